From an optimization exercise on the open Yosys and OpenROAD flow, aimed at small area, a short achievable clock period and few clock cycles; shortcuts taken in it are not production practice.
Function was checked by simulation only, so behaviour that the tests miss may differ from the original.
Order is by start time. A run may have started before the one above it ended, and the first run may already hold edits.
Not every run is shown, and edits may drop behaviour that the tests do not exercise.
Power is estimated from default activity; no workload was simulated.

`design/flow/design.v`:
```
module ntt_intt_top_reg (
    input  wire        clk,
    input  wire        rst,
    input  wire        start,
    input  wire        mode,       
    output wire        done,
    output wire [7:0]  bram_addr_a,
    output wire        bram_we_a,
    output wire [15:0] bram_din_a,
    input  wire [15:0] bram_dout_a,
    output wire [7:0]  bram_addr_b,
    output wire        bram_we_b,
    output wire [15:0] bram_din_b,
    input  wire [15:0] bram_dout_b
);
    localparam [12:0] Q = 13'd3329;
    function [11:0] zrom(input [6:0] k);
    begin
      case (k)
      7'd0: zrom = 12'd2285;
      7'd1: zrom = 12'd2571;
      7'd2: zrom = 12'd2970;
      7'd3: zrom = 12'd1812;
      7'd4: zrom = 12'd1493;
      7'd5: zrom = 12'd1422;
      7'd6: zrom = 12'd287;
      7'd7: zrom = 12'd202;
      7'd8: zrom = 12'd3158;
      7'd9: zrom = 12'd622;
      7'd10: zrom = 12'd1577;
      7'd11: zrom = 12'd182;
      7'd12: zrom = 12'd962;
      7'd13: zrom = 12'd2127;
      7'd14: zrom = 12'd1855;
      7'd15: zrom = 12'd1468;
      7'd16: zrom = 12'd573;
      7'd17: zrom = 12'd2004;
      7'd18: zrom = 12'd264;
      7'd19: zrom = 12'd383;
      7'd20: zrom = 12'd2500;
      7'd21: zrom = 12'd1458;
      7'd22: zrom = 12'd1727;
      7'd23: zrom = 12'd3199;
      7'd24: zrom = 12'd2648;
      7'd25: zrom = 12'd1017;
      7'd26: zrom = 12'd732;
      7'd27: zrom = 12'd608;
      7'd28: zrom = 12'd1787;
      7'd29: zrom = 12'd411;
      7'd30: zrom = 12'd3124;
      7'd31: zrom = 12'd1758;
      7'd32: zrom = 12'd1223;
      7'd33: zrom = 12'd652;
      7'd34: zrom = 12'd2777;
      7'd35: zrom = 12'd1015;
      7'd36: zrom = 12'd2036;
      7'd37: zrom = 12'd1491;
      7'd38: zrom = 12'd3047;
      7'd39: zrom = 12'd1785;
      7'd40: zrom = 12'd516;
      7'd41: zrom = 12'd3321;
      7'd42: zrom = 12'd3009;
      7'd43: zrom = 12'd2663;
      7'd44: zrom = 12'd1711;
      7'd45: zrom = 12'd2167;
      7'd46: zrom = 12'd126;
      7'd47: zrom = 12'd1469;
      7'd48: zrom = 12'd2476;
      7'd49: zrom = 12'd3239;
      7'd50: zrom = 12'd3058;
      7'd51: zrom = 12'd830;
      7'd52: zrom = 12'd107;
      7'd53: zrom = 12'd1908;
      7'd54: zrom = 12'd3082;
      7'd55: zrom = 12'd2378;
      7'd56: zrom = 12'd2931;
      7'd57: zrom = 12'd961;
      7'd58: zrom = 12'd1821;
      7'd59: zrom = 12'd2604;
      7'd60: zrom = 12'd448;
      7'd61: zrom = 12'd2264;
      7'd62: zrom = 12'd677;
      7'd63: zrom = 12'd2054;
      7'd64: zrom = 12'd2226;
      7'd65: zrom = 12'd430;
      7'd66: zrom = 12'd555;
      7'd67: zrom = 12'd843;
      7'd68: zrom = 12'd2078;
      7'd69: zrom = 12'd871;
      7'd70: zrom = 12'd1550;
      7'd71: zrom = 12'd105;
      7'd72: zrom = 12'd422;
      7'd73: zrom = 12'd587;
      7'd74: zrom = 12'd177;
      7'd75: zrom = 12'd3094;
      7'd76: zrom = 12'd3038;
      7'd77: zrom = 12'd2869;
      7'd78: zrom = 12'd1574;
      7'd79: zrom = 12'd1653;
      7'd80: zrom = 12'd3083;
      7'd81: zrom = 12'd778;
      7'd82: zrom = 12'd1159;
      7'd83: zrom = 12'd3182;
      7'd84: zrom = 12'd2552;
      7'd85: zrom = 12'd1483;
      7'd86: zrom = 12'd2727;
      7'd87: zrom = 12'd1119;
      7'd88: zrom = 12'd1739;
      7'd89: zrom = 12'd644;
      7'd90: zrom = 12'd2457;
      7'd91: zrom = 12'd349;
      7'd92: zrom = 12'd418;
      7'd93: zrom = 12'd329;
      7'd94: zrom = 12'd3173;
      7'd95: zrom = 12'd3254;
      7'd96: zrom = 12'd817;
      7'd97: zrom = 12'd1097;
      7'd98: zrom = 12'd603;
      7'd99: zrom = 12'd610;
      7'd100: zrom = 12'd1322;
      7'd101: zrom = 12'd2044;
      7'd102: zrom = 12'd1864;
      7'd103: zrom = 12'd384;
      7'd104: zrom = 12'd2114;
      7'd105: zrom = 12'd3193;
      7'd106: zrom = 12'd1218;
      7'd107: zrom = 12'd1994;
      7'd108: zrom = 12'd2455;
      7'd109: zrom = 12'd220;
      7'd110: zrom = 12'd2142;
      7'd111: zrom = 12'd1670;
      7'd112: zrom = 12'd2144;
      7'd113: zrom = 12'd1799;
      7'd114: zrom = 12'd2051;
      7'd115: zrom = 12'd794;
      7'd116: zrom = 12'd1819;
      7'd117: zrom = 12'd2475;
      7'd118: zrom = 12'd2459;
      7'd119: zrom = 12'd478;
      7'd120: zrom = 12'd3221;
      7'd121: zrom = 12'd3021;
      7'd122: zrom = 12'd996;
      7'd123: zrom = 12'd991;
      7'd124: zrom = 12'd958;
      7'd125: zrom = 12'd1869;
      7'd126: zrom = 12'd1522;
      7'd127: zrom = 12'd1628;
      default: zrom = 12'd0;
      endcase
    end
    endfunction
    function [22:0] agen(input [2:0] pp, input [7:0] cc, input md);
      reg [6:0] t, n;
      reg [7:0] x, ph, lm, pu, pd, X;
      reg [3:0] v;
      reg [4:0] v5;
      reg [6:0] kn, ki;
    begin
      if (cc[7]) t = {4'd0, cc[2:0] ^ {2'b00, (pp == 3'd0 || pp == 3'd1)}};
      else       t = cc[6:0];
      n = (pp == 3'd2 || pp == 3'd4 || pp == 3'd6) ? ~t : t;
      case (pp)
        3'd0: begin x = {1'b0, n[2:0], n[6:3]};               lm = 8'h80; end
        3'd1: begin x = {n[2], 1'b0, n[1:0], n[6:3]};         lm = 8'h40; end
        3'd2: begin x = {n[2], n[1], 1'b0, n[6:3], n[0]};     lm = 8'h20; end
        3'd3: begin x = {n[2], n[1], n[6], 1'b0, n[0], n[5:3]}; lm = 8'h10; end
        3'd4: begin x = {n[2], n[1], n[6], n[0], 1'b0, n[5:3]}; lm = 8'h08; end
        3'd5: begin x = {n[2], n[1], n[6:4], 1'b0, n[0], n[3]}; lm = 8'h04; end
        default: begin x = {n[2], n[1], n[6:4], n[0], 1'b0, n[3]}; lm = 8'h02; end
      endcase
      case (pp)
        3'd1: begin v5 = x[4:0] + 5'd1; ph = {x[7:5], v5}; end
        3'd2: begin v = x[4:1] + 4'd1; ph = {x[7:5], v, x[0]}; end
        3'd4: begin v = {x[5], x[2:0]} + 4'd1; ph = {x[7:6], v[3], x[4:3], v[2:0]}; end
        3'd6: begin v = {x[5:3], x[0]} + 4'd1; ph = {x[7:6], v[3:1], x[2:1], v[0]}; end
        default: ph = x;
      endcase
      pu = ph;
      pd = ph | lm;
      X = {x[1], x[2], x[3], x[4], x[5], x[6], x[7], x[0]};
      case (pp)
        3'd0: begin kn = 7'd1;             ki = {1'b1, ~X[7:2]}; end
        3'd1: begin kn = {6'd1, x[7]};     ki = {2'b01, ~X[7:3]}; end
        3'd2: begin kn = {5'd1, x[7:6]};   ki = {3'b001, ~X[7:4]}; end
        3'd3: begin kn = {4'd1, x[7:5]};   ki = {4'b0001, ~X[7:5]}; end
        3'd4: begin kn = {3'd1, x[7:4]};   ki = {5'b00001, ~X[7:6]}; end
        3'd5: begin kn = {2'd1, x[7:3]};   ki = {6'b000001, ~X[7]}; end
        default: begin kn = {1'b1, x[7:2]}; ki = 7'd1; end
      endcase
      if (md)
        agen = {pu[1], pu[2], pu[3], pu[4], pu[5], pu[6], pu[7], pu[0],
                pd[1], pd[2], pd[3], pd[4], pd[5], pd[6], pd[7], pd[0], ki};
      else
        agen = {pu, pd, kn};
    end
    endfunction
    reg        busy;
    reg [2:0]  p;         
    reg [7:0]  c;         
    reg        mode_r;
    reg        we_r;
    reg        done_r;
    reg [7:0]  addr_a_r, addr_b_r;
    reg [6:0]  k0, k1, k2;
    wire       last_c = (c == 8'd135);
    wire [2:0] p_n    = last_c ? p + 3'd1 : p;
    wire [7:0] c_n    = last_c ? 8'd0 : c + 8'd1;
    wire       fin    = last_c && (p == 3'd6);
    wire [22:0] ag    = agen(p_n, c_n, mode_r);
    always @(posedge clk or posedge rst) begin
      if (rst) begin
        busy   <= 1'b0;
        p      <= 3'd0;
        c      <= 8'd0;
        mode_r <= 1'b0;
        we_r   <= 1'b0;
        done_r <= 1'b0;
      end else begin
        done_r <= 1'b0;
        we_r   <= 1'b0;
        if (!busy) begin
          if (start) begin
            busy   <= 1'b1;
            p      <= 3'd0;
            c      <= 8'd0;
            mode_r <= mode;
          end
        end else if (fin) begin
          busy <= 1'b0;
        end else begin
          p      <= p_n;
          c      <= c_n;
          we_r   <= (c_n >= 8'd8);
          done_r <= (p_n == 3'd6) && (c_n == 8'd135);
        end
      end
    end
    always @(posedge clk) begin
      if (!busy) begin
        addr_a_r <= 8'd0;
        addr_b_r <= mode ? 8'd2 : 8'd128;
        k0       <= mode ? 7'd127 : 7'd1;
      end else begin
        {addr_a_r, addr_b_r, k0} <= ag;
      end
      k1 <= k0;
      k2 <= k1;
    end
    reg  [11:0] a0, b0;           
    reg  [12:0] m1;               
    reg  [11:0] a1, zr;
    reg  [24:0] p2;               
    reg  [11:0] a2;
    reg  [17:0] r1;        
    reg  [11:0] a3;
    reg  [12:0] r2;        
    reg  [11:0] a4;
    reg  [11:0] t5, a5;           
    reg  [11:0] o_up, o_dn;       
    wire [12:0] s2_s  = {1'b0, a0} + {1'b0, b0};
    wire [12:0] s2_sm = (s2_s >= Q) ? s2_s - Q : s2_s;
    wire [12:0] s2_h  = s2_sm[0] ? s2_sm + Q : s2_sm;
    wire [12:0] s2_d  = {1'b0, b0} + (Q - {1'b0, a0});
    wire [11:0] s4_l13 = {p2[7:0], 3'b000} + {1'b0, p2[7:0], 2'b00} + {4'b0000, p2[7:0]};
    wire [17:0] s4_r = {6'd0, s4_l13} - {1'b0, p2[24:8]};    
    wire [11:0] s5_l13 = {r1[7:0], 3'b000} + {1'b0, r1[7:0], 2'b00} + {4'b0000, r1[7:0]};
    wire [12:0] s5_r = {1'b0, s5_l13} - {{3{r1[17]}}, r1[17:8]};
    wire [12:0] s6_t = r2[12] ? r2 + Q : (r2 >= Q) ? r2 - Q : r2;
    wire [12:0] s7_sum  = {1'b0, a5} + {1'b0, t5};
    wire [12:0] s7_sumr = (s7_sum >= Q) ? s7_sum - Q : s7_sum;
    wire [12:0] s7_dif  = {1'b0, a5} - {1'b0, t5};
    wire [12:0] s7_difr = s7_dif[12] ? s7_dif + Q : s7_dif;
    wire [12:0] s7_h    = t5[0] ? {1'b0, t5} + Q : {1'b0, t5};
    always @(posedge clk) begin
      a0 <= bram_dout_a[11:0];
      b0 <= bram_dout_b[11:0];
      zr <= zrom(k2);
      m1 <= mode_r ? s2_d : {1'b0, b0};
      a1 <= mode_r ? s2_h[12:1] : a0;
      p2 <= m1 * zr;
      a2 <= a1;
      r1 <= s4_r;
      a3 <= a2;
      r2 <= s5_r;
      a4 <= a3;
      t5 <= s6_t[11:0];
      a5 <= a4;
      o_up <= mode_r ? a5 : s7_sumr[11:0];
      o_dn <= mode_r ? s7_h[12:1] : s7_difr[11:0];
    end
    assign bram_addr_a = addr_a_r;
    assign bram_addr_b = addr_b_r;
    assign bram_we_a   = we_r;
    assign bram_we_b   = we_r;
    assign bram_din_a  = {4'd0, o_up};
    assign bram_din_b  = {4'd0, o_dn};
    assign done        = done_r;
endmodule
```
`design/flow/run.sh`:
```
#!/bin/bash
# synth_recipe.tcl (not shown) runs the flow's synth.tcl, then flattens the netlist and writes it again
# the make line also repeats each setting of config.mk as NAME=value (left out here)
make -C /OpenROAD-flow-scripts/flow DESIGN_CONFIG=/design/flow/config.mk WORK_HOME=/design/flow/orfs CLKGATE_MAP_FILE= SYNTH_SCRIPT=/design/flow/synth_recipe.tcl finish
```
`design/flow/config.mk`:
```
export PLATFORM = sky130hd
export DESIGN_NAME = ntt_intt_top_reg
export DESIGN_NICKNAME = ntt_intt_top_reg
export VERILOG_FILES = /design/flow/design.v
export SDC_FILE = /design/flow/constraint.sdc
export NUM_CORES = 4
export LEC_CHECK = 0
export CAP_MARGIN = 20
export CORE_MARGIN = 2
export CORE_UTILIZATION = 40
export PLACE_DENSITY = 0.6
export SLEW_MARGIN = 20
export SYNTH_MEMORY_MAX_BITS = 4096
```
`design/flow/constraint.sdc`:
```
create_clock -name core_clock -period 18.0 [get_ports {clk}]
set_input_delay 3.6000 -clock core_clock [delete_from_list [all_inputs] [get_ports {clk}]]
set_output_delay 3.6000 -clock core_clock [all_outputs]
set_load 0.01 [all_outputs]
```
==> metrics.yaml, run 1 <==
status: "no timing/DRC/antenna violations"
layout.nets: 2920
die_w_um: 234.1
grt_pass1_wl_mm: 88.11
synth_warnings: 1
fin_skew_ns: 0.01478
clock-sinks: 252
ios: 87
syn-instance-count: 2580
fin_crit_ns: 6.144
area_growth_pct: 9.797
cp_max_fo: 12
route.vias.total: 17790
critical_path_class: "reg -> reg"
fillers: 5161
report.final.setup_viol: 0
cts_buffer_depth: 3
hold_buffers: 0
drc: 0
htreeDepth: 1
first_global_vias: 17344
yosysMostFrequentCell: "inv_1"
drv_cap: 0
yosys-top-cells-count: "310 x inv_1, 275 x nand2_1, 237 x dfxtp_1"
design_area_um2: 23250
startpoint_type: "register"
wl_per_cell_um: 16.43
holdCritPathClass: "reg -> reg"
yosysTopAreaCellShare_pct: 22.41
crit_path_end_kind: "register"
fmax_mhz: 162.8
synth_top_area_cell: "dfxtp_1"
final_antenna_net_count: 0
diodes: 0
yosys-top-cells-area: "dfxtp_1 22%, fa_1 14%, ha_1 11%"
dp_hpwl_mm: 40.84
cts_tree: "done"
gp_congestion: 0.9233
slew_viol_final: 0
clk_pin_slew_ns: 0.06
reg2reg_depth: 19
grt_max_degree: 106
wl_mm: 53.61
syn-cell-area_um2: 21170
avgSynthCellArea_um2: 8.207
num_rows: 84
clock-root-buffer: "clkbuf_16"
drtIter0Drc: 1353
drive_gt1_share_pct: 4.117
synth_edf_count: 0
hold_ws_ns: 0.3168
dp.cells: 3210
ys_seq_area_share_pct: 24.18
via_per_inst: 5.452
die_y_um: 234.1
dpl_cell_area_um2: 22280
cts_resized: 0
clock_latency_ns: 0.56
fin_crit_sh_pct: 34.13
worstPathArrival_ns: 6.64
first_pass_iters: 8
ys_ff_latch: 252
ys_types: 87
initial_core_util_pct: 40.37
overflow: 0
cp.required_ns: 18.50
rrSetupSlack_ns: 11.86
io_buffers: 70
grt_use_total_pct: 19.57
whs_path_depth: 0
tightest_slew_ns: 1.044
grt_setup_unrepaired: "no"
synthArstFlopShare_pct: 5.952
die_area_um2: 54790
tns_ns: 0
synth_flop_cell: "dfxtp_1"
fin_cells: 3263
fp.coreArea_um2: 52450
slew_headroom_pct: 30.33
cts_made_buffers: 29
post_cts_buffers: 0
antenna_found_initial: 2
hold_viol: 0
==> layout make-up <==
| cell class | instances | area (um2) | share of cell area (%) |
|---|---|---|---|
| Inverter | 313 | 1175 | 5.054 |
| Clock inverter | 14 | 140.1 | 0.6028 |
| Multi-Input combinational cell | 1872 | 14300 | 61.51 |
| Timing Repair Buffer | 85 | 813.3 | 3.498 |
| Sequential cell | 252 | 5126 | 22.05 |
| Tap cell | 688 | 860.8 | 3.703 |
| Clock buffer | 39 | 833.3 | 3.584 |
==> worst paths after layout <==
| check | endpoint | from |
|---|---|---|
| worst max-delay path | p2[21] | m1[2] |
| worst min-delay path | a5[9] | a4[9] |
| worst max register to register | p2[21] | m1[2] |
| worst min register to register | a5[9] | a4[9] |
| max in group asynchronous | mode_r | rst |
| min in group asynchronous | c[1] | rst |
==> routing by layer <==
layer	share of wire [%]	track usage (%)	vias to the layer above
li1	-	-	8633
met1	45	26.17	8530
met2	47	33.29	517
met3	4.6	2.152	106
met4	2.7	5.657	4
met5	0.056	0	-
==> critical path, stage by stage (launching register included) <==
cell,delay [ns]
dfxtp_1,0.74
nand2_1,0.18
fa_1,0.52
fa_1,0.55
inv_1,0.05
fa_1,0.50
fa_1,0.54
inv_1,0.05
fa_1,0.52
inv_1,0.04
ha_1,0.34
and2_1,0.15
o21ai_0,0.16
o31ai_1,0.13
o41ai_1,0.61
o2111ai_1,0.23
a21oi_1,0.32
o21bai_1,0.10
a21oi_1,0.18
xnor2_1,0.13
==> flip-flops by register name, summed over array words and instances, names as in the netlist, 8 cells and up <==
| name | cells |
|---|---|
| addr_a_r | 8 |
| b0 | 12 |
| p2 | 25 |
| a1 | 12 |
| m1 | 13 |
| a4 | 12 |
| a2 | 12 |
| o_dn | 12 |
| t5 | 12 |
| r1 | 18 |
| a5 | 12 |
| a0 | 12 |
| r2 | 13 |
| a3 | 12 |
| c | 8 |
| zr | 12 |
| o_up | 12 |
==> through the flow <==
stage / util [%] / worst slack [ns]
3_3_place_gp: 42.47 / 11.97
4_1_cts: 44.33 / 11.84
2_1_floorplan: - / 12.59
5_1_grt: 44.33 / 11.44
3_5_place_dp: 42.47 / 11.87
6_report: 44.33 / 11.86
==> cell families after synthesis <==
| kind of cell | Yosys count | share of synthesized area (%) |
|---|---|---|
| DFF | 252 | 24.18 |
| AOI/OAI and AO/OA | 617 | 18.85 |
| other | 1 | 0.01771 |
| muxes | 23 | 1.312 |
| buffers and inverters | 463 | 8.444 |
| and+or+nand+nor | 758 | 16.98 |
| xor gates and xnor gates | 135 | 5.584 |
| adders and majority gates | 331 | 24.63 |
==> cells in the final DEF, fill, tap and decap left out, types with 14 or more instances in the layout <==
cell	synthesis	layout
inv_1	310	310
nand2_1	275	275
dfxtp_1	237	235
ha_1	188	188
nor2_1	163	163
a21oi_1	159	159
o21ai_0	143	143
fa_1	143	143
xnor2_1	97	97
and2_1	72	72
clkdlybuf4s50_1	0	70
nand3_1	48	48
nor3_1	46	46
a31oi_1	41	41
xor2_1	38	37
o211ai_1	33	33
clkbuf_16	0	29
nor2b_1	27	27
nand2b_1	26	26
o21bai_1	24	24
a211oi_1	23	23
and3_1	22	22
a21o_1	22	22
nand4_1	19	19
o21a_1	16	16
o31ai_1	15	15
or3_1	15	15
buf_4	10	15
dfrtp_1	15	14
Testbench counts, summed over its fixed seeds: cycles 30,496.
Power of run 1 is left out: the tool's default activity adds up to more than one toggle a clock period on the data nets, which glitch-free logic cannot reach.
==> run 2, diff against run 1 <==
==> design/flow/design.v (replaced) <==
module ntt_intt_top_reg (
    input  wire        clk,
    input  wire        rst,
    input  wire        start,
    input  wire        mode,       
    output wire        done,
    output wire [7:0]  bram_addr_a,
    output wire        bram_we_a,
    output wire [15:0] bram_din_a,
    input  wire [15:0] bram_dout_a,
    output wire [7:0]  bram_addr_b,
    output wire        bram_we_b,
    output wire [15:0] bram_din_b,
    input  wire [15:0] bram_dout_b
);
    localparam [12:0] Q = 13'd3329;
    function [24:0] zrom(input [6:0] k);
    begin
      case (k)
      7'd0: zrom = {1'b1, 6'b100110, 6'b000000, 6'b000000, 6'b000000};   
      7'd1: zrom = {1'b1, 6'b100000, 6'b000010, 6'b010100, 6'b000001};   
      7'd2: zrom = {1'b1, 6'b010000, 6'b001010, 6'b000001, 6'b000100};   
      7'd3: zrom = {1'b1, 6'b100001, 6'b010000, 6'b000110, 6'b000000};   
      7'd4: zrom = {1'b0, 6'b100111, 6'b010000, 6'b001000, 6'b000000};   
      7'd5: zrom = {1'b0, 6'b100100, 6'b010000, 6'b000000, 6'b001001};   
      7'd6: zrom = {1'b0, 6'b010000, 6'b000100, 6'b000001, 6'b000000};   
      7'd7: zrom = {1'b0, 6'b010100, 6'b000000, 6'b001010, 6'b000001};   
      7'd8: zrom = {1'b1, 6'b010000, 6'b000000, 6'b001111, 6'b000000};   
      7'd9: zrom = {1'b0, 6'b100000, 6'b001000, 6'b000100, 6'b010001};   
      7'd10: zrom = {1'b0, 6'b001001, 6'b100000, 6'b000100, 6'b010010};   
      7'd11: zrom = {1'b0, 6'b010000, 6'b000010, 6'b001100, 6'b000001};   
      7'd12: zrom = {1'b0, 6'b100010, 6'b000000, 6'b001000, 6'b000001};   
      7'd13: zrom = {1'b1, 6'b110010, 6'b000000, 6'b001100, 6'b000001};   
      7'd14: zrom = {1'b1, 6'b100010, 6'b010000, 6'b001000, 6'b000001};   
      7'd15: zrom = {1'b0, 6'b100000, 6'b010000, 6'b001010, 6'b000000};   
      7'd16: zrom = {1'b0, 6'b101001, 6'b000000, 6'b000010, 6'b010000};   
      7'd17: zrom = {1'b1, 6'b111001, 6'b000000, 6'b000110, 6'b000000};   
      7'd18: zrom = {1'b0, 6'b010100, 6'b000000, 6'b000000, 6'b000010};   
      7'd19: zrom = {1'b0, 6'b010000, 6'b001000, 6'b000001, 6'b000000};   
      7'd20: zrom = {1'b1, 6'b101001, 6'b000000, 6'b010010, 6'b000000};   
      7'd21: zrom = {1'b0, 6'b100010, 6'b010000, 6'b001100, 6'b000001};   
      7'd22: zrom = {1'b1, 6'b001010, 6'b100000, 6'b000000, 6'b010001};   
      7'd23: zrom = {1'b1, 6'b010010, 6'b000000, 6'b000000, 6'b001001};   
      7'd24: zrom = {1'b1, 6'b100001, 6'b000000, 6'b011100, 6'b000010};   
      7'd25: zrom = {1'b0, 6'b100001, 6'b000000, 6'b000000, 6'b000010};   
      7'd26: zrom = {1'b0, 6'b100000, 6'b000100, 6'b011010, 6'b000000};   
      7'd27: zrom = {1'b0, 6'b100000, 6'b001000, 6'b000000, 6'b010100};   
      7'd28: zrom = {1'b1, 6'b000000, 6'b100010, 6'b000000, 6'b010001};   
      7'd29: zrom = {1'b0, 6'b000000, 6'b010100, 6'b000011, 6'b001000};   
      7'd30: zrom = {1'b1, 6'b010101, 6'b000000, 6'b001010, 6'b000000};   
      7'd31: zrom = {1'b1, 6'b001010, 6'b100000, 6'b000001, 6'b010100};   
      7'd32: zrom = {1'b0, 6'b110000, 6'b000010, 6'b001001, 6'b000000};   
      7'd33: zrom = {1'b0, 6'b100100, 6'b000000, 6'b010010, 6'b001000};   
      7'd34: zrom = {1'b1, 6'b101000, 6'b000000, 6'b000100, 6'b010010};   
      7'd35: zrom = {1'b0, 6'b100000, 6'b000010, 6'b000101, 6'b000000};   
      7'd36: zrom = {1'b1, 6'b110101, 6'b000000, 6'b000010, 6'b000000};   
      7'd37: zrom = {1'b0, 6'b100110, 6'b010000, 6'b001001, 6'b000000};   
      7'd38: zrom = {1'b1, 6'b010000, 6'b000100, 6'b000010, 6'b000001};   
      7'd39: zrom = {1'b1, 6'b000100, 6'b100000, 6'b000000, 6'b010010};   
      7'd40: zrom = {1'b0, 6'b100010, 6'b000000, 6'b000000, 6'b010000};   
      7'd41: zrom = {1'b1, 6'b000100, 6'b000000, 6'b000000, 6'b000010};   
      7'd42: zrom = {1'b1, 6'b011000, 6'b000000, 6'b000000, 6'b000000};   
      7'd43: zrom = {1'b1, 6'b100000, 6'b000100, 6'b010010, 6'b001001};   
      7'd44: zrom = {1'b1, 6'b001110, 6'b100000, 6'b000000, 6'b010001};   
      7'd45: zrom = {1'b1, 6'b110100, 6'b000000, 6'b000010, 6'b001001};   
      7'd46: zrom = {1'b0, 6'b000000, 6'b001000, 6'b000000, 6'b000001};   
      7'd47: zrom = {1'b0, 6'b100001, 6'b010000, 6'b001010, 6'b000000};   
      7'd48: zrom = {1'b1, 6'b101111, 6'b000000, 6'b010000, 6'b000000};   
      7'd49: zrom = {1'b1, 6'b001000, 6'b000100, 6'b000010, 6'b000001};   
      7'd50: zrom = {1'b1, 6'b010100, 6'b000000, 6'b000001, 6'b000000};   
      7'd51: zrom = {1'b0, 6'b101000, 6'b000000, 6'b010000, 6'b000001};   
      7'd52: zrom = {1'b0, 6'b000000, 6'b001000, 6'b000111, 6'b000000};   
      7'd53: zrom = {1'b1, 6'b100101, 6'b010000, 6'b000010, 6'b001000};   
      7'd54: zrom = {1'b1, 6'b010000, 6'b000010, 6'b000101, 6'b000000};   
      7'd55: zrom = {1'b1, 6'b100000, 6'b000010, 6'b001101, 6'b000000};   
      7'd56: zrom = {1'b1, 6'b000100, 6'b010000, 6'b000000, 6'b001001};   
      7'd57: zrom = {1'b0, 6'b100001, 6'b000000, 6'b001000, 6'b000000};   
      7'd58: zrom = {1'b1, 6'b100010, 6'b010000, 6'b000000, 6'b000100};   
      7'd59: zrom = {1'b1, 6'b100111, 6'b000000, 6'b011000, 6'b000000};   
      7'd60: zrom = {1'b0, 6'b000000, 6'b010000, 6'b001000, 6'b000000};   
      7'd61: zrom = {1'b1, 6'b101001, 6'b000000, 6'b000100, 6'b000010};   
      7'd62: zrom = {1'b0, 6'b100011, 6'b000000, 6'b011000, 6'b000100};   
      7'd63: zrom = {1'b1, 6'b110000, 6'b000000, 6'b000011, 6'b000000};   
      7'd64: zrom = {1'b1, 6'b101100, 6'b000000, 6'b000001, 6'b000000};   
      7'd65: zrom = {1'b0, 6'b000000, 6'b010000, 6'b001100, 6'b000001};   
      7'd66: zrom = {1'b0, 6'b101000, 6'b000000, 6'b000111, 6'b010000};   
      7'd67: zrom = {1'b0, 6'b101100, 6'b000000, 6'b010011, 6'b000000};   
      7'd68: zrom = {1'b1, 6'b110010, 6'b000000, 6'b000001, 6'b000100};   
      7'd69: zrom = {1'b0, 6'b100000, 6'b001010, 6'b010001, 6'b000100};   
      7'd70: zrom = {1'b0, 6'b000100, 6'b100000, 6'b000000, 6'b010001};   
      7'd71: zrom = {1'b0, 6'b000001, 6'b001000, 6'b000100, 6'b000010};   
      7'd72: zrom = {1'b0, 6'b000000, 6'b010010, 6'b001000, 6'b000101};   
      7'd73: zrom = {1'b0, 6'b101100, 6'b000000, 6'b000011, 6'b010000};   
      7'd74: zrom = {1'b0, 6'b010001, 6'b000000, 6'b001100, 6'b000000};   
      7'd75: zrom = {1'b1, 6'b010000, 6'b000000, 6'b000111, 6'b000000};   
      7'd76: zrom = {1'b1, 6'b011010, 6'b000000, 6'b000001, 6'b000100};   
      7'd77: zrom = {1'b1, 6'b000100, 6'b010000, 6'b001010, 6'b000000};   
      7'd78: zrom = {1'b0, 6'b001000, 6'b100010, 6'b000000, 6'b010101};   
      7'd79: zrom = {1'b0, 6'b000011, 6'b101000, 6'b000100, 6'b010000};   
      7'd80: zrom = {1'b1, 6'b010000, 6'b000010, 6'b000100, 6'b000001};   
      7'd81: zrom = {1'b0, 6'b100100, 6'b000000, 6'b010010, 6'b000001};   
      7'd82: zrom = {1'b0, 6'b110000, 6'b000010, 6'b000001, 6'b001000};   
      7'd83: zrom = {1'b1, 6'b010110, 6'b000000, 6'b000001, 6'b001000};   
      7'd84: zrom = {1'b1, 6'b100101, 6'b000000, 6'b010000, 6'b000010};   
      7'd85: zrom = {1'b0, 6'b100100, 6'b010000, 6'b001011, 6'b000000};   
      7'd86: zrom = {1'b1, 6'b101000, 6'b000100, 6'b000010, 6'b010001};   
      7'd87: zrom = {1'b0, 6'b101000, 6'b000100, 6'b000001, 6'b000000};   
      7'd88: zrom = {1'b1, 6'b001000, 6'b100010, 6'b000100, 6'b010001};   
      7'd89: zrom = {1'b0, 6'b100010, 6'b000000, 6'b010000, 6'b001000};   
      7'd90: zrom = {1'b1, 6'b100000, 6'b001000, 6'b010100, 6'b000010};   
      7'd91: zrom = {1'b0, 6'b011001, 6'b000100, 6'b000010, 6'b000000};   
      7'd92: zrom = {1'b0, 6'b000010, 6'b010000, 6'b001000, 6'b000101};   
      7'd93: zrom = {1'b0, 6'b011101, 6'b000000, 6'b000000, 6'b000010};   
      7'd94: zrom = {1'b1, 6'b010000, 6'b000100, 6'b000010, 6'b001000};   
      7'd95: zrom = {1'b1, 6'b001100, 6'b000000, 6'b000011, 6'b000000};   
      7'd96: zrom = {1'b0, 6'b101001, 6'b000000, 6'b010100, 6'b000000};   
      7'd97: zrom = {1'b0, 6'b101101, 6'b000000, 6'b000000, 6'b000010};   
      7'd98: zrom = {1'b0, 6'b101000, 6'b000100, 6'b000011, 6'b010000};   
      7'd99: zrom = {1'b0, 6'b100010, 6'b001000, 6'b000000, 6'b010101};   
      7'd100: zrom = {1'b0, 6'b111000, 6'b000000, 6'b000110, 6'b000001};   
      7'd101: zrom = {1'b1, 6'b110011, 6'b000000, 6'b000000, 6'b000000};   
      7'd102: zrom = {1'b1, 6'b100001, 6'b010000, 6'b001000, 6'b000010};   
      7'd103: zrom = {1'b0, 6'b000000, 6'b010000, 6'b000000, 6'b001000};   
      7'd104: zrom = {1'b1, 6'b110000, 6'b000000, 6'b001001, 6'b000000};   
      7'd105: zrom = {1'b1, 6'b010100, 6'b000000, 6'b000000, 6'b001010};   
      7'd106: zrom = {1'b0, 6'b110010, 6'b000000, 6'b001000, 6'b000001};   
      7'd107: zrom = {1'b1, 6'b111000, 6'b000010, 6'b000101, 6'b000000};   
      7'd108: zrom = {1'b1, 6'b100000, 6'b001000, 6'b010110, 6'b000001};   
      7'd109: zrom = {1'b0, 6'b010000, 6'b000100, 6'b001010, 6'b000000};   
      7'd110: zrom = {1'b1, 6'b110010, 6'b000000, 6'b001001, 6'b000100};   
      7'd111: zrom = {1'b1, 6'b000000, 6'b101000, 6'b000011, 6'b010000};   
      7'd112: zrom = {1'b1, 6'b110001, 6'b000000, 6'b001000, 6'b000100};   
      7'd113: zrom = {1'b1, 6'b100000, 6'b010000, 6'b000010, 6'b000001};   
      7'd114: zrom = {1'b1, 6'b110000, 6'b000000, 6'b000000, 6'b000001};   
      7'd115: zrom = {1'b0, 6'b100000, 6'b000100, 6'b010010, 6'b000001};   
      7'd116: zrom = {1'b1, 6'b100000, 6'b010010, 6'b000000, 6'b000101};   
      7'd117: zrom = {1'b1, 6'b101100, 6'b000010, 6'b010000, 6'b000001};   
      7'd118: zrom = {1'b1, 6'b100000, 6'b001010, 6'b010000, 6'b000101};   
      7'd119: zrom = {1'b0, 6'b000000, 6'b010100, 6'b001000, 6'b000001};   
      7'd120: zrom = {1'b1, 6'b000000, 6'b001000, 6'b000110, 6'b000000};   
      7'd121: zrom = {1'b1, 6'b011010, 6'b000000, 6'b000100, 6'b000000};   
      7'd122: zrom = {1'b0, 6'b100010, 6'b000000, 6'b000000, 6'b000100};   
      7'd123: zrom = {1'b0, 6'b100000, 6'b000100, 6'b001001, 6'b000000};   
      7'd124: zrom = {1'b0, 6'b100000, 6'b000000, 6'b001000, 6'b000001};   
      7'd125: zrom = {1'b1, 6'b100010, 6'b010000, 6'b001100, 6'b000000};   
      7'd126: zrom = {1'b0, 6'b100010, 6'b010000, 6'b000100, 6'b000001};   
      7'd127: zrom = {1'b0, 6'b001000, 6'b100100, 6'b000010, 6'b010000};   
      default: zrom = 25'd0;
      endcase
    end
    endfunction
    function [7:0] place(input [2:0] pp, input [7:0] cc);
      reg [6:0] t, n;
    begin
      if (cc[7]) t = {4'd0, cc[2:0] ^ {2'b00, (pp == 3'd0 || pp == 3'd1)}};
      else       t = cc[6:0];
      n = (pp == 3'd2 || pp == 3'd4 || pp == 3'd6) ? ~t : t;
      case (pp)
        3'd0: place = {1'b0, n[2:0], n[6:3]};
        3'd1: place = {n[2], 1'b0, n[1:0], n[6:3]};
        3'd2: place = {n[2], n[1], 1'b0, n[6:3], n[0]};
        3'd3: place = {n[2], n[1], n[6], 1'b0, n[0], n[5:3]};
        3'd4: place = {n[2], n[1], n[6], n[0], 1'b0, n[5:3]};
        3'd5: place = {n[2], n[1], n[6:4], 1'b0, n[0], n[3]};
        default: place = {n[2], n[1], n[6:4], n[0], 1'b0, n[3]};
      endcase
    end
    endfunction
    function [22:0] phys(input [2:0] pp, input [7:0] x, input md);
      reg [7:0] ph, lm, pu, pd, X;
      reg [3:0] v;
      reg [4:0] v5;
      reg [6:0] kn, ki;
    begin
      case (pp)
        3'd0: lm = 8'h80;
        3'd1: lm = 8'h40;
        3'd2: lm = 8'h20;
        3'd3: lm = 8'h10;
        3'd4: lm = 8'h08;
        3'd5: lm = 8'h04;
        default: lm = 8'h02;
      endcase
      case (pp)
        3'd1: begin v5 = x[4:0] + 5'd1; ph = {x[7:5], v5}; end
        3'd2: begin v = x[4:1] + 4'd1; ph = {x[7:5], v, x[0]}; end
        3'd4: begin v = {x[5], x[2:0]} + 4'd1; ph = {x[7:6], v[3], x[4:3], v[2:0]}; end
        3'd6: begin v = {x[5:3], x[0]} + 4'd1; ph = {x[7:6], v[3:1], x[2:1], v[0]}; end
        default: ph = x;
      endcase
      pu = ph;
      pd = ph | lm;
      X = {x[1], x[2], x[3], x[4], x[5], x[6], x[7], x[0]};
      case (pp)
        3'd0: begin kn = 7'd1;             ki = {1'b1, ~X[7:2]}; end
        3'd1: begin kn = {6'd1, x[7]};     ki = {2'b01, ~X[7:3]}; end
        3'd2: begin kn = {5'd1, x[7:6]};   ki = {3'b001, ~X[7:4]}; end
        3'd3: begin kn = {4'd1, x[7:5]};   ki = {4'b0001, ~X[7:5]}; end
        3'd4: begin kn = {3'd1, x[7:4]};   ki = {5'b00001, ~X[7:6]}; end
        3'd5: begin kn = {2'd1, x[7:3]};   ki = {6'b000001, ~X[7]}; end
        default: begin kn = {1'b1, x[7:2]}; ki = 7'd1; end
      endcase
      if (md)
        phys = {pu[1], pu[2], pu[3], pu[4], pu[5], pu[6], pu[7], pu[0],
                pd[1], pd[2], pd[3], pd[4], pd[5], pd[6], pd[7], pd[0], ki};
      else
        phys = {pu, pd, kn};
    end
    endfunction
    reg        busy;
    reg        run;       
    reg [2:0]  pc;
    reg [7:0]  cc;
    reg        va;        
    reg [2:0]  pa;
    reg [7:0]  xa;
    reg        wa, la;    
    reg        mode_r;
    reg        we_r;
    reg        done_r;
    reg [7:0]  addr_a_r, addr_b_r;
    reg [6:0]  k0, k1, k2;
    wire       last_c = (cc == 8'd135);
    wire       last_s = last_c && (pc == 3'd6);
    wire       go     = run | (start & ~busy);
    wire [22:0] ag    = phys(pa, xa, mode_r);
    always @(posedge clk or posedge rst) begin
      if (rst) begin
        busy   <= 1'b0;
        run    <= 1'b0;
        pc     <= 3'd0;
        cc     <= 8'd1;
        va     <= 1'b0;
        wa     <= 1'b0;
        la     <= 1'b0;
        mode_r <= 1'b0;
        we_r   <= 1'b0;
        done_r <= 1'b0;
      end else begin
        if (!busy) begin
          if (start) begin
            busy   <= 1'b1;
            run    <= 1'b1;
            mode_r <= mode;
          end
        end else if (done_r) begin
          busy <= 1'b0;
        end
        va     <= go;
        wa     <= go && (cc >= 8'd8);
        la     <= go && last_s;
        we_r   <= va && wa;
        done_r <= va && la;
        if (go) begin
          if (last_s) begin
            run <= 1'b0;
            pc  <= 3'd0;
            cc  <= 8'd1;
          end else if (last_c) begin
            pc <= pc + 3'd1;
            cc <= 8'd0;
          end else begin
            cc <= cc + 8'd1;
          end
        end
      end
    end
    always @(posedge clk) begin
      xa <= place(pc, cc);
      pa <= pc;
      if (!busy) begin
        addr_a_r <= 8'd0;
        addr_b_r <= mode ? 8'd2 : 8'd128;
        k0       <= mode ? 7'd127 : 7'd1;
      end else begin
        {addr_a_r, addr_b_r, k0} <= ag;
      end
      k1 <= k0;
      k2 <= k1;
    end
    reg  [11:0] a0, b0;           
    reg  [11:0] m1;               
    reg  [12:0] a1;
    reg  [5:0]  zb_p1, zb_p2, zb_n1, zb_n2;    
    reg         f3;
    reg  [8:0]  p4l;              
    reg  [15:0] p4s, p4c;
    reg  [11:0] a2;
    reg         f4;
    reg  [15:0] r1;               
    reg  [11:0] a3;
    reg         f5;
    reg  [12:0] r2;               
    reg  [11:0] a4;
    reg         f6;
    reg  [11:0] t5, a5;           
    reg         f7;
    reg  [11:0] o_up, o_dn;       
    integer bi;
    wire [12:0] s2_s  = {1'b0, a0} + {1'b0, b0};
    wire [12:0] s2_d  = {1'b0, b0} - {1'b0, a0};
    wire [12:0] s2_dm = s2_d[12] ? s2_d + Q : s2_d;
    reg  [23:0] rw [0:5];
    reg  [12:0] mg;
    reg  [5:0]  ng;
    always @* begin
      for (bi = 0; bi < 6; bi = bi + 1) begin
        ng[bi] = zb_n1[bi] | zb_n2[bi];
        mg = ({13{zb_p1[bi]}} & {1'b0, m1}) | ({13{zb_p2[bi]}} & {m1, 1'b0}) |
             ({13{zb_n1[bi]}} & ~{1'b0, m1}) | ({13{zb_n2[bi]}} & ~{m1, 1'b0});
        if (bi == 0)
          rw[bi] = {8'd0, ~ng[0], ng[0], ng[0], mg};
        else if (bi == 5)
          rw[bi] = ({9'd0, 2'b11, mg} << 10) | ({23'd0, ng[4]} << 8);
        else
          rw[bi] = ({9'd0, 1'b1, ~ng[bi], mg} << (2*bi)) |
                   ({23'd0, ng[bi-1]} << (2*(bi-1)));
      end
    end
    wire [23:0] c1s = rw[0] ^ rw[1] ^ rw[2];
    wire [23:0] c1c = {(rw[0][22:0] & rw[1][22:0]) | (rw[0][22:0] & rw[2][22:0]) | (rw[1][22:0] & rw[2][22:0]), 1'b0};
    wire [23:0] c2s = rw[3] ^ rw[4] ^ rw[5];
    wire [23:0] c2c = {(rw[3][22:0] & rw[4][22:0]) | (rw[3][22:0] & rw[5][22:0]) | (rw[4][22:0] & rw[5][22:0]), 1'b0};
    wire [23:0] c3s = c1s ^ c1c ^ c2s;
    wire [23:0] c3c = {(c1s[22:0] & c1c[22:0]) | (c1s[22:0] & c2s[22:0]) | (c1c[22:0] & c2s[22:0]), 1'b0};
    wire [23:0] c4s = c3s ^ c3c ^ c2c;
    wire [23:0] c4c = {(c3s[22:0] & c3c[22:0]) | (c3s[22:0] & c2c[22:0]) | (c3c[22:0] & c2c[22:0]), 1'b0};
    wire [8:0]  s3_pl = {1'b0, c4s[7:0]} + {1'b0, c4c[7:0]};
    wire [12:0] s3_sm = (a1 >= Q) ? a1 - Q : a1;
    wire [15:0] s4_r   = {5'd0, p4l[7:0], 3'b000} + {6'd0, p4l[7:0], 2'b00} + {8'd0, p4l[7:0]}
                       - p4s - p4c - {15'd0, p4l[8]};    
    wire [12:0] s4_h   = a2[0] ? {1'b0, a2} + Q : {1'b0, a2};
    wire [11:0] s5_l13 = {r1[7:0], 3'b000} + {1'b0, r1[7:0], 2'b00} + {4'b0000, r1[7:0]};
    wire [12:0] s5_r   = {1'b0, s5_l13} - {{5{r1[15]}}, r1[15:8]};
    wire [12:0] s6_t = r2[12] ? r2 + Q : (r2 >= Q) ? r2 - Q : r2;
    wire [12:0] s7_sum  = {1'b0, a5} + {1'b0, t5};
    wire [12:0] s7_sumr = (s7_sum >= Q) ? s7_sum - Q : s7_sum;
    wire [12:0] s7_dif  = {1'b0, a5} - {1'b0, t5};
    wire [12:0] s7_difr = s7_dif[12] ? s7_dif + Q : s7_dif;
    wire [12:0] s7_h    = t5[0] ? {1'b0, t5} + Q : {1'b0, t5};
    wire [11:0] s7_hn   = (s7_h[12:1] == 12'd0) ? 12'd0 : Q[11:0] - s7_h[12:1];
    always @(posedge clk) begin
      a0 <= bram_dout_a[11:0];
      b0 <= bram_dout_b[11:0];
      {f3, zb_p1, zb_p2, zb_n1, zb_n2} <= zrom(k2);
      m1 <= mode_r ? s2_dm[11:0] : b0;
      a1 <= mode_r ? s2_s : {1'b0, a0};
      p4l <= s3_pl;
      p4s <= c4s[23:8];
      p4c <= c4c[23:8];
      a2 <= mode_r ? s3_sm[11:0] : a1[11:0];
      f4 <= f3;
      r1 <= s4_r;
      a3 <= mode_r ? s4_h[12:1] : a2;
      f5 <= f4;
      r2 <= s5_r;
      a4 <= a3;
      f6 <= f5;
      t5 <= s6_t[11:0];
      a5 <= a4;
      f7 <= f6;
      o_up <= mode_r ? a5 : (f7 ? s7_difr[11:0] : s7_sumr[11:0]);
      o_dn <= mode_r ? (f7 ? s7_hn : s7_h[12:1]) : (f7 ? s7_sumr[11:0] : s7_difr[11:0]);
    end
    assign bram_addr_a = addr_a_r;
    assign bram_addr_b = addr_b_r;
    assign bram_we_a   = we_r;
    assign bram_we_b   = we_r;
    assign bram_din_a  = {4'd0, o_up};
    assign bram_din_b  = {4'd0, o_dn};
    assign done        = done_r;
endmodule
--- a/design/flow/config.mk
+++ b/design/flow/config.mk
@@ -5,6 +5,7 @@
 export SDC_FILE = /design/flow/constraint.sdc
 export NUM_CORES = 4
 export LEC_CHECK = 0
+export ABC_AREA = 1
 export CAP_MARGIN = 20
 export CORE_MARGIN = 2
 export CORE_UTILIZATION = 40
==> run 2 against run 1 <==
  * Synthesized cell count grew 12%
  * Die area grew 0.27%
  * Synthesized area grew 0.27%
==> metrics.yaml, run 2 <==
synthArstFlopShare_pct: 6.441  # +0.49 points
antenna_found_initial: 1  # -1
pre_cts_ws_ns: 12.77  # +0.8994 ns
fin_crit_sh_pct: 27.99  # -6.1 points
final_cell_mix: "517 x nand2_1, 456 x inv_1, 275 x dfxtp_1, 194 x nand3_1, 189 x nor2_1"
cp_slowest_cell: "clkdlybuf4s50_1"
startpoint_type: "register"
htreeDepth: 2  # +1
crit_family: "buffers and inverters"
yosys-top-cells-count: "517 x nand2_1, 457 x inv_1, 276 x dfxtp_1"
grt_pass1_wl_mm: 102.8  # +17%
synth_flop_cell: "dfxtp_1"
design_area_um2: 23440  # +0.84%
die_w_um: 234.4  # +0.13%
cp_max_fo: 2  # -10
cts_tree: "done"
cts_made_buffers: 35  # +21%
io_buffers: 70  # unchanged
route.vias.total: 19680  # +11%
worstPathArrival_ns: 1.44  # -5.20 ns
ys_types: 64  # -26%
area_growth_pct: 10.42
holdCritPathClass: "reg -> reg"
ir_drop_uv: 138.5
synth_top_area_cell: "dfxtp_1"
cp.buffers_inverters: 1  # -2
yosys-top-cells-area: "dfxtp_1 26%, ha_1 9.4%, nand2_1 9.1%"
layout.nets: 3187  # +9.1%
crit_path_end_kind: "primary output"
clock-root-buffer: "clkbuf_16"
reg_top3: "p4c: 16 flops, p4s: 16 flops, r1: 16 flops"
grt_setup_unrepaired: "no"
fin_crit_ns: 5.038  # -1.106 ns
tightest_slew_ns: 1.021  # -0.02318 ns
clk_pin_slew_ns: 0.06  # about the same
clock_latency_ns: 0.55  # about the same
fin_skew_ns: 0.02026  # +0.005485 ns
first_global_vias: 18924  # +9.1%
final_common_cell: "nand2_1"
dp_hpwl_mm: 50.79  # +24%
drtIter0Drc: 1775  # +31%
overflow: 0  # unchanged
clock-sinks: 295  # +17%
first_pass_iters: 6  # -2
fillers: 5366  # +4.0%
leakage_nw: 11.22
wl_mm: 65.41  # +22%
final_antenna_net_count: 0  # unchanged
hold_buffers: 0  # unchanged
post_cts_buffers: 0  # unchanged
ys_seq_area_share_pct: 28.27  # +4.1 points
diodes: 0  # unchanged
syn-instance-count: 2893  # +12%
slew_headroom_pct: 31.87  # +1.5 points
fin_cells: 3608  # +11%
die_y_um: 234.4  # +0.13%
avgSynthCellArea_um2: 7.339  # -11%
drive_gt1_share_pct: 3.870  # -0.25 points
via_per_inst: 5.455  # about the same
crit_chain: "clkdlybuf4s50_1"
utilization_pct: 44.61  # +0.28 points
num_rows: 84  # unchanged
ys_ff_latch: 295  # +17%
yosysMostFrequentCell: "nand2_1"
status: "no timing/DRC/antenna violations"
gp_congestion: 0.9418  # +2.0%
cp.required_ns: 14.40  # -4.10 ns
setup_ws_ns: 12.96  # +1.106 ns
powerDensity_nw_per_um2: 171.1
tns_ns: 0  # unchanged
yosysTopAreaCellShare_pct: 26.02  # +3.6 points
fp.coreArea_um2: 52550  # +0.20%
synth_warnings: 2  # +1
dp.cells: 3549  # +11%
cts_resized: 0  # unchanged
fmax_mhz: 198.5  # +22%
max_stage_delay_ns: 0.54  # -0.20 ns
cts_buffer_depth: 3  # unchanged
drc: 0  # unchanged
slew_viol_final: 0  # unchanged
drv_cap: 0  # unchanged
hold_viol: 0  # unchanged
synth_edf_count: 0  # unchanged
die_area_um2: 54940  # +0.27%
critical_path_class: "reg -> out"
wl_per_cell_um: 18.13  # +10%
syn-cell-area_um2: 21230  # +0.27%
initial_core_util_pct: 40.40  # about the same
grt_use_total_pct: 23.76  # +4.2 points
report.final.setup_viol: 0  # unchanged
dpl_cell_area_um2: 22380  # +0.48%
grt_max_degree: 93  # -12%
ios: 87  # unchanged
## run 2: worst paths after layout
path / start / end / slack (ns) / cells past startpoint
min in group asynchronous: rst / we_r / 3.50 / 2
max: done_r / done / 12.96 / 1
max reg2reg: p4l[2] / r1[14] / 14.31 / 18
max in group asynchronous: rst / mode_r / 13.99 / 2
min reg2reg: a3[9] / a4[9] / 0.32 / 0
min: a3[9] / a4[9] / 0.32 / 0
## run 2: power breakdown
group / switching (mW) / total [mW] / internal [mW]
clock: 0.276 / 0.653 / 0.377
sequential: 0.0975 / 0.914 / 0.816
combinational: 1.50 / 2.44 / 0.943
total: 1.88 / 4.01 / 2.14
## run 2: worst reg2reg max path, stage by stage, from the launching register on
cell and delay, ns:
dfxtp_1 0.42, ha_1 0.29, fa_1 0.54, inv_1 0.05, fa_1 0.47, inv_1 0.04
ha_1 0.21, fa_1 0.47, nand3_1 0.09, nand2_1 0.10, nand4_1 0.10, nand2_1 0.09
a21oi_1 0.14, o21bai_1 0.09, nand2_1 0.06, inv_1 0.05, o21ai_0 0.14, nand2_1 0.08
xor2_1 0.15
## run 2: kinds of logic (layout without fill, tap and decap cells)
family,count (synthesis),in the layout,share of synthesized area (%)
xor gates and xnor gates,112,112,4.620
buffers and inverters,610,630,11.19
muxes,1,1,0.04715
AOI/OAI and AO/OA,586,586,16.67
adders and majority gates,253,253,18.23
other,1,8,0.01766
DFF,295,295,28.27
and+or+nand+nor,1035,1035,20.96
## run 2: area by class of cell
cell class	instances	area, um2	share of cell area (%)
multi-input cells	1995	12880	54.94
inverters	487	1831	7.808
well taps	688	860.8	3.672
flip-flops and latches	295	6005	25.61
repair buffers	84	805.8	3.437
clock buffers	49	958.4	4.088
clock inverters	10	102.6	0.4376
## run 2: per-stage QoR
stage          total power, mW  hold WS [ns]
5_1_grt                  4.451        0.3247
2_1_floorplan            2.770        0.3096
3_5_place_dp             3.375        0.3121
4_1_cts                  4.051        0.3244
3_3_place_gp             3.324        0.3107
6_report                 4.012        0.3235
## run 2: metal layers
metal / wire length, um / GRT usage, %
met4: 2753 / 9.984
met2: 29890 / 39.72
met5: 0 / 0
met1: 28570 / 30.89
met3: 4196 / 3.016
Testbench counts for the RTL of run 2, summed over its fixed seeds: cycles 30,496.
==> run 3, diff against run 2 <==
==> design/flow/flow/run.sh (new file) <==
#!/bin/bash
# The standard layout (standard.sh, all ORFS steps unchanged), except
# that buffer_ports puts a sky130_fd_sc_hd__buf_2 on every input and output
# port instead of the delay cell it picks by default.
set -euo pipefail
export BUFFER_PORTS_ARGS="-buffer_cell sky130_fd_sc_hd__buf_2"
bash standard.sh > standard_flow.log 2>&1
==> design/flow/standard.sh (new file) <==
#!/bin/bash
# synth_recipe.tcl (not shown) runs the flow's synth.tcl, then flattens the netlist and writes it again
# the make line also repeats each setting of config.mk as NAME=value (left out here)
make -C /OpenROAD-flow-scripts/flow DESIGN_CONFIG=/design/flow/config.mk WORK_HOME=/design/flow/orfs CLKGATE_MAP_FILE= SYNTH_SCRIPT=/design/flow/synth_recipe.tcl "${@:-finish}"
removed: design/flow/run.sh
==> run 3 against run 2 <==
  * Final area shrank 0.66%
  * Wire length shrank 1.6%
  * Combinational power shrank 2%
  * Synthesized area is the same
  * Highest routed layer unchanged
  * Register-to-register slack lost 0.03 ns
  * Still clean
  * Critical path depth is the same
  * Die area is the same
==> metrics.yaml, run 3 <==
die_y_um: 234.4  # unchanged
yosys-top-cells-area: "dfxtp_1 26%, ha_1 9.4%, nand2_1 9.1%"
synth_warnings: 2  # unchanged
num_rows: 84  # unchanged
critical_path_class: "reg -> out"
synthSimpleGateAreaFrac_pct: 20.96  # unchanged
synth_top_area_cell: "dfxtp_1"
synth_edf_count: 0  # unchanged
die_area_um2: 54940  # unchanged
ys_seq_area_share_pct: 28.27  # unchanged
slew_viol_final: 0  # unchanged
cts_tree: "done"
pre_cts_ws_ns: 12.99  # +0.2275 ns
reg_top3: "p4c: 16 flops, p4s: 16 flops, r1: 16 flops"
tns_ns: 0  # unchanged
grt_use_total_pct: 23.25  # -0.51 points
endpoint: "done"
fin_crit_ns: 4.683  # -0.3549 ns
cts_resized: 0  # unchanged
wl_per_cell_um: 17.82  # -1.7%
diodes: 0  # unchanged
fmax_mhz: 213.5  # +7.6%
cp_max_fo: 2  # unchanged
avgSynthCellArea_um2: 7.339  # unchanged
clock_latency_ns: 0.57  # +0.02 ns
synth-compound-area-share_pct: 16.67  # unchanged
seq_power_share_pct: 22.5  # -0.3 points
internal_power_mw: 2.171  # +1.6%
powerDensity_nw_per_um2: 173.9  # +1.6%
final_cell_mix: "517 x nand2_1, 456 x inv_1, 275 x dfxtp_1, 194 x nand3_1, 188 x nor2_1"
p_comb_share_pct: 59.0  # -1.9 points
drc: 0  # unchanged
crit_chain: "buf_2"
crit_path_end_kind: "primary output"
dp_hpwl_mm: 49.58  # -2.4%
ir_drop_uv: 156.4  # +13%
crit_path_start: "done_r"
htreeDepth: 2  # unchanged
fp.coreArea_um2: 52550  # unchanged
syn-instance-count: 2893  # unchanged
fin_crit_sh_pct: 26.02  # -2.0 points
drv_cap: 0  # unchanged
clock-root-buffer: "clkbuf_16"
layout.nets: 3187  # unchanged
synthAdderAreaFrac_pct: 18.23  # unchanged
wl_mm: 64.38  # -1.6%
via_per_inst: 5.450  # about the same
post_cts_buffers: 0  # unchanged
rrSetupSlack_ns: 14.28  # -0.03 ns
fin_skew_ns: 0.02613  # +0.005871 ns
first_global_vias: 18760  # -0.87%
dp.cells: 3548  # -0.028%
status: "no timing/DRC/antenna violations"
final_antenna_net_count: 0  # unchanged
worstPathArrival_ns: 1.08  # -0.36 ns
drive_gt1_share_pct: 6.803  # +2.9 points
report.final.setup_viol: 0  # unchanged
crit_cells: 1  # unchanged
reg2reg_depth: 18  # unchanged
ys_ff_latch: 295  # unchanged
ys_types: 64  # unchanged
area_growth_pct: 9.694
antenna_found_initial: 1  # unchanged
crit_family: "flip-flops"
yosysTopAreaCellShare_pct: 26.02  # unchanged
grt_setup_unrepaired: "no"
utilization_pct: 44.32  # -0.29 points
final_common_cell: "nand2_1"
die_w_um: 234.4  # unchanged
clk_pin_slew_ns: 0.06  # about the same
clock-sinks: 295  # unchanged
syn-cell-area_um2: 21230  # unchanged
synthMuxAreaShare_pct: 0.04714  # unchanged
drtIter0Drc: 1657  # -6.6%
startpoint_type: "register"
clockPowerShare_pct: 18.5  # +2.2 points
synth_xor_area_share_pct: 4.620  # unchanged
reg2reg_from: "p4l[2]"
switching_share_pct: 46.40  # -0.35 points
holdCritPathClass: "reg -> reg"
tightest_slew_ns: 0.9387  # -0.08204 ns
hold_viol: 0  # unchanged
ios: 87  # unchanged
slew_headroom_pct: 37.35  # +5.5 points
cts_made_buffers: 36  # +2.9%
p_sw_mw: 1.879  # +0.21%
route.vias.total: 19690  # +0.051%
setup_ws_ns: 13.32  # +0.3549 ns
io_buffers: 70  # unchanged
initial_core_util_pct: 40.40  # unchanged
cp_slowest_cell: "dfrtp_1"
cts_buffer_depth: 3  # unchanged
max_stage_delay_ns: 0.37  # -0.17 ns
rr_endpoint: "r1[14]"
synth_top_family_by_area: "simple AND/OR/NAND/NOR gates"
grt_pass1_wl_mm: 100.9  # -1.9%
leakage_nw: 11.38  # +1.4%
fin_cells: 3613  # +0.14%
gp_congestion: 0.9689  # +2.9%
yosys-top-cells-count: "517 x nand2_1, 457 x inv_1, 276 x dfxtp_1"
cp.required_ns: 14.40  # about the same
cp.buffers_inverters: 1  # unchanged
synthArstFlopShare_pct: 6.441  # unchanged
overflow: 0  # unchanged
synth_flop_cell: "dfxtp_1"
first_pass_iters: 7  # +1
grt_max_degree: 93  # unchanged
yosysMostFrequentCell: "nand2_1"
hold_buffers: 0  # unchanged
==> run 3: cell counts after synthesis <==
No cell type changed its count.
==> run 3: power groups by stage <==
stage          combinational, mW  clock [mW]  sequential [mW]
3_3_place_gp                2.35           0            0.923
2_1_floorplan               1.87           0            0.903
6_report                    2.39       0.747            0.912
5_1_grt                     2.77       0.797            0.925
4_1_cts                     2.40       0.771            0.914
3_5_place_dp                2.38           0            0.927
==> run 3: area by class of cell <==
| type | count | area, um2 |
|---|---|---|
| timing repair buffer | 83 | 447.9 |
| multi-input combinational | 1995 | 12880 |
| clock buffer | 42 | 973.4 |
| fill | 5354 | 29260 |
| sequential | 295 | 6005 |
| inverter | 487 | 1831 |
| clock inverter | 23 | 289.0 |
| tap | 688 | 860.8 |
==> run 3: cell families after synthesis <==
logic type | count (synthesis)
AOI/OAI and AO/OA | 586
xor gates and xnor gates | 112
adders and majority gates | 253
buffers and inverters | 610
DFF | 295
muxes | 1
other | 1
and+or+nand+nor | 1035
==> run 3: worst min path at each step <==
stage | to | start | slack, ns | depth (start not counted)
2_1_floorplan | a4[0] | a3[0] | 0.31 | 0
3_3_place_gp | a4[8] | a3[8] | 0.31 | 0
3_5_place_dp | a4[8] | a3[8] | 0.31 | 0
4_1_cts | k2[3] | k1[3] | 0.33 | 0
5_1_grt | k2[3] | k1[3] | 0.33 | 0
6_report | k1[0] | k0[0] | 0.32 | 0
==> run 3: worst reg2reg max path, stage by stage (launching register included) <==
cell and delay [ns]:
dfxtp_1 0.44, ha_1 0.29, fa_1 0.53, inv_1 0.05
fa_1 0.47, inv_1 0.04, ha_1 0.20, fa_1 0.47
nand3_1 0.09, nand2_1 0.11, nand4_1 0.09, nand2_1 0.09
a21oi_1 0.15, o21bai_1 0.10, nand2_1 0.07, inv_1 0.05
o21ai_0 0.15, nand2_1 0.08, xor2_1 0.14
==> run 3: metrics by stage <==
step	hold WS [ns]	instance area (um2)	power, mW
2_1_floorplan	0.3096	21260	2.770
3_3_place_gp	0.3104	22020	3.272
3_5_place_dp	0.3121	22020	3.311
4_1_cts	0.3259	23290	4.089
5_1_grt	0.3274	23290	4.488
6_report	0.3248	23290	4.051
==> run 3: metal layers <==
metal,up-vias,track usage (%),share of wire [%]
met5,-,0,0
met4,0,11.30,4.8
met3,196,3.307,6.5
met2,851,38.08,46
met1,9067,30.06,43
li1,9576,-,-
==> run 4, diff against run 3 <==
==> design/flow/design.v (replaced) <==
module ntt_intt_top_reg (
    input  wire        clk,
    input  wire        rst,
    input  wire        start,
    input  wire        mode,       
    output wire        done,
    output wire [7:0]  bram_addr_a,
    output wire        bram_we_a,
    output wire [15:0] bram_din_a,
    input  wire [15:0] bram_dout_a,
    output wire [7:0]  bram_addr_b,
    output wire        bram_we_b,
    output wire [15:0] bram_din_b,
    input  wire [15:0] bram_dout_b
);
    localparam [12:0] Q = 13'd3329;
    function [17:0] zrom(input [6:0] k);
    begin
      case (k)
      7'd0: zrom = {1'b1, 6'b100110, 6'b000000, 5'b00000};   
      7'd1: zrom = {1'b1, 6'b110100, 6'b000011, 5'b10101};   
      7'd2: zrom = {1'b1, 6'b010001, 6'b001110, 5'b00101};   
      7'd3: zrom = {1'b1, 6'b100111, 6'b010000, 5'b00110};   
      7'd4: zrom = {1'b0, 6'b101111, 6'b010000, 5'b01000};   
      7'd5: zrom = {1'b0, 6'b100100, 6'b011001, 5'b01001};   
      7'd6: zrom = {1'b0, 6'b010001, 6'b000100, 5'b00001};   
      7'd7: zrom = {1'b0, 6'b011110, 6'b000001, 5'b01011};   
      7'd8: zrom = {1'b1, 6'b011111, 6'b000000, 5'b01111};   
      7'd9: zrom = {1'b0, 6'b100100, 6'b011001, 5'b10101};   
      7'd10: zrom = {1'b0, 6'b001101, 6'b110010, 5'b10110};   
      7'd11: zrom = {1'b0, 6'b011100, 6'b000011, 5'b01101};   
      7'd12: zrom = {1'b0, 6'b101010, 6'b000001, 5'b01001};   
      7'd13: zrom = {1'b1, 6'b111110, 6'b000001, 5'b01101};   
      7'd14: zrom = {1'b1, 6'b101010, 6'b010001, 5'b01001};   
      7'd15: zrom = {1'b0, 6'b101010, 6'b010000, 5'b01010};   
      7'd16: zrom = {1'b0, 6'b101011, 6'b010000, 5'b10010};   
      7'd17: zrom = {1'b1, 6'b111111, 6'b000000, 5'b00110};   
      7'd18: zrom = {1'b0, 6'b010100, 6'b000010, 5'b00010};   
      7'd19: zrom = {1'b0, 6'b010001, 6'b001000, 5'b00001};   
      7'd20: zrom = {1'b1, 6'b111011, 6'b000000, 5'b10010};   
      7'd21: zrom = {1'b0, 6'b101110, 6'b010001, 5'b01101};   
      7'd22: zrom = {1'b1, 6'b001010, 6'b110001, 5'b10001};   
      7'd23: zrom = {1'b1, 6'b010010, 6'b001001, 5'b01001};   
      7'd24: zrom = {1'b1, 6'b111101, 6'b000010, 5'b11110};   
      7'd25: zrom = {1'b0, 6'b100001, 6'b000010, 5'b00010};   
      7'd26: zrom = {1'b0, 6'b111010, 6'b000100, 5'b11010};   
      7'd27: zrom = {1'b0, 6'b100000, 6'b011100, 5'b10100};   
      7'd28: zrom = {1'b1, 6'b000000, 6'b110011, 5'b10001};   
      7'd29: zrom = {1'b0, 6'b000011, 6'b011100, 5'b01011};   
      7'd30: zrom = {1'b1, 6'b011111, 6'b000000, 5'b01010};   
      7'd31: zrom = {1'b1, 6'b001011, 6'b110100, 5'b10101};   
      7'd32: zrom = {1'b0, 6'b111001, 6'b000010, 5'b01001};   
      7'd33: zrom = {1'b0, 6'b110110, 6'b001000, 5'b11010};   
      7'd34: zrom = {1'b1, 6'b101100, 6'b010010, 5'b10110};   
      7'd35: zrom = {1'b0, 6'b100101, 6'b000010, 5'b00101};   
      7'd36: zrom = {1'b1, 6'b110111, 6'b000000, 5'b00010};   
      7'd37: zrom = {1'b0, 6'b101111, 6'b010000, 5'b01001};   
      7'd38: zrom = {1'b1, 6'b010010, 6'b000101, 5'b00011};   
      7'd39: zrom = {1'b1, 6'b000100, 6'b110010, 5'b10010};   
      7'd40: zrom = {1'b0, 6'b100010, 6'b010000, 5'b10000};   
      7'd41: zrom = {1'b1, 6'b000100, 6'b000010, 5'b00010};   
      7'd42: zrom = {1'b1, 6'b011000, 6'b000000, 5'b00000};   
      7'd43: zrom = {1'b1, 6'b110010, 6'b001101, 5'b11011};   
      7'd44: zrom = {1'b1, 6'b001110, 6'b110001, 5'b10001};   
      7'd45: zrom = {1'b1, 6'b110110, 6'b001001, 5'b01011};   
      7'd46: zrom = {1'b0, 6'b000000, 6'b001001, 5'b00001};   
      7'd47: zrom = {1'b0, 6'b101011, 6'b010000, 5'b01010};   
      7'd48: zrom = {1'b1, 6'b111111, 6'b000000, 5'b10000};   
      7'd49: zrom = {1'b1, 6'b001010, 6'b000101, 5'b00011};   
      7'd50: zrom = {1'b1, 6'b010101, 6'b000000, 5'b00001};   
      7'd51: zrom = {1'b0, 6'b111000, 6'b000001, 5'b10001};   
      7'd52: zrom = {1'b0, 6'b000111, 6'b001000, 5'b00111};   
      7'd53: zrom = {1'b1, 6'b100111, 6'b011000, 5'b01010};   
      7'd54: zrom = {1'b1, 6'b010101, 6'b000010, 5'b00101};   
      7'd55: zrom = {1'b1, 6'b101101, 6'b000010, 5'b01101};   
      7'd56: zrom = {1'b1, 6'b000100, 6'b011001, 5'b01001};   
      7'd57: zrom = {1'b0, 6'b101001, 6'b000000, 5'b01000};   
      7'd58: zrom = {1'b1, 6'b100010, 6'b010100, 5'b00100};   
      7'd59: zrom = {1'b1, 6'b111111, 6'b000000, 5'b11000};   
      7'd60: zrom = {1'b0, 6'b001000, 6'b010000, 5'b01000};   
      7'd61: zrom = {1'b1, 6'b101101, 6'b000010, 5'b00110};   
      7'd62: zrom = {1'b0, 6'b111011, 6'b000100, 5'b11100};   
      7'd63: zrom = {1'b1, 6'b110011, 6'b000000, 5'b00011};   
      7'd64: zrom = {1'b1, 6'b101101, 6'b000000, 5'b00001};   
      7'd65: zrom = {1'b0, 6'b001100, 6'b010001, 5'b01101};   
      7'd66: zrom = {1'b0, 6'b101111, 6'b010000, 5'b10111};   
      7'd67: zrom = {1'b0, 6'b111111, 6'b000000, 5'b10011};   
      7'd68: zrom = {1'b1, 6'b110011, 6'b000100, 5'b00101};   
      7'd69: zrom = {1'b0, 6'b110001, 6'b001110, 5'b10101};   
      7'd70: zrom = {1'b0, 6'b000100, 6'b110001, 5'b10001};   
      7'd71: zrom = {1'b0, 6'b000101, 6'b001010, 5'b00110};   
      7'd72: zrom = {1'b0, 6'b001000, 6'b010111, 5'b01101};   
      7'd73: zrom = {1'b0, 6'b101111, 6'b010000, 5'b10011};   
      7'd74: zrom = {1'b0, 6'b011101, 6'b000000, 5'b01100};   
      7'd75: zrom = {1'b1, 6'b010111, 6'b000000, 5'b00111};   
      7'd76: zrom = {1'b1, 6'b011011, 6'b000100, 5'b00101};   
      7'd77: zrom = {1'b1, 6'b001110, 6'b010000, 5'b01010};   
      7'd78: zrom = {1'b0, 6'b001000, 6'b110111, 5'b10101};   
      7'd79: zrom = {1'b0, 6'b000111, 6'b111000, 5'b10100};   
      7'd80: zrom = {1'b1, 6'b010100, 6'b000011, 5'b00101};   
      7'd81: zrom = {1'b0, 6'b110110, 6'b000001, 5'b10011};   
      7'd82: zrom = {1'b0, 6'b110001, 6'b001010, 5'b01001};   
      7'd83: zrom = {1'b1, 6'b010111, 6'b001000, 5'b01001};   
      7'd84: zrom = {1'b1, 6'b110101, 6'b000010, 5'b10010};   
      7'd85: zrom = {1'b0, 6'b101111, 6'b010000, 5'b01011};   
      7'd86: zrom = {1'b1, 6'b101010, 6'b010101, 5'b10011};   
      7'd87: zrom = {1'b0, 6'b101001, 6'b000100, 5'b00001};   
      7'd88: zrom = {1'b1, 6'b001100, 6'b110011, 5'b10101};   
      7'd89: zrom = {1'b0, 6'b110010, 6'b001000, 5'b11000};   
      7'd90: zrom = {1'b1, 6'b110100, 6'b001010, 5'b10110};   
      7'd91: zrom = {1'b0, 6'b011011, 6'b000100, 5'b00010};   
      7'd92: zrom = {1'b0, 6'b001010, 6'b010101, 5'b01101};   
      7'd93: zrom = {1'b0, 6'b011101, 6'b000010, 5'b00010};   
      7'd94: zrom = {1'b1, 6'b010010, 6'b001100, 5'b01010};   
      7'd95: zrom = {1'b1, 6'b001111, 6'b000000, 5'b00011};   
      7'd96: zrom = {1'b0, 6'b111101, 6'b000000, 5'b10100};   
      7'd97: zrom = {1'b0, 6'b101101, 6'b000010, 5'b00010};   
      7'd98: zrom = {1'b0, 6'b101011, 6'b010100, 5'b10011};   
      7'd99: zrom = {1'b0, 6'b100010, 6'b011101, 5'b10101};   
      7'd100: zrom = {1'b0, 6'b111110, 6'b000001, 5'b00111};   
      7'd101: zrom = {1'b1, 6'b110011, 6'b000000, 5'b00000};   
      7'd102: zrom = {1'b1, 6'b101001, 6'b010010, 5'b01010};   
      7'd103: zrom = {1'b0, 6'b000000, 6'b011000, 5'b01000};   
      7'd104: zrom = {1'b1, 6'b111001, 6'b000000, 5'b01001};   
      7'd105: zrom = {1'b1, 6'b010100, 6'b001010, 5'b01010};   
      7'd106: zrom = {1'b0, 6'b111010, 6'b000001, 5'b01001};   
      7'd107: zrom = {1'b1, 6'b111101, 6'b000010, 5'b00101};   
      7'd108: zrom = {1'b1, 6'b110110, 6'b001001, 5'b10111};   
      7'd109: zrom = {1'b0, 6'b011010, 6'b000100, 5'b01010};   
      7'd110: zrom = {1'b1, 6'b111011, 6'b000100, 5'b01101};   
      7'd111: zrom = {1'b1, 6'b000011, 6'b111000, 5'b10011};   
      7'd112: zrom = {1'b1, 6'b111001, 6'b000100, 5'b01100};   
      7'd113: zrom = {1'b1, 6'b100010, 6'b010001, 5'b00011};   
      7'd114: zrom = {1'b1, 6'b110000, 6'b000001, 5'b00001};   
      7'd115: zrom = {1'b0, 6'b110010, 6'b000101, 5'b10011};   
      7'd116: zrom = {1'b1, 6'b100000, 6'b010111, 5'b00101};   
      7'd117: zrom = {1'b1, 6'b111100, 6'b000011, 5'b10001};   
      7'd118: zrom = {1'b1, 6'b110000, 6'b001111, 5'b10101};   
      7'd119: zrom = {1'b0, 6'b001000, 6'b010101, 5'b01001};   
      7'd120: zrom = {1'b1, 6'b000110, 6'b001000, 5'b00110};   
      7'd121: zrom = {1'b1, 6'b011110, 6'b000000, 5'b00100};   
      7'd122: zrom = {1'b0, 6'b100010, 6'b000100, 5'b00100};   
      7'd123: zrom = {1'b0, 6'b101001, 6'b000100, 5'b01001};   
      7'd124: zrom = {1'b0, 6'b101000, 6'b000001, 5'b01001};   
      7'd125: zrom = {1'b1, 6'b101110, 6'b010000, 5'b01100};   
      7'd126: zrom = {1'b0, 6'b100110, 6'b010001, 5'b00101};   
      7'd127: zrom = {1'b0, 6'b001010, 6'b110100, 5'b10010};   
      default: zrom = 18'd0;
      endcase
    end
    endfunction
    function [7:0] place(input [2:0] pp, input [7:0] cc);
      reg [6:0] t, n;
    begin
      if (cc[7]) t = {4'd0, cc[2:0] ^ {2'b00, (pp == 3'd0 || pp == 3'd1)}};
      else       t = cc[6:0];
      n = (pp == 3'd2 || pp == 3'd4 || pp == 3'd6) ? ~t : t;
      case (pp)
        3'd0: place = {1'b0, n[2:0], n[6:3]};
        3'd1: place = {n[2], 1'b0, n[1:0], n[6:3]};
        3'd2: place = {n[2], n[1], 1'b0, n[6:3], n[0]};
        3'd3: place = {n[2], n[1], n[6], 1'b0, n[0], n[5:3]};
        3'd4: place = {n[2], n[1], n[6], n[0], 1'b0, n[5:3]};
        3'd5: place = {n[2], n[1], n[6:4], 1'b0, n[0], n[3]};
        default: place = {n[2], n[1], n[6:4], n[0], 1'b0, n[3]};
      endcase
    end
    endfunction
    function [22:0] phys(input [2:0] pp, input [7:0] x, input md);
      reg [7:0] ph, lm, pu, pd, X;
      reg [3:0] v;
      reg [4:0] v5;
      reg [6:0] kn, ki;
    begin
      case (pp)
        3'd0: lm = 8'h80;
        3'd1: lm = 8'h40;
        3'd2: lm = 8'h20;
        3'd3: lm = 8'h10;
        3'd4: lm = 8'h08;
        3'd5: lm = 8'h04;
        default: lm = 8'h02;
      endcase
      case (pp)
        3'd1: begin v5 = x[4:0] + 5'd1; ph = {x[7:5], v5}; end
        3'd2: begin v = x[4:1] + 4'd1; ph = {x[7:5], v, x[0]}; end
        3'd4: begin v = {x[5], x[2:0]} + 4'd1; ph = {x[7:6], v[3], x[4:3], v[2:0]}; end
        3'd6: begin v = {x[5:3], x[0]} + 4'd1; ph = {x[7:6], v[3:1], x[2:1], v[0]}; end
        default: ph = x;
      endcase
      pu = ph;
      pd = ph | lm;
      X = {x[1], x[2], x[3], x[4], x[5], x[6], x[7], x[0]};
      case (pp)
        3'd0: begin kn = 7'd1;             ki = {1'b1, ~X[7:2]}; end
        3'd1: begin kn = {6'd1, x[7]};     ki = {2'b01, ~X[7:3]}; end
        3'd2: begin kn = {5'd1, x[7:6]};   ki = {3'b001, ~X[7:4]}; end
        3'd3: begin kn = {4'd1, x[7:5]};   ki = {4'b0001, ~X[7:5]}; end
        3'd4: begin kn = {3'd1, x[7:4]};   ki = {5'b00001, ~X[7:6]}; end
        3'd5: begin kn = {2'd1, x[7:3]};   ki = {6'b000001, ~X[7]}; end
        default: begin kn = {1'b1, x[7:2]}; ki = 7'd1; end
      endcase
      if (md)
        phys = {pu[1], pu[2], pu[3], pu[4], pu[5], pu[6], pu[7], pu[0],
                pd[1], pd[2], pd[3], pd[4], pd[5], pd[6], pd[7], pd[0], ki};
      else
        phys = {pu, pd, kn};
    end
    endfunction
    reg        busy;
    reg        run;       
    reg [2:0]  pc;
    reg [7:0]  cc;
    reg [2:0]  pa;
    reg [7:0]  xa;
    reg        wa, la;    
    reg        mode_r;
    reg        we_r;
    reg        done_r;
    reg [7:0]  addr_a_r, addr_b_r;
    reg [6:0]  k0, k1, k2;
    wire       last_c = (cc == 8'd135);
    wire       last_s = last_c && (pc == 3'd6);
    wire [22:0] ag    = phys(pa, xa, mode_r);
    always @(posedge clk or posedge rst) begin
      if (rst) begin
        busy   <= 1'b0;
        run    <= 1'b0;
        pc     <= 3'd0;
        cc     <= 8'd2;
        wa     <= 1'b0;
        la     <= 1'b0;
        mode_r <= 1'b0;
        we_r   <= 1'b0;
        done_r <= 1'b0;
      end else begin
        if (!busy) begin
          if (start) begin
            busy   <= 1'b1;
            run    <= 1'b1;
            mode_r <= mode;
          end
        end else if (done_r) begin
          busy <= 1'b0;
        end
        wa     <= run && (cc >= 8'd8);
        la     <= run && last_s;
        we_r   <= wa;
        done_r <= la;
        if (run) begin
          if (last_s) begin
            run <= 1'b0;
            pc  <= 3'd0;
            cc  <= 8'd2;
          end else if (last_c) begin
            pc <= pc + 3'd1;
            cc <= 8'd0;
          end else begin
            cc <= cc + 8'd1;
          end
        end
      end
    end
    always @(posedge clk) begin
      if (run) begin
        xa <= place(pc, cc);
        pa <= pc;
      end else begin
        xa <= 8'h10;      
        pa <= 3'd0;
      end
      if (!busy) begin
        addr_a_r <= 8'd0;
        addr_b_r <= mode ? 8'd2 : 8'd128;
        k0       <= mode ? 7'd127 : 7'd1;
      end else begin
        {addr_a_r, addr_b_r, k0} <= ag;
      end
      k1 <= k0;
      k2 <= k1;
    end
    reg  [11:0] a0, b0;           
    reg  [11:0] m1;               
    reg  [12:0] a1;
    reg  [5:0]  zb_one, zb_two;   
    reg  [4:0]  zb_neg;           
    reg         f3;
    reg  [8:0]  p4l;              
    reg  [15:0] p4s, p4c;
    reg  [11:0] a2;
    reg         f4;
    reg  [15:0] r1;               
    reg  [11:0] a3;
    reg         f5;
    reg  [12:0] r2;               
    reg  [11:0] a4;
    reg         f6;
    reg  [11:0] t5, a5;           
    reg         f7;
    reg  [11:0] o_up, o_dn;       
    integer bi;
    wire [12:0] s2_s  = {1'b0, a0} + {1'b0, b0};
    wire [12:0] s2_d  = {1'b0, b0} - {1'b0, a0};
    wire [12:0] s2_dm = s2_d[12] ? s2_d + Q : s2_d;
    reg  [23:0] rw [0:5];
    reg  [12:0] mg;
    reg  [5:0]  ng;
    always @* begin
      ng = {1'b0, zb_neg};
      for (bi = 0; bi < 6; bi = bi + 1) begin
        mg = (({13{zb_one[bi]}} & {1'b0, m1}) | ({13{zb_two[bi]}} & {m1, 1'b0})) ^ {13{ng[bi]}};
        if (bi == 0)
          rw[bi] = {8'd0, ~ng[0], ng[0], ng[0], mg};
        else if (bi == 5)
          rw[bi] = ({9'd0, 2'b11, mg} << 10) | ({23'd0, ng[4]} << 8);
        else
          rw[bi] = ({9'd0, 1'b1, ~ng[bi], mg} << (2*bi)) |
                   ({23'd0, ng[bi-1]} << (2*(bi-1)));
      end
    end
    wire [23:0] c1s = rw[0] ^ rw[1] ^ rw[2];
    wire [23:0] c1c = {(rw[0][22:0] & rw[1][22:0]) | (rw[0][22:0] & rw[2][22:0]) | (rw[1][22:0] & rw[2][22:0]), 1'b0};
    wire [23:0] c2s = rw[3] ^ rw[4] ^ rw[5];
    wire [23:0] c2c = {(rw[3][22:0] & rw[4][22:0]) | (rw[3][22:0] & rw[5][22:0]) | (rw[4][22:0] & rw[5][22:0]), 1'b0};
    wire [23:0] c3s = c1s ^ c1c ^ c2s;
    wire [23:0] c3c = {(c1s[22:0] & c1c[22:0]) | (c1s[22:0] & c2s[22:0]) | (c1c[22:0] & c2s[22:0]), 1'b0};
    wire [23:0] c4s = c3s ^ c3c ^ c2c;
    wire [23:0] c4c = {(c3s[22:0] & c3c[22:0]) | (c3s[22:0] & c2c[22:0]) | (c3c[22:0] & c2c[22:0]), 1'b0};
    wire [8:0]  s3_pl = {1'b0, c4s[7:0]} + {1'b0, c4c[7:0]};
    wire [12:0] s3_sm = (a1 >= Q) ? a1 - Q : a1;
    wire [15:0] s4_r   = {5'd0, p4l[7:0], 3'b000} + {6'd0, p4l[7:0], 2'b00} + {8'd0, p4l[7:0]}
                       - p4s - p4c - {15'd0, p4l[8]};    
    wire [12:0] s4_h   = a2[0] ? {1'b0, a2} + Q : {1'b0, a2};
    wire [11:0] s5_l13 = {r1[7:0], 3'b000} + {1'b0, r1[7:0], 2'b00} + {4'b0000, r1[7:0]};
    wire [12:0] s5_r   = {1'b0, s5_l13} - {{5{r1[15]}}, r1[15:8]};
    wire [12:0] s6_t = r2[12] ? r2 + Q : (r2 >= Q) ? r2 - Q : r2;
    wire [12:0] s7_sum  = {1'b0, a5} + {1'b0, t5};
    wire [12:0] s7_sumr = (s7_sum >= Q) ? s7_sum - Q : s7_sum;
    wire [12:0] s7_dif  = {1'b0, a5} - {1'b0, t5};
    wire [12:0] s7_difr = s7_dif[12] ? s7_dif + Q : s7_dif;
    wire [12:0] s7_h    = t5[0] ? {1'b0, t5} + Q : {1'b0, t5};
    wire [11:0] s7_hn   = (s7_h[12:1] == 12'd0) ? 12'd0 : Q[11:0] - s7_h[12:1];
    always @(posedge clk) begin
      a0 <= bram_dout_a[11:0];
      b0 <= bram_dout_b[11:0];
      {f3, zb_one, zb_two, zb_neg} <= zrom(k2);
      m1 <= mode_r ? s2_dm[11:0] : b0;
      a1 <= mode_r ? s2_s : {1'b0, a0};
      p4l <= s3_pl;
      p4s <= c4s[23:8];
      p4c <= c4c[23:8];
      a2 <= mode_r ? s3_sm[11:0] : a1[11:0];
      f4 <= f3;
      r1 <= s4_r;
      a3 <= mode_r ? s4_h[12:1] : a2;
      f5 <= f4;
      r2 <= s5_r;
      a4 <= a3;
      f6 <= f5;
      t5 <= s6_t[11:0];
      a5 <= a4;
      f7 <= f6;
      o_up <= mode_r ? a5 : (f7 ? s7_difr[11:0] : s7_sumr[11:0]);
      o_dn <= mode_r ? (f7 ? s7_hn : s7_h[12:1]) : (f7 ? s7_sumr[11:0] : s7_difr[11:0]);
    end
    assign bram_addr_a = addr_a_r;
    assign bram_addr_b = addr_b_r;
    assign bram_we_a   = we_r;
    assign bram_we_b   = we_r;
    assign bram_din_a  = {4'd0, o_up};
    assign bram_din_b  = {4'd0, o_dn};
    assign done        = done_r;
endmodule
--- a/design/flow/config.mk
+++ b/design/flow/config.mk
@@ -9,6 +9,8 @@
 export CAP_MARGIN = 20
 export CORE_MARGIN = 2
 export CORE_UTILIZATION = 40
+export CTS_CLUSTER_DIAMETER = 200
+export CTS_CLUSTER_SIZE = 30
 export PLACE_DENSITY = 0.6
 export SLEW_MARGIN = 20
 export SYNTH_MEMORY_MAX_BITS = 4096
==> run 4 against run 3 <==
  * Critical endpoint unchanged
  * Core utilization fell by 1.5 points
  * Largest power group unchanged
  * Global-route usage decreased by 0.65 points
  * Power decreased by 14%
  * Sequential power shrank 2%
  * Final area fell by 3.0%
  * Maximum frequency rose by 0.87%
  * Still clean
==> metrics.yaml, run 4 <==
crit_cells: 1  # unchanged
grt_use_met2_pct: 37.82  # -0.26 points
p_comb_share_pct: 64.5  # +5.5 points
fin_skew_ns: 0.03207  # +0.005941 ns
wl_per_cell_um: 17.88  # +0.34%
die_w_um: 235.4  # +0.44%
initial_core_util_pct: 40.60  # +0.20 points
synth_flop_cell: "dfxtp_1"
antenna_found_initial: 0  # -1
synthArstFlopShare_pct: 6.207  # -0.23 points
tightest_slew_ns: 1.089  # +0.1506 ns
report.final.setup_viol: 0  # unchanged
crit_chain: "buf_2"
ir_drop_uv: 162.0  # +3.5%
fp.coreArea_um2: 52760  # +0.40%
cp_slowest_cell: "dfrtp_1"
status: "no timing/DRC/antenna violations"
cts_made_buffers: 13  # -64%
startpoint_type: "register"
met3_usage_pct: 2.873  # -0.43 points
route.vias.total: 19099  # -3.0%
dp_hpwl_mm: 49.75  # +0.36%
htreeDepth: 1  # -1
internal_power_mw: 1.806  # -17%
critical_path_class: "reg -> out"
synth_top_area_cell: "dfxtp_1"
drc: 0  # unchanged
use_met1_pct: 29.68  # -0.38 points
yosysTopAreaCellShare_pct: 25.42  # -0.61 points
layout.nets: 3190  # +0.094%
tns_ns: 0  # unchanged
setup_ws_ns: 13.36  # +0.04030 ns
clk_pin_slew_ns: 0.12  # +0.06 ns
avgSynthCellArea_um2: 7.380  # +0.55%
slew_headroom_pct: 27.11  # -10 points
first_pass_iters: 6  # -1
worstPathArrival_ns: 1.04  # -0.04 ns
clock-root-buffer: "clkbuf_16"
hold_viol: 0  # unchanged
synth_edf_count: 0  # unchanged
ys_seq_area_share_pct: 27.53  # -0.74 points
holdCritPathClass: "reg -> reg"
fillers: 5457  # +1.9%
top_usage_layer: "met2"
crit_path_end_kind: "primary output"
first_global_vias: 18376  # -2.0%
synth_warnings: 2  # unchanged
hold_buffers: 0  # unchanged
fin_cells: 3583  # -0.83%
final_cell_mix: "508 x nand2_1, 483 x inv_1, 271 x dfxtp_1, 203 x nor2_1, 179 x o21ai_0"
reg2reg_depth: 8  # -10
diodes: 0  # unchanged
gp_congestion: 0.9950  # +2.7%
cts_buffer_depth: 3  # unchanged
grt_use_total_pct: 22.60  # -0.65 points
cp_max_fo: 2  # unchanged
wl_mm: 64.06  # -0.50%
crit_family: "flip-flops"
reg_top3: "p4c: 16 flops, p4s: 16 flops, r1: 16 flops"
drtIter0Drc: 1548  # -6.6%
num_rows: 84  # unchanged
rrSetupSlack_ns: 14.13  # -0.15 ns
drive_gt1_share_pct: 5.354  # -1.4 points
die_y_um: 235.4  # +0.44%
clock-sinks: 290  # -1.7%
leakage_nw: 11.16  # -2.0%
cts_resized: 0  # unchanged
grt_max_degree: 90  # -3.2%
pre_cts_ws_ns: 13.70  # +0.7087 ns
fin_crit_ns: 4.643  # -0.04030 ns
post_cts_buffers: 0  # unchanged
yosys-top-cells-area: "dfxtp_1 25%, ha_1 9.9%, nand2_1 8.9%"
syn-cell-area_um2: 21420  # +0.90%
crit_path_start: "done_r"
endpoint: "done"
io_buffers: 70  # unchanged
rr_endpoint: "p4l[7]"
yosysMostFrequentCell: "nand2_1"
cts_tree: "done"
final_common_cell: "nand2_1"
seq_power_share_pct: 25.7  # +3.2 points
area_growth_pct: 5.467
ys_ff_latch: 290  # -1.7%
powerDensity_nw_per_um2: 154.0  # -11%
fmax_mhz: 215.4  # +0.87%
dp.cells: 3566  # +0.51%
via_per_inst: 5.330  # -2.2%
switching_share_pct: 48.08  # +1.7 points
max_stage_delay_ns: 0.39  # +0.02 ns
fin_crit_sh_pct: 25.79  # -0.22 points
overflow: 0  # unchanged
drv_cap: 0  # unchanged
yosys-top-cells-count: "508 x nand2_1, 484 x inv_1, 272 x dfxtp_1"
cp.required_ns: 14.40  # about the same
reg2reg_from: "zb_neg[0]"
p_sw_mw: 1.673  # -11%
clock_latency_ns: 0.52  # -0.05 ns
grt_setup_unrepaired: "no"
cp.buffers_inverters: 1  # unchanged
syn-instance-count: 2903  # +0.35%
die_area_um2: 55420  # +0.88%
slew_viol_final: 0  # unchanged
grt_pass1_wl_mm: 100.9  # about the same
ys_types: 64  # unchanged
clockPowerShare_pct: 9.7  # -8.8 points
final_antenna_net_count: 0  # unchanged
utilization_pct: 42.82  # -1.5 points
ios: 87  # unchanged
==> run 4: cell count changes in the layout (fill, tap and decap cells not counted), sizes merged, moves of 13 or more <==
cell | previous run | this run
a21oi | 144 | 131
a221oi | 37 | 10
clkbuf | 42 | 15
clkinv | 30 | 5
inv | 476 | 496
nand3 | 197 | 169
nand4 | 50 | 30
nor2 | 192 | 207
xor2 | 92 | 164
==> run 4: power by group through the flow <==
stage               logic [mW]  registers, mW  clock network, mW
CTS                       2.27          0.896              0.356
global route              2.61          0.907              0.375
floorplan                 1.79          0.885                  0
detailed placement        2.25          0.911                  0
global placement          2.21          0.908                  0
finish                    2.24          0.896              0.338
==> run 4: layout make-up <==
cell class / instances / area, um2 / area share, %
Multi-Input combinational cell: 2001 / 13120 / 58.08
Sequential cell: 290 / 5899 / 26.11
Inverter: 499 / 1873 / 8.290
Tap cell: 688 / 860.8 / 3.810
Timing Repair Buffer: 88 / 485.5 / 2.149
Clock buffer: 15 / 332.8 / 1.473
Clock inverter: 2 / 20.02 / 0.08860
==> run 4: through the flow <==
stage / hold slack (ns) / power, mW / instance area [um2]
4_1_cts: 0.3184 / 3.519 / 22590
3_3_place_gp: 0.3105 / 3.123 / 22240
5_1_grt: 0.3235 / 3.897 / 22590
6_report: 0.3198 / 3.479 / 22590
2_1_floorplan: 0.3096 / 2.671 / 21450
3_5_place_dp: 0.3121 / 3.162 / 22240
==> run 4: cell families (layout without fill, tap and decap cells) <==
group                      after synthesis  count (layout)  synth area share [%]
and+or+nand+nor                       1004            1004                 19.95
buffers and inverters                  619             604                 11.34
AOI/OAI and AO/OA                      537             537                 14.92
DFF                                    290             290                 27.53
adders and majority gates              261             261                 18.43
xor gates and xnor gates               190             190                 7.768
other                                    1               8               0.01750
muxes                                    1               1               0.04673
==> run 4: how the worst min path moves through the flow <==
stage | start | to | slack [ns] | cells after the start
finish | k1[1] | k2[1] | 0.32 | 0
global route | k0[4] | k1[4] | 0.32 | 0
CTS | k1[1] | k2[1] | 0.32 | 0
detailed placement | k1[1] | k2[1] | 0.31 | 0
global placement | f5 | f6 | 0.31 | 0
floorplan | a3[0] | a4[0] | 0.31 | 0
==> run 4: per-layer routing <==
metal	vias up	share of wire, %
li1	9364	-
met1	8800	43
met2	759	46
met3	176	6.5
met4	0	4.4
met5	-	0
Testbench counts for the RTL of run 4, summed over its fixed seeds: cycles 30,496.
==> run 5, diff against run 4 <==
==> design/flow/design.v (replaced) <==
module ntt_intt_top_reg (
    input  wire        clk,
    input  wire        rst,
    input  wire        start,
    input  wire        mode,       
    output wire        done,
    output wire [7:0]  bram_addr_a,
    output wire        bram_we_a,
    output wire [15:0] bram_din_a,
    input  wire [15:0] bram_dout_a,
    output wire [7:0]  bram_addr_b,
    output wire        bram_we_b,
    output wire [15:0] bram_din_b,
    input  wire [15:0] bram_dout_b
);
    localparam [12:0] Q = 13'd3329;
    function [10:0] zrom(input [6:0] k);
    begin
      case (k)
      7'd0: zrom = 11'd1044;
      7'd1: zrom = 11'd758;
      7'd2: zrom = 11'd359;
      7'd3: zrom = 11'd1517;
      7'd4: zrom = 11'd1493;
      7'd5: zrom = 11'd1422;
      7'd6: zrom = 11'd287;
      7'd7: zrom = 11'd202;
      7'd8: zrom = 11'd171;
      7'd9: zrom = 11'd622;
      7'd10: zrom = 11'd1577;
      7'd11: zrom = 11'd182;
      7'd12: zrom = 11'd962;
      7'd13: zrom = 11'd1202;
      7'd14: zrom = 11'd1474;
      7'd15: zrom = 11'd1468;
      7'd16: zrom = 11'd573;
      7'd17: zrom = 11'd1325;
      7'd18: zrom = 11'd264;
      7'd19: zrom = 11'd383;
      7'd20: zrom = 11'd829;
      7'd21: zrom = 11'd1458;
      7'd22: zrom = 11'd1602;
      7'd23: zrom = 11'd130;
      7'd24: zrom = 11'd681;
      7'd25: zrom = 11'd1017;
      7'd26: zrom = 11'd732;
      7'd27: zrom = 11'd608;
      7'd28: zrom = 11'd1542;
      7'd29: zrom = 11'd411;
      7'd30: zrom = 11'd205;
      7'd31: zrom = 11'd1571;
      7'd32: zrom = 11'd1223;
      7'd33: zrom = 11'd652;
      7'd34: zrom = 11'd552;
      7'd35: zrom = 11'd1015;
      7'd36: zrom = 11'd1293;
      7'd37: zrom = 11'd1491;
      7'd38: zrom = 11'd282;
      7'd39: zrom = 11'd1544;
      7'd40: zrom = 11'd516;
      7'd41: zrom = 11'd8;
      7'd42: zrom = 11'd320;
      7'd43: zrom = 11'd666;
      7'd44: zrom = 11'd1618;
      7'd45: zrom = 11'd1162;
      7'd46: zrom = 11'd126;
      7'd47: zrom = 11'd1469;
      7'd48: zrom = 11'd853;
      7'd49: zrom = 11'd90;
      7'd50: zrom = 11'd271;
      7'd51: zrom = 11'd830;
      7'd52: zrom = 11'd107;
      7'd53: zrom = 11'd1421;
      7'd54: zrom = 11'd247;
      7'd55: zrom = 11'd951;
      7'd56: zrom = 11'd398;
      7'd57: zrom = 11'd961;
      7'd58: zrom = 11'd1508;
      7'd59: zrom = 11'd725;
      7'd60: zrom = 11'd448;
      7'd61: zrom = 11'd1065;
      7'd62: zrom = 11'd677;
      7'd63: zrom = 11'd1275;
      7'd64: zrom = 11'd1103;
      7'd65: zrom = 11'd430;
      7'd66: zrom = 11'd555;
      7'd67: zrom = 11'd843;
      7'd68: zrom = 11'd1251;
      7'd69: zrom = 11'd871;
      7'd70: zrom = 11'd1550;
      7'd71: zrom = 11'd105;
      7'd72: zrom = 11'd422;
      7'd73: zrom = 11'd587;
      7'd74: zrom = 11'd177;
      7'd75: zrom = 11'd235;
      7'd76: zrom = 11'd291;
      7'd77: zrom = 11'd460;
      7'd78: zrom = 11'd1574;
      7'd79: zrom = 11'd1653;
      7'd80: zrom = 11'd246;
      7'd81: zrom = 11'd778;
      7'd82: zrom = 11'd1159;
      7'd83: zrom = 11'd147;
      7'd84: zrom = 11'd777;
      7'd85: zrom = 11'd1483;
      7'd86: zrom = 11'd602;
      7'd87: zrom = 11'd1119;
      7'd88: zrom = 11'd1590;
      7'd89: zrom = 11'd644;
      7'd90: zrom = 11'd872;
      7'd91: zrom = 11'd349;
      7'd92: zrom = 11'd418;
      7'd93: zrom = 11'd329;
      7'd94: zrom = 11'd156;
      7'd95: zrom = 11'd75;
      7'd96: zrom = 11'd817;
      7'd97: zrom = 11'd1097;
      7'd98: zrom = 11'd603;
      7'd99: zrom = 11'd610;
      7'd100: zrom = 11'd1322;
      7'd101: zrom = 11'd1285;
      7'd102: zrom = 11'd1465;
      7'd103: zrom = 11'd384;
      7'd104: zrom = 11'd1215;
      7'd105: zrom = 11'd136;
      7'd106: zrom = 11'd1218;
      7'd107: zrom = 11'd1335;
      7'd108: zrom = 11'd874;
      7'd109: zrom = 11'd220;
      7'd110: zrom = 11'd1187;
      7'd111: zrom = 11'd1659;
      7'd112: zrom = 11'd1185;
      7'd113: zrom = 11'd1530;
      7'd114: zrom = 11'd1278;
      7'd115: zrom = 11'd794;
      7'd116: zrom = 11'd1510;
      7'd117: zrom = 11'd854;
      7'd118: zrom = 11'd870;
      7'd119: zrom = 11'd478;
      7'd120: zrom = 11'd108;
      7'd121: zrom = 11'd308;
      7'd122: zrom = 11'd996;
      7'd123: zrom = 11'd991;
      7'd124: zrom = 11'd958;
      7'd125: zrom = 11'd1460;
      7'd126: zrom = 11'd1522;
      7'd127: zrom = 11'd1628;
      default: zrom = 11'd0;
      endcase
    end
    endfunction
    function zflip(input [6:0] k);
    begin
      case (k)
      7'd0: zflip = 1'b1;
      7'd1: zflip = 1'b1;
      7'd2: zflip = 1'b1;
      7'd3: zflip = 1'b1;
      7'd4: zflip = 1'b0;
      7'd5: zflip = 1'b0;
      7'd6: zflip = 1'b0;
      7'd7: zflip = 1'b0;
      7'd8: zflip = 1'b1;
      7'd9: zflip = 1'b0;
      7'd10: zflip = 1'b0;
      7'd11: zflip = 1'b0;
      7'd12: zflip = 1'b0;
      7'd13: zflip = 1'b1;
      7'd14: zflip = 1'b1;
      7'd15: zflip = 1'b0;
      7'd16: zflip = 1'b0;
      7'd17: zflip = 1'b1;
      7'd18: zflip = 1'b0;
      7'd19: zflip = 1'b0;
      7'd20: zflip = 1'b1;
      7'd21: zflip = 1'b0;
      7'd22: zflip = 1'b1;
      7'd23: zflip = 1'b1;
      7'd24: zflip = 1'b1;
      7'd25: zflip = 1'b0;
      7'd26: zflip = 1'b0;
      7'd27: zflip = 1'b0;
      7'd28: zflip = 1'b1;
      7'd29: zflip = 1'b0;
      7'd30: zflip = 1'b1;
      7'd31: zflip = 1'b1;
      7'd32: zflip = 1'b0;
      7'd33: zflip = 1'b0;
      7'd34: zflip = 1'b1;
      7'd35: zflip = 1'b0;
      7'd36: zflip = 1'b1;
      7'd37: zflip = 1'b0;
      7'd38: zflip = 1'b1;
      7'd39: zflip = 1'b1;
      7'd40: zflip = 1'b0;
      7'd41: zflip = 1'b1;
      7'd42: zflip = 1'b1;
      7'd43: zflip = 1'b1;
      7'd44: zflip = 1'b1;
      7'd45: zflip = 1'b1;
      7'd46: zflip = 1'b0;
      7'd47: zflip = 1'b0;
      7'd48: zflip = 1'b1;
      7'd49: zflip = 1'b1;
      7'd50: zflip = 1'b1;
      7'd51: zflip = 1'b0;
      7'd52: zflip = 1'b0;
      7'd53: zflip = 1'b1;
      7'd54: zflip = 1'b1;
      7'd55: zflip = 1'b1;
      7'd56: zflip = 1'b1;
      7'd57: zflip = 1'b0;
      7'd58: zflip = 1'b1;
      7'd59: zflip = 1'b1;
      7'd60: zflip = 1'b0;
      7'd61: zflip = 1'b1;
      7'd62: zflip = 1'b0;
      7'd63: zflip = 1'b1;
      7'd64: zflip = 1'b1;
      7'd65: zflip = 1'b0;
      7'd66: zflip = 1'b0;
      7'd67: zflip = 1'b0;
      7'd68: zflip = 1'b1;
      7'd69: zflip = 1'b0;
      7'd70: zflip = 1'b0;
      7'd71: zflip = 1'b0;
      7'd72: zflip = 1'b0;
      7'd73: zflip = 1'b0;
      7'd74: zflip = 1'b0;
      7'd75: zflip = 1'b1;
      7'd76: zflip = 1'b1;
      7'd77: zflip = 1'b1;
      7'd78: zflip = 1'b0;
      7'd79: zflip = 1'b0;
      7'd80: zflip = 1'b1;
      7'd81: zflip = 1'b0;
      7'd82: zflip = 1'b0;
      7'd83: zflip = 1'b1;
      7'd84: zflip = 1'b1;
      7'd85: zflip = 1'b0;
      7'd86: zflip = 1'b1;
      7'd87: zflip = 1'b0;
      7'd88: zflip = 1'b1;
      7'd89: zflip = 1'b0;
      7'd90: zflip = 1'b1;
      7'd91: zflip = 1'b0;
      7'd92: zflip = 1'b0;
      7'd93: zflip = 1'b0;
      7'd94: zflip = 1'b1;
      7'd95: zflip = 1'b1;
      7'd96: zflip = 1'b0;
      7'd97: zflip = 1'b0;
      7'd98: zflip = 1'b0;
      7'd99: zflip = 1'b0;
      7'd100: zflip = 1'b0;
      7'd101: zflip = 1'b1;
      7'd102: zflip = 1'b1;
      7'd103: zflip = 1'b0;
      7'd104: zflip = 1'b1;
      7'd105: zflip = 1'b1;
      7'd106: zflip = 1'b0;
      7'd107: zflip = 1'b1;
      7'd108: zflip = 1'b1;
      7'd109: zflip = 1'b0;
      7'd110: zflip = 1'b1;
      7'd111: zflip = 1'b1;
      7'd112: zflip = 1'b1;
      7'd113: zflip = 1'b1;
      7'd114: zflip = 1'b1;
      7'd115: zflip = 1'b0;
      7'd116: zflip = 1'b1;
      7'd117: zflip = 1'b1;
      7'd118: zflip = 1'b1;
      7'd119: zflip = 1'b0;
      7'd120: zflip = 1'b1;
      7'd121: zflip = 1'b1;
      7'd122: zflip = 1'b0;
      7'd123: zflip = 1'b0;
      7'd124: zflip = 1'b0;
      7'd125: zflip = 1'b1;
      7'd126: zflip = 1'b0;
      7'd127: zflip = 1'b0;
      default: zflip = 1'b0;
      endcase
    end
    endfunction
    function [7:0] place(input [2:0] pp, input [7:0] cc);
      reg [6:0] t, n;
    begin
      if (cc[7]) t = {4'd0, cc[2:0] ^ {2'b00, (pp == 3'd0 || pp == 3'd1)}};
      else       t = cc[6:0];
      n = (pp == 3'd2 || pp == 3'd4 || pp == 3'd6) ? ~t : t;
      case (pp)
        3'd0: place = {1'b0, n[2:0], n[6:3]};
        3'd1: place = {n[2], 1'b0, n[1:0], n[6:3]};
        3'd2: place = {n[2], n[1], 1'b0, n[6:3], n[0]};
        3'd3: place = {n[2], n[1], n[6], 1'b0, n[0], n[5:3]};
        3'd4: place = {n[2], n[1], n[6], n[0], 1'b0, n[5:3]};
        3'd5: place = {n[2], n[1], n[6:4], 1'b0, n[0], n[3]};
        default: place = {n[2], n[1], n[6:4], n[0], 1'b0, n[3]};
      endcase
    end
    endfunction
    function [22:0] phys(input [2:0] pp, input [7:0] x, input md);
      reg [7:0] ph, lm, pu, pd, X;
      reg [3:0] v;
      reg [4:0] v5;
      reg [6:0] kn, ki;
    begin
      case (pp)
        3'd0: lm = 8'h80;
        3'd1: lm = 8'h40;
        3'd2: lm = 8'h20;
        3'd3: lm = 8'h10;
        3'd4: lm = 8'h08;
        3'd5: lm = 8'h04;
        default: lm = 8'h02;
      endcase
      case (pp)
        3'd1: begin v5 = x[4:0] + 5'd1; ph = {x[7:5], v5}; end
        3'd2: begin v = x[4:1] + 4'd1; ph = {x[7:5], v, x[0]}; end
        3'd4: begin v = {x[5], x[2:0]} + 4'd1; ph = {x[7:6], v[3], x[4:3], v[2:0]}; end
        3'd6: begin v = {x[5:3], x[0]} + 4'd1; ph = {x[7:6], v[3:1], x[2:1], v[0]}; end
        default: ph = x;
      endcase
      pu = ph;
      pd = ph | lm;
      X = {x[1], x[2], x[3], x[4], x[5], x[6], x[7], x[0]};
      case (pp)
        3'd0: begin kn = 7'd1;             ki = {1'b1, ~X[7:2]}; end
        3'd1: begin kn = {6'd1, x[7]};     ki = {2'b01, ~X[7:3]}; end
        3'd2: begin kn = {5'd1, x[7:6]};   ki = {3'b001, ~X[7:4]}; end
        3'd3: begin kn = {4'd1, x[7:5]};   ki = {4'b0001, ~X[7:5]}; end
        3'd4: begin kn = {3'd1, x[7:4]};   ki = {5'b00001, ~X[7:6]}; end
        3'd5: begin kn = {2'd1, x[7:3]};   ki = {6'b000001, ~X[7]}; end
        default: begin kn = {1'b1, x[7:2]}; ki = 7'd1; end
      endcase
      if (md)
        phys = {pu[1], pu[2], pu[3], pu[4], pu[5], pu[6], pu[7], pu[0],
                pd[1], pd[2], pd[3], pd[4], pd[5], pd[6], pd[7], pd[0], ki};
      else
        phys = {pu, pd, kn};
    end
    endfunction
    reg        busy;
    reg        run;       
    reg [2:0]  pc;
    reg [7:0]  cc;
    reg [2:0]  pa;
    reg [7:0]  xa;
    reg        wa, la;    
    reg        mode_r;
    reg        we_r;
    reg        done_r;
    reg [7:0]  addr_a_r, addr_b_r;
    reg [6:0]  k0, k1, k2;
    wire       last_c = (cc == 8'd135);
    wire       last_s = last_c && (pc == 3'd6);
    wire [22:0] ag    = phys(pa, xa, mode_r);
    always @(posedge clk or posedge rst) begin
      if (rst) begin
        busy   <= 1'b0;
        run    <= 1'b0;
        pc     <= 3'd0;
        cc     <= 8'd2;
        wa     <= 1'b0;
        la     <= 1'b0;
        mode_r <= 1'b0;
        we_r   <= 1'b0;
        done_r <= 1'b0;
      end else begin
        if (!busy) begin
          if (start) begin
            busy   <= 1'b1;
            run    <= 1'b1;
            mode_r <= mode;
          end
        end else if (done_r) begin
          busy <= 1'b0;
        end
        wa     <= run && (cc >= 8'd8);
        la     <= run && last_s;
        we_r   <= wa;
        done_r <= la;
        if (run) begin
          if (last_s) begin
            run <= 1'b0;
            pc  <= 3'd0;
            cc  <= 8'd2;
          end else if (last_c) begin
            pc <= pc + 3'd1;
            cc <= 8'd0;
          end else begin
            cc <= cc + 8'd1;
          end
        end
      end
    end
    always @(posedge clk) begin
      if (run) begin
        xa <= place(pc, cc);
        pa <= pc;
      end else begin
        xa <= 8'h10;      
        pa <= 3'd0;
      end
      if (!busy) begin
        addr_a_r <= 8'd0;
        addr_b_r <= mode ? 8'd2 : 8'd128;
        k0       <= mode ? 7'd127 : 7'd1;
      end else begin
        {addr_a_r, addr_b_r, k0} <= ag;
      end
      k1 <= k0;
      k2 <= k1;
    end
    reg  [11:0] a0, b0;           
    reg         f2;               
    reg  [11:0] m1;               
    reg  [12:0] a1;
    reg  [10:0] zr;               
    reg  [8:0]  p4l;              
    reg  [15:0] p4s, p4c;
    reg  [11:0] a2;
    reg  [15:0] r1;               
    reg  [11:0] a3;
    reg  [12:0] r2;               
    reg  [11:0] a4;
    reg  [11:0] t5, a5;           
    reg  [11:0] o_up, o_dn;       
    integer bi;
    wire [12:0] s2_s  = {1'b0, a0} + {1'b0, b0};
    wire [11:0] s2_pp = f2 ? (mode_r ? a0 : 12'd0) : b0;
    wire [11:0] s2_nn = f2 ? b0 : (mode_r ? a0 : 12'd0);
    wire [12:0] s2_d  = {1'b0, s2_pp} - {1'b0, s2_nn};
    wire [12:0] s2_dm = s2_d[12] ? s2_d + Q : s2_d;
    wire [12:0] zx = {1'b0, zr, 1'b0};
    reg  [5:0]  zb_one, zb_two, zb_neg;
    always @* begin
      for (bi = 0; bi < 6; bi = bi + 1) begin
        zb_one[bi] = zx[2*bi+1] ^ zx[2*bi];
        zb_two[bi] = (zx[2*bi+2] & ~zx[2*bi+1] & ~zx[2*bi]) | (~zx[2*bi+2] & zx[2*bi+1] & zx[2*bi]);
        zb_neg[bi] = zx[2*bi+2] & ~(zx[2*bi+1] & zx[2*bi]);
      end
    end
    reg  [23:0] rw [0:5];
    reg  [12:0] mg;
    reg  [5:0]  ng;
    always @* begin
      ng = {1'b0, zb_neg[4:0]};
      for (bi = 0; bi < 6; bi = bi + 1) begin
        mg = (({13{zb_one[bi]}} & {1'b0, m1}) | ({13{zb_two[bi]}} & {m1, 1'b0})) ^ {13{ng[bi]}};
        if (bi == 0)
          rw[bi] = {8'd0, ~ng[0], ng[0], ng[0], mg};
        else if (bi == 5)
          rw[bi] = ({9'd0, 2'b11, mg} << 10) | ({23'd0, ng[4]} << 8);
        else
          rw[bi] = ({9'd0, 1'b1, ~ng[bi], mg} << (2*bi)) |
                   ({23'd0, ng[bi-1]} << (2*(bi-1)));
      end
    end
    wire [23:0] c1s = rw[0] ^ rw[1] ^ rw[2];
    wire [23:0] c1c = {(rw[0][22:0] & rw[1][22:0]) | (rw[0][22:0] & rw[2][22:0]) | (rw[1][22:0] & rw[2][22:0]), 1'b0};
    wire [23:0] c2s = rw[3] ^ rw[4] ^ rw[5];
    wire [23:0] c2c = {(rw[3][22:0] & rw[4][22:0]) | (rw[3][22:0] & rw[5][22:0]) | (rw[4][22:0] & rw[5][22:0]), 1'b0};
    wire [23:0] c3s = c1s ^ c1c ^ c2s;
    wire [23:0] c3c = {(c1s[22:0] & c1c[22:0]) | (c1s[22:0] & c2s[22:0]) | (c1c[22:0] & c2s[22:0]), 1'b0};
    wire [23:0] c4s = c3s ^ c3c ^ c2c;
    wire [23:0] c4c = {(c3s[22:0] & c3c[22:0]) | (c3s[22:0] & c2c[22:0]) | (c3c[22:0] & c2c[22:0]), 1'b0};
    wire [8:0]  s3_pl = {1'b0, c4s[7:0]} + {1'b0, c4c[7:0]};
    wire [12:0] s3_sm = (a1 >= Q) ? a1 - Q : a1;
    wire [15:0] k1a = {5'd0, p4l[7:0], 3'b000};
    wire [15:0] k1b = {6'd0, p4l[7:0], 2'b00};
    wire [15:0] k1c = {8'd0, p4l[7:0]};
    wire [15:0] k1d = ~p4s;
    wire [15:0] k1e = ~p4c;
    wire [15:0] k1f = {14'd0, ~p4l[8], p4l[8]};
    wire [15:0] k1s1 = k1a ^ k1b ^ k1c;
    wire [15:0] k1c1 = {(k1a[14:0] & k1b[14:0]) | (k1a[14:0] & k1c[14:0]) | (k1b[14:0] & k1c[14:0]), 1'b0};
    wire [15:0] k1s2 = k1d ^ k1e ^ k1f;
    wire [15:0] k1c2 = {(k1d[14:0] & k1e[14:0]) | (k1d[14:0] & k1f[14:0]) | (k1e[14:0] & k1f[14:0]), 1'b0};
    wire [15:0] k1s3 = k1s1 ^ k1c1 ^ k1s2;
    wire [15:0] k1c3 = {(k1s1[14:0] & k1c1[14:0]) | (k1s1[14:0] & k1s2[14:0]) | (k1c1[14:0] & k1s2[14:0]), 1'b0};
    wire [15:0] k1s4 = k1s3 ^ k1c3 ^ k1c2;
    wire [15:0] k1c4 = {(k1s3[14:0] & k1c3[14:0]) | (k1s3[14:0] & k1c2[14:0]) | (k1c3[14:0] & k1c2[14:0]), 1'b0};
    wire [15:0] s4_r = k1s4 + k1c4;
    wire [12:0] s4_h = a2[0] ? {1'b0, a2} + Q : {1'b0, a2};
    wire [12:0] k2a = {2'd0, r1[7:0], 3'b000};
    wire [12:0] k2b = {3'd0, r1[7:0], 2'b00};
    wire [12:0] k2c = {5'd0, r1[7:0]};
    wire [12:0] k2d = ~{{5{r1[15]}}, r1[15:8]};
    wire [12:0] k2s1 = k2a ^ k2b ^ k2c;
    wire [12:0] k2c1 = {(k2a[11:0] & k2b[11:0]) | (k2a[11:0] & k2c[11:0]) | (k2b[11:0] & k2c[11:0]), 1'b0};
    wire [12:0] k2s2 = k2s1 ^ k2c1 ^ k2d;
    wire [12:0] k2c2 = {(k2s1[11:0] & k2c1[11:0]) | (k2s1[11:0] & k2d[11:0]) | (k2c1[11:0] & k2d[11:0]), 1'b1};
    wire [12:0] s5_r = k2s2 + k2c2;
    wire [12:0] s6_t = r2[12] ? r2 + Q : (r2 >= Q) ? r2 - Q : r2;
    wire [12:0] s7_sum  = {1'b0, a5} + {1'b0, t5};
    wire [12:0] s7_sumr = (s7_sum >= Q) ? s7_sum - Q : s7_sum;
    wire [12:0] s7_dif  = {1'b0, a5} - {1'b0, t5};
    wire [12:0] s7_difr = s7_dif[12] ? s7_dif + Q : s7_dif;
    wire [12:0] s7_h    = t5[0] ? {1'b0, t5} + Q : {1'b0, t5};
    always @(posedge clk) begin
      a0 <= bram_dout_a[11:0];
      b0 <= bram_dout_b[11:0];
      zr <= zrom(k2);
      f2 <= zflip(k1);
      m1 <= s2_dm[11:0];
      a1 <= mode_r ? s2_s : {1'b0, a0};
      p4l <= s3_pl;
      p4s <= c4s[23:8];
      p4c <= c4c[23:8];
      a2 <= mode_r ? s3_sm[11:0] : a1[11:0];
      r1 <= s4_r;
      a3 <= mode_r ? s4_h[12:1] : a2;
      r2 <= s5_r;
      a4 <= a3;
      t5 <= s6_t[11:0];
      a5 <= a4;
      o_up <= mode_r ? a5 : s7_sumr[11:0];
      o_dn <= mode_r ? s7_h[12:1] : s7_difr[11:0];
    end
    assign bram_addr_a = addr_a_r;
    assign bram_addr_b = addr_b_r;
    assign bram_we_a   = we_r;
    assign bram_we_b   = we_r;
    assign bram_din_a  = {4'd0, o_up};
    assign bram_din_b  = {4'd0, o_dn};
    assign done        = done_r;
endmodule
--- a/design/flow/config.mk
+++ b/design/flow/config.mk
@@ -9,8 +9,8 @@
 export CAP_MARGIN = 20
 export CORE_MARGIN = 2
 export CORE_UTILIZATION = 40
-export CTS_CLUSTER_DIAMETER = 200
-export CTS_CLUSTER_SIZE = 30
+export CTS_CLUSTER_DIAMETER = 150
+export CTS_CLUSTER_SIZE = 20
 export PLACE_DENSITY = 0.6
 export SLEW_MARGIN = 20
 export SYNTH_MEMORY_MAX_BITS = 4096
==> run 5 against run 4 <==
  * Still clean
  * Clock skew is 0.013 ns lower
  * Core utilization is 0.19 points higher
  * Global-route usage is 3.1 points lower
  * Setup slack better by 0.0053 ns
  * Die area is 5.3% lower
  * Sequential share of layout area is 0.35 points higher
  * Sequential power is 0.6% lower
  * Synthesized area is 5.4% lower
  * Largest power group unchanged
==> metrics.yaml, run 5 <==
leakage_nw: 10.55  # -5.4%
area_growth_pct: 6.306
fin_crit_sh_pct: 25.76  # -0.029 points
first_global_vias: 16978  # -7.6%
startpoint_type: "register"
layout.nets: 3007  # -5.7%
crit_family: "flip-flops"
tightest_slew_ns: 1.008  # -0.08104 ns
hold_viol: 0  # unchanged
yosys-top-cells-count: "495 x nand2_1, 432 x inv_1, 262 x dfxtp_1"
drive_gt1_share_pct: 5.263  # -0.091 points
synth_edf_count: 0  # unchanged
drc: 0  # unchanged
syn-instance-count: 2715  # -6.5%
initial_core_util_pct: 40.46  # -0.14 points
clock-root-buffer: "clkbuf_16"
ys_types: 58  # -9.4%
yosysMostFrequentCell: "nand2_1"
final_cell_mix: "495 x nand2_1, 431 x inv_1, 262 x dfxtp_1, 206 x o21ai_0, 168 x ha_1"
die_area_um2: 52460  # -5.3%
report.final.setup_viol: 0  # unchanged
first_pass_iters: 6  # unchanged
route.vias.total: 17543  # -8.1%
ir_drop_uv: 177.8  # +9.8%
synthArstFlopShare_pct: 6.429  # +0.22 points
slew_headroom_pct: 32.69  # +5.6 points
antenna_found_initial: 1  # +1
cp.required_ns: 14.40  # about the same
cts_resized: 0  # unchanged
yosys-top-cells-area: "dfxtp_1 26%, ha_1 10%, nand2_1 9.2%"
ys_ff_latch: 280  # -3.4%
overflow: 0  # unchanged
fin_crit_ns: 4.637  # -0.005300 ns
grt_setup_unrepaired: "no"
reg_top3: "p4c: 16 flops, p4s: 16 flops, r1: 16 flops"
grt_pass1_wl_mm: 85.05  # -16%
gp_congestion: 0.9478  # -4.7%
post_cts_buffers: 0  # unchanged
cp_slowest_cell: "dfrtp_1"
avgSynthCellArea_um2: 7.462  # +1.1%
drv_cap: 0  # unchanged
num_rows: 82  # -2.4%
clock_latency_ns: 0.52  # about the same
cts_buffer_depth: 3  # unchanged
htreeDepth: 1  # unchanged
fin_skew_ns: 0.01920  # -0.01287 ns
internal_power_mw: 1.934  # +7.1%
dp_hpwl_mm: 40.04  # -20%
tns_ns: 0  # unchanged
final_common_cell: "nand2_1"
die_w_um: 229.0  # -2.7%
syn-cell-area_um2: 20260  # -5.4%
p_comb_share_pct: 65.4  # +0.9 points
synth_flop_cell: "dfxtp_1"
hold_buffers: 0  # unchanged
cp_max_fo: 2  # unchanged
clk_pin_slew_ns: 0.09  # -0.03 ns
crit_path_end_kind: "primary output"
cts_tree: "done"
clockPowerShare_pct: 10.3  # +0.6 points
grt_max_degree: 70  # -22%
crit_chain: "buf_2"
ios: 87  # unchanged
switching_share_pct: 47.34  # -0.74 points
cp.buffers_inverters: 1  # unchanged
worstPathArrival_ns: 1.04  # about the same
yosysTopAreaCellShare_pct: 25.89  # +0.47 points
cts_made_buffers: 17  # +4
seq_power_share_pct: 24.3  # -1.4 points
drtIter0Drc: 1481  # -4.3%
fmax_mhz: 215.6  # +0.12%
fp.coreArea_um2: 50070  # -5.1%
max_stage_delay_ns: 0.38  # about the same
slew_viol_final: 0  # unchanged
status: "no timing/DRC/antenna violations"
grt_use_total_pct: 19.51  # -3.1 points
final_antenna_net_count: 0  # unchanged
clock-sinks: 280  # -3.4%
diodes: 0  # unchanged
die_y_um: 229.0  # -2.7%
via_per_inst: 5.176  # -2.9%
totalPowerFinal_mw: 3.673  # +5.6%
p_sw_mw: 1.739  # +3.9%
wl_mm: 52.06  # -19%
synth_top_area_cell: "dfxtp_1"
powerDensity_nw_per_um2: 170.5  # +11%
critical_path_class: "reg -> out"
synth_warnings: 2  # unchanged
io_buffers: 70  # unchanged
ys_seq_area_share_pct: 28.12  # +0.59 points
wl_per_cell_um: 15.36  # -14%
holdCritPathClass: "reg -> reg"
run 5: metal layers:
metal  GRT usage [%]  part of all wire, %  up-vias
met5               0                    0        -
met4           5.885                  2.5        0
met3           1.980                  5.3       96
met2           33.60                   48      545
met1           25.79                   44     8087
li1                -                    -     8815
run 5: power groups by stage:
| stage | clock, mW | sequential (mW) | combinational, mW |
|---|---|---|---|
| final | 0.379 | 0.891 | 2.40 |
| after global routing | 0.421 | 0.910 | 2.79 |
| after CTS | 0.397 | 0.894 | 2.42 |
| after detailed placement | 0 | 0.908 | 2.41 |
| after global placement | 0 | 0.905 | 2.36 |
| after floorplan | 0 | 0.885 | 1.92 |
run 5: through the flow:
step                worst slack, ns  utilization, %  instances  hold slack [ns]  instance area, um2
floorplan                     13.86               -       2722           0.3096               20280
global placement              13.60           42.12       3368           0.3105               21090
detailed placement            13.46           42.12       3368           0.3121               21090
CTS                           13.33           43.01       3389           0.3298               21540
global route                  13.14           43.01       3389           0.3366               21540
finish                        13.36           43.01       3389           0.3232               21540
run 5: kinds of logic after synthesis:
family	synth area share [%]
other cells	0.01851
simple gates	18.39
xor+xnor	7.689
buf+inv	10.64
mux	0.1112
fa+ha+maj	19.07
compound gates	15.97
flops	28.12
run 5: worst paths after layout:
kind | start | end | slack, ns | cells past startpoint
max | we_r | bram_we_b | 13.36 | 1
min | a3[5] | a4[5] | 0.32 | 0
max reg2reg | zr[1] | p4l[8] | 13.37 | 14
min reg2reg | a3[5] | a4[5] | 0.32 | 0
max in group asynchronous | rst | mode_r | 14.27 | 2
min in group asynchronous | rst | cc[0] | 3.20 | 2
run 5: area by class of cell:
cell class,count,area (um2)
Clock buffer,20,436.7
Clock inverter,1,8.758
Fill cell,5138,28530
Inverter,447,1678
Multi-Input combinational cell,1887,12430
Sequential cell,280,5698
Tap cell,672,840.8
Timing Repair Buffer,82,440.4
Testbench counts for the RTL of run 5, summed over its fixed seeds: cycles 30,496.
==> run 6, diff against run 5 <==
--- a/design/flow/design.v
+++ b/design/flow/design.v
@@ -353,7 +353,7 @@
     reg        we_r;
     reg        done_r;
     reg [7:0]  addr_a_r, addr_b_r;
-    reg [6:0]  k0, k1, k2;
+    reg [6:0]  k0, k1;
     wire       last_c = (cc == 8'd135);
     wire       last_s = last_c && (pc == 3'd6);
     wire [22:0] ag    = phys(pa, xa, mode_r);
@@ -412,13 +412,14 @@
         {addr_a_r, addr_b_r, k0} <= ag;
       end
       k1 <= k0;
-      k2 <= k1;
     end
     reg  [11:0] a0, b0;           
     reg         f2;               
     reg  [11:0] m1;               
     reg  [12:0] a1;
     reg  [10:0] zr;               
+    reg  [5:0]  zb_one, zb_two;   
+    reg  [4:0]  zb_neg;           
     reg  [8:0]  p4l;              
     reg  [15:0] p4s, p4c;
     reg  [11:0] a2;
@@ -435,12 +436,12 @@
     wire [12:0] s2_d  = {1'b0, s2_pp} - {1'b0, s2_nn};
     wire [12:0] s2_dm = s2_d[12] ? s2_d + Q : s2_d;
     wire [12:0] zx = {1'b0, zr, 1'b0};
-    reg  [5:0]  zb_one, zb_two, zb_neg;
+    reg  [5:0]  zx_one, zx_two, zx_neg;
     always @* begin
       for (bi = 0; bi < 6; bi = bi + 1) begin
-        zb_one[bi] = zx[2*bi+1] ^ zx[2*bi];
-        zb_two[bi] = (zx[2*bi+2] & ~zx[2*bi+1] & ~zx[2*bi]) | (~zx[2*bi+2] & zx[2*bi+1] & zx[2*bi]);
-        zb_neg[bi] = zx[2*bi+2] & ~(zx[2*bi+1] & zx[2*bi]);
+        zx_one[bi] = zx[2*bi+1] ^ zx[2*bi];
+        zx_two[bi] = (zx[2*bi+2] & ~zx[2*bi+1] & ~zx[2*bi]) | (~zx[2*bi+2] & zx[2*bi+1] & zx[2*bi]);
+        zx_neg[bi] = zx[2*bi+2] & ~(zx[2*bi+1] & zx[2*bi]);
       end
     end
     reg  [23:0] rw [0:5];
@@ -503,7 +504,10 @@
     always @(posedge clk) begin
       a0 <= bram_dout_a[11:0];
       b0 <= bram_dout_b[11:0];
-      zr <= zrom(k2);
+      zr <= zrom(k1);
+      zb_one <= zx_one;
+      zb_two <= zx_two;
+      zb_neg <= zx_neg[4:0];
       f2 <= zflip(k1);
       m1 <= s2_dm[11:0];
       a1 <= mode_r ? s2_s : {1'b0, a0};
==> run 6 against run 5 <==
  * Still clean on timing, DRC and antenna
  * Register-to-register slack better by 0.89 ns
  * Sequential power up 2.2%
  * Clock power up 5.5%
  * Global-route usage up 0.42 points
  * Core utilization up 0.15 points
  * Clock skew down 0.0054 ns
  * Wire length up 3.0%
  * Die area up 0.55%
  * First-iteration DRC count down 3.6%
  * Synthesized area up 0.56%
  * Clock-buffer cell count up 1
  * Critical path type unchanged
  * Largest power group unchanged
==> metrics.yaml, run 6 <==
grt_pass1_wl_mm: 86.71  # +1.9%
hold_viol: 0  # unchanged
wl_mm: 53.60  # +3.0%
p_sw_mw: 1.820  # +4.7%
die_area_um2: 52750  # +0.55%
holdCritPathClass: "reg -> reg"
cp_max_fo: 2  # unchanged
leakage_nw: 10.61  # +0.58%
htreeDepth: 1  # unchanged
slew_viol_final: 0  # unchanged
status: "no timing/DRC/antenna violations"
multiInputGateArea_um2: 12300  # -1.1%
wl_per_cell_um: 15.84  # +3.1%
powerDensity_nw_per_um2: 176.3  # +3.4%
synth_warnings: 2  # unchanged
internal_power_mw: 1.998  # +3.3%
crit_chain: "buf_2"
tns_ns: 0  # unchanged
first_global_vias: 17092  # +0.67%
ys_types: 60  # +3.4%
setup_ws_ns: 13.36  # -0.005900 ns
reg_top3: "p4c: 16 flops, p4s: 16 flops, r1: 16 flops"
num_rows: 82  # unchanged
yosys-top-cells-area: "dfxtp_1 27%, ha_1 10%, nand2_1 9.0%"
drive_gt1_share_pct: 4.795  # -0.47 points
clock_latency_ns: 0.52  # about the same
fp.coreArea_um2: 50170  # +0.20%
gp_congestion: 0.9644  # +1.8%
cp.required_ns: 14.40  # about the same
die_w_um: 229.7  # +0.27%
seq_power_share_pct: 23.9  # -0.4 points
post_cts_buffers: 0  # unchanged
avgSynthCellArea_um2: 7.509  # +0.63%
synth_flop_cell: "dfxtp_1"
clockPowerShare_pct: 10.5  # +0.2 points
yosys-top-cells-count: "489 x nand2_1, 442 x inv_1, 272 x dfxtp_1"
grt_setup_unrepaired: "no"
final_common_cell: "nand2_1"
grt_max_degree: 66  # -5.7%
clock-root-buffer: "clkbuf_16"
worstPathArrival_ns: 1.04  # about the same
slew_headroom_pct: 39.63  # +6.9 points
clk_pin_slew_ns: 0.08  # about the same
cp_slowest_cell: "dfrtp_1"
ios: 87  # unchanged
synth_edf_count: 0  # unchanged
overflow: 0  # unchanged
ys_seq_area_share_pct: 28.95  # +0.83 points
report.final.setup_viol: 0  # unchanged
tightest_slew_ns: 0.9044  # -0.1039 ns
io_buffers: 70  # unchanged
cts_tree: "done"
final_cell_mix: "489 x nand2_1, 442 x inv_1, 271 x dfxtp_1, 184 x o21ai_0, 173 x nor2_1"
fin_crit_ns: 4.643  # +0.005900 ns
switching_share_pct: 47.67  # +0.33 points
ir_drop_uv: 169.0  # -4.9%
crit_path_end_kind: "primary output"
ys_ff_latch: 290  # +3.6%
p_comb_share_pct: 65.7  # +0.3 points
yosysTopAreaCellShare_pct: 26.73  # +0.84 points
cp.buffers_inverters: 1  # unchanged
antenna_found_initial: 0  # -1
drc: 0  # unchanged
initial_core_util_pct: 40.60  # +0.14 points
hold_buffers: 0  # unchanged
max_stage_delay_ns: 0.39  # about the same
diodes: 0  # unchanged
via_per_inst: 5.263  # +1.7%
crit_family: "flip-flops"
yosysMostFrequentCell: "nand2_1"
area_growth_pct: 6.296  # about the same
synth_top_area_cell: "dfxtp_1"
synthArstFlopShare_pct: 6.207  # -0.22 points
route.vias.total: 17805  # +1.5%
fillers: 5068  # -1.4%
first_pass_iters: 6  # unchanged
fin_skew_ns: 0.01383  # -0.005371 ns
cts_resized: 0  # unchanged
final_antenna_net_count: 0  # unchanged
clock-sinks: 290  # +3.6%
cts_made_buffers: 18  # +1
seqCellArea_um2: 5899  # +3.5%
pre_cts_ws_ns: 13.67  # +0.2053 ns
die_y_um: 229.7  # +0.27%
fmax_mhz: 215.4  # -0.13%
cts_buffer_depth: 3  # unchanged
syn-cell-area_um2: 20370  # +0.56%
syn-instance-count: 2713  # -0.074%
drtIter0Drc: 1427  # -3.6%
layout.nets: 2999  # -0.27%
grt_use_total_pct: 19.93  # +0.42 points
startpoint_type: "register"
critical_path_class: "reg -> out"
drv_cap: 0  # unchanged
fin_crit_sh_pct: 25.80  # +0.033 points
dp_hpwl_mm: 41.71  # +4.2%
==> run 6: cell count changes in the layout (fill, tap and decap cells not counted), sizes merged, moves of 6 or more <==
cell,delta
inv,+9
o22ai,+7
dfxtp,+10
o21ai,-22
a31oi,-6
==> run 6: kinds of logic after synthesis <==
family | after synthesis | synth area share (%)
flops | 290 | 28.95
compound gates | 553 | 15.97
buf+inv | 565 | 10.83
other cells | 1 | 0.01841
xor+xnor | 173 | 7.475
fa+ha+maj | 254 | 18.88
simple gates | 877 | 17.88
==> run 6: path summary, 6_finish.rpt <==
check	startpoint	endpoint	slack [ns]	depth (start not counted)
setup / recovery	we_r	bram_we_b	13.36	1
hold / removal	a4[4]	a5[4]	0.32	0
hold reg to reg	a4[4]	a5[4]	0.32	0
max in group asynchronous	rst	mode_r	14.30	2
min in group asynchronous	rst	we_r	3.19	2
setup reg to reg	zb_neg[0]	p4l[7]	14.26	10
==> run 6: routing by layer <==
metal | track usage, % | routed length (um)
met5 | 0 | 0
met2 | 33.03 | 24450
met1 | 26.24 | 23920
met3 | 2.716 | 3296
met4 | 7.873 | 1934
==> run 6: area by class of cell <==
| type | count | area share [%] |
|---|---|---|
| Clock buffer | 21 | 2.230 |
| Sequential cell | 290 | 27.24 |
| Clock inverter | 1 | 0.05201 |
| Tap cell | 672 | 3.883 |
| Timing Repair Buffer | 77 | 1.861 |
| Inverter | 457 | 7.922 |
| Multi-Input combinational cell | 1865 | 56.81 |
==> run 6: power by group through the flow <==
stage | logic [mW] | registers (mW) | clock network (mW)
6_report | 2.51 | 0.911 | 0.400
5_1_grt | 2.86 | 0.928 | 0.440
4_1_cts | 2.52 | 0.913 | 0.418
3_5_place_dp | 2.50 | 0.928 | 0
3_3_place_gp | 2.45 | 0.925 | 0
2_1_floorplan | 1.95 | 0.910 | 0
==> run 6: through the flow <==
step                      hold WS (ns)  area [um2]  std cells  utilization (%)  power [mW]
after floorplan                 0.3096       20400       2720                -       2.858
after global placement          0.3098       21150       3361            42.16       3.376
after detailed placement        0.3121       21150       3361            42.16       3.426
after CTS                       0.3268       21650       3383            43.15       3.847
after global routing            0.3251       21650       3383            43.16       4.228
final                           0.3249       21650       3383            43.16       3.818
Testbench counts for the RTL of run 6, summed over its fixed seeds: cycles 30,496.
==> run 7, diff against run 6 <==
--- a/design/flow/design.v
+++ b/design/flow/design.v
@@ -350,8 +350,8 @@
     reg [7:0]  xa;
     reg        wa, la;    
     reg        mode_r;
-    reg        we_r;
-    reg        done_r;
+    reg        done_r;    
+    reg        we_a_o, we_b_o, done_o;
     reg [7:0]  addr_a_r, addr_b_r;
     reg [6:0]  k0, k1;
     wire       last_c = (cc == 8'd135);
@@ -366,7 +366,6 @@
         wa     <= 1'b0;
         la     <= 1'b0;
         mode_r <= 1'b0;
-        we_r   <= 1'b0;
         done_r <= 1'b0;
       end else begin
         if (!busy) begin
@@ -380,7 +379,6 @@
         end
         wa     <= run && (cc >= 8'd8);
         la     <= run && last_s;
-        we_r   <= wa;
         done_r <= la;
         if (run) begin
           if (last_s) begin
@@ -397,6 +395,9 @@
       end
     end
     always @(posedge clk) begin
+      we_a_o <= wa;
+      we_b_o <= wa;
+      done_o <= la;
       if (run) begin
         xa <= place(pc, cc);
         pa <= pc;
@@ -526,9 +527,9 @@
     end
     assign bram_addr_a = addr_a_r;
     assign bram_addr_b = addr_b_r;
-    assign bram_we_a   = we_r;
-    assign bram_we_b   = we_r;
+    assign bram_we_a   = we_a_o;
+    assign bram_we_b   = we_b_o;
     assign bram_din_a  = {4'd0, o_up};
     assign bram_din_b  = {4'd0, o_dn};
-    assign done        = done_r;
+    assign done        = done_o;
 endmodule
==> run 7 against run 6 <==
  * Critical path depth stayed put
  * Setup slack better by 0.057 ns
  * Via count is 2.1% lower
  * Highest routed layer is now met5
  * Global-route usage is 0.27 points lower
  * Hold slack worse by 0.011 ns
  * Non-clock buffer count is 2 higher
  * Final area is 0.61% lower
  * Final cell count is 1.3% lower
  * Sequential cell count is 1 higher
  * Maximum frequency is 1.3% higher
  * Synthesized area is 0.63% lower
  * Register-to-register slack worse by 0.08 ns
  * Largest cell class unchanged
==> metrics.yaml, run 7 <==
status: "no timing/DRC/antenna violations"
slew_viol_final: 0  # unchanged
htreeDepth: 1  # unchanged
drc: 0  # unchanged
final_antenna_net_count: 0  # unchanged
report.final.setup_viol: 0  # unchanged
yosys-top-cells-area: "dfxtp_1 27%, ha_1 10%, fa_1 8.8%"
initial_core_util_pct: 40.43  # -0.17 points
fin_skew_ns: 0.01708  # +0.003255 ns
die_y_um: 229.0  # -0.31%
worstPathArrival_ns: 0.99  # -0.05 ns
fmax_mhz: 218.1  # +1.3%
num_rows: 82  # unchanged
die_w_um: 229.0  # -0.31%
reg_top3: "p4c: 16 flops, p4s: 16 flops, r1: 16 flops"
startpoint_type: "register"
first_pass_iters: 5  # -1
gp_congestion: 0.9537  # -1.1%
drv_cap: 0  # unchanged
critical_path_class: "reg -> out"
fin_crit_ns: 4.586  # -0.05740 ns
drtIter0Drc: 1191  # -17%
hold_ws_ns: 0.3141  # -0.01084 ns
area_growth_pct: 6.323  # about the same
dp.cells: 3315  # -1.4%
holdCritPathClass: "reg -> reg"
hold_buffers: 0  # unchanged
ys_types: 63  # +5.0%
fp.coreArea_um2: 50070  # -0.20%
clk_pin_slew_ns: 0.09  # about the same
syn-cell-area_um2: 20240  # -0.63%
slew_headroom_pct: 35.76  # -3.9 points
grt_max_degree: 63  # -4.5%
synth_edf_count: 0  # unchanged
grt_pass1_wl_mm: 85.56  # -1.3%
diodes: 0  # unchanged
synth-compound-area-share_pct: 16.00  # +0.034 points
io_buffers: 70  # unchanged
yosysMostFrequentCell: "nand2_1"
crit_chain: "buf_2"
cts_made_buffers: 18  # unchanged
via_per_inst: 5.223  # -0.76%
synth_warnings: 2  # unchanged
cts_tree: "done"
layout.nets: 2953  # -1.5%
cp_max_fo: 1  # -1
ios: 87  # unchanged
synthAdderAreaFrac_pct: 19.00  # +0.12 points
drive_gt1_share_pct: 5.514  # +0.72 points
syn-instance-count: 2666  # -1.7%
dp_hpwl_mm: 40.97  # -1.8%
ys_ff_latch: 291  # +0.34%
grt_use_total_pct: 19.66  # -0.27 points
cp.buffers_inverters: 1  # unchanged
fin_cells: 3338  # -1.3%
yosys-top-cells-count: "471 x nand2_1, 417 x inv_1, 274 x dfxtp_1"
crit_path_end_kind: "primary output"
wl_mm: 52.62  # -1.8%
synth_top_area_cell: "dfxtp_1"
wl_per_cell_um: 15.76  # -0.51%
cts_buffer_depth: 3  # unchanged
post_cts_buffers: 0  # unchanged
clock-sinks: 291  # +0.34%
cts_resized: 0  # unchanged
route.vias.total: 17435  # -2.1%
die_area_um2: 52420  # -0.62%
hold_viol: 0  # unchanged
clock-root-buffer: "clkbuf_16"
synth_xor_area_share_pct: 7.696  # +0.22 points
overflow: 0  # unchanged
tightest_slew_ns: 0.9535  # +0.04918 ns
max_stage_delay_ns: 0.33  # -0.06 ns
synth_top_family_by_area: "adder cells"
crit_family: "flip-flops"
ys_seq_area_share_pct: 29.21  # +0.26 points
cp.required_ns: 14.40  # about the same
cp_slowest_cell: "dfxtp_1"
synthMuxAreaShare_pct: 0  # unchanged
yosysTopAreaCellShare_pct: 27.10  # +0.37 points
synthSimpleGateAreaFrac_pct: 17.51  # -0.37 points
grt_setup_unrepaired: "no"
first_global_vias: 16780  # -1.8%
clock_latency_ns: 0.54  # +0.02 ns
final_cell_mix: "471 x nand2_1, 415 x inv_1, 273 x dfxtp_1, 187 x o21ai_0, 165 x ha_1"
tns_ns: 0  # unchanged
final_common_cell: "nand2_1"
avgSynthCellArea_um2: 7.593  # +1.1%
synthArstFlopShare_pct: 5.842  # -0.36 points
antenna_found_initial: 3  # +3
fin_crit_sh_pct: 25.48  # -0.32 points
synth_flop_cell: "dfxtp_1"
## run 7: changes by cell type after synthesis, moves of 3 or more
cell,delta
inv_1,-25
nand2_1,-18
nand3_1,-12
nor2_1,-12
nor3_1,+7
o211ai_1,-6
a21oi_1,-3
a21oi_2,+3
a32oi_1,+3
buf_2,-3
inv_2,+3
o21a_1,-3
o21ai_0,+3
o21ai_1,+3
## run 7: per-stage QoR
stage | setup slack, ns | utilization (%) | instance area (um2)
2_1_floorplan | 13.91 | - | 20270
3_3_place_gp | 13.78 | 42.01 | 21040
3_5_place_dp | 13.77 | 42.01 | 21040
4_1_cts | 13.38 | 42.99 | 21520
5_1_grt | 13.36 | 42.99 | 21520
6_report | 13.41 | 42.99 | 21520
## run 7: worst reg2reg max path, delay by kind of cell (launching register included)
kind / cells / cell delay (ns)
xor+xnor: 1 / 0.16
compound gates: 5 / 1.00
simple gates: 3 / 0.21
buf+inv: 2 / 0.13
flops: 1 / 0.40
fa+ha+maj: 4 / 1.83
## run 7: cell families after synthesis
family,after synthesis
AO/OA/AOI/OAI,552
XOR/XNOR,177
buffers and inverters,546
AND/OR/NAND/NOR,845
flip-flops,291
other,1
adder cells (fa/ha/maj),254
## run 7: metal layers
| layer | global-route usage [%] | share of wire, % |
|---|---|---|
| met5 | 0 | 0.034 |
| met1 | 26.25 | 45 |
| met3 | 2.894 | 5.5 |
| met2 | 32.52 | 46 |
| met4 | 6.595 | 3.5 |
## run 7: final timing paths
check	slack (ns)	cells after the start	from	to
hold reg to reg	0.31	0	a3[7]	a4[7]
setup / recovery	13.41	1	o_up[0]	bram_din_a[0]
hold / removal	0.31	0	a3[7]	a4[7]
min in group asynchronous	3.15	2	rst	pc[2]
setup reg to reg	14.18	15	p4l[1]	r1[13]
max in group asynchronous	14.37	2	rst	mode_r
## run 7: layout make-up
type / instances / area [um2]
clock inverter: 2 / 25.02
fill: 5175 / 28550
tap: 672 / 840.8
sequential: 291 / 5914
clock buffer: 21 / 461.7
inverter: 437 / 1645
multi-input combinational: 1836 / 12220
timing repair buffer: 79 / 417.9
Testbench counts for the RTL of run 7, summed over its fixed seeds: cycles 30,496.
Power of run 7 is left out: the tool's default activity adds up to more than one toggle a clock period on the data nets, which glitch-free logic cannot reach.

==> re-timing with driven ports <==
In the flow no input, the clock included, has a driving cell. The finished layouts below were timed again as built, in two steps.
Step 1, drivers: a clkbuf_16 drives clk and a buf_2 each remaining input, both assumed.
Step 2 times the ports against the registers' clock, not the clock port: input delays grow and output delays shrink by t, the midpoint of the rising clock arrivals with the driver on.
a / b / c = ideal / step 1 / step 2; a / b = the first two.
run	t (ns)	setup slack, ns	hold WS [ns]	pins driven straight from the clock port
run 1	0.613	11.856 / 11.856 / 11.856	0.317 / 0.317 / 0.317	1
run 2	0.601	12.962 / 12.903 / 12.760	0.323 / 0.323 / 0.323	1
run 3	0.615	13.317 / 13.255 / 12.992	0.325 / 0.325 / 0.325	1
run 4	0.557	13.357 / 13.307 / 13.685	0.320 / 0.320 / 0.320	1
run 5	0.568	13.363 / 13.310 / 13.366	0.323 / 0.323 / 0.323	1
run 6	0.563	13.357 / 13.304 / 13.661	0.325 / 0.325 / 0.325	1
run 7	0.575	13.414 / 13.366 / 13.778	0.314 / 0.314 / 0.314	1
After both steps setup and hold are still met in every run listed. For run 3, which loses most, drivers alone change the setup slack by -0.062 ns; drivers and shift together by -0.325 ns.
